Background: an optimization exercise with open tools, aiming at small area. Do not read the settings as production practice.
The RTL was checked by simulation tests, not by an equivalence proof against the original design.
Runs are listed by start time; runs that overlapped did not see each other's results, and the first one shown may already differ from the original design.
Some runs may be left out. An edit can pass the tests and still lose a function that they never use.
The clock port is modelled as an ideal driver; clocking choices that lean on that would not hold on a real chip.
No activity file was given, so power comes from the tool's default toggle rates.

File: config.mk
export PLATFORM = sky130hd
export DESIGN_NAME = parking_meter
export DESIGN_NICKNAME = parking_meter
export VERILOG_FILES = /design/flow/design.v
export SDC_FILE = /design/flow/constraint.sdc
export NUM_CORES = 4
export LEC_CHECK = 0
export CAP_MARGIN = 20
export CORE_MARGIN = 2
export CORE_UTILIZATION = 40
export SLEW_MARGIN = 20
File: constraint.sdc
create_clock -name core_clock -period 20.0 [get_ports {clk}]
set_input_delay 4.0000 -clock core_clock [delete_from_list [all_inputs] [get_ports {clk}]]
set_output_delay 4.0000 -clock core_clock [all_outputs]
set_load 0.01 [all_outputs]
File: design.v
`timescale 1ns / 1ps
module parking_meter(
    input clk,  
    input rst, 
    input add1,add2,add3,add4,rst1,rst2,  
    output reg a1,a2,a3,a4,    
    output [6:0] led_seg,      
    output [3:0] val1,val2,val3,val4  
    );
localparam INITIAL     = 3'b000;
localparam ADD_60      = 3'b001;
localparam ADD_120     = 3'b010;
localparam ADD_180     = 3'b011;
localparam ADD_300     = 3'b100;
localparam COUNT_DOWN  = 3'b101;
localparam RST_16      = 3'b110;
localparam RST_150     = 3'b111;
reg [13:0] input_time;  
reg [13:0] timer;  
reg [2:0] state;  
reg initial_state;  
reg return_initial;  
reg input_time_valid;  
reg input_time_captured;  
wire tick_1Hz;    
wire tick_2Hz;    
always @ (posedge(clk))
begin
    if (rst == 1'b1 && rst1 == 1'b0 && rst2 == 1'b0) begin   
        input_time <= 0;   
        state   <= INITIAL;  
        input_time_valid <= 1'b0;
        initial_state <= 1'b0;
    end 
    else if (rst == 1'b0 && rst1 == 1'b1 && rst2 == 1'b0) begin   
        state   <= RST_16;  
        input_time <= 14'd16;  
        input_time_valid <= 1'b1;  
        initial_state <= 1'b0;  
    end
    else if (rst == 1'b0 && rst1 == 1'b0 && rst2 == 1'b1) begin   
        state   <= RST_150;  
        input_time <= 14'd150;   
        input_time_valid <= 1'b1;  
        initial_state <= 1'b0;  
    end
    else begin
        case (state)
            INITIAL:begin
                if (add1 == 1'b1 && add2 == 1'b0 && add3 == 1'b0 && add4 == 1'b0) begin  
                    input_time <= input_time + 14'd60;  
                    input_time_valid <= 1'b1;  
                    initial_state <= 1'b0;  
                    state   <= ADD_60;  
                end
                else if (add1 == 1'b0 && add2 == 1'b1 && add3 == 1'b0 && add4 == 1'b0) begin  
                    input_time <= input_time + 14'd120;
                    input_time_valid <= 1'b1;
                    initial_state <= 1'b0;
                    state   <= ADD_120;
                end
                else if (add1 == 1'b0 && add2 == 1'b0 && add3 == 1'b1 && add4 == 1'b0) begin  
                    input_time <= input_time + 14'd180;
                    input_time_valid <= 1'b1;
                    initial_state <= 1'b0;
                    state   <= ADD_180;
                end
                else if (add1 == 1'b0 && add2 == 1'b0 && add3 == 1'b0 && add4 == 1'b1) begin  
                    input_time <= input_time + 14'd300;
                    input_time_valid <= 1'b1;
                    initial_state <= 1'b0;
                    state   <= ADD_300;
                end
                else begin  
                    state   <= INITIAL;
                    input_time_valid <= 1'b0;
                    initial_state <= 1'b1;
                    input_time <= 0;
                end
            end
            ADD_60:begin   
                if (add1 == 1'b0)
                    state <= COUNT_DOWN;
                else
                    state <= ADD_60;  
            end
            ADD_120:begin
                if (add2 == 1'b0)  
                    state <= COUNT_DOWN;
                else
                    state <= ADD_120;
            end
            ADD_180:begin 
                if (add3 == 1'b0)  
                    state <= COUNT_DOWN;
                else
                    state <= ADD_180;
            end   
            ADD_300:begin   
                if (add4 == 1'b0)
                    state <= COUNT_DOWN;
                else
                    state <= ADD_300;
            end      
            COUNT_DOWN:begin  
                if (add1 == 1'b1 && add2 == 1'b0 && add3 == 1'b0 && add4 == 1'b0) begin  
                    input_time <= input_time + 14'd60;  
                    input_time_valid <= 1'b1;
                    state   <= ADD_60;
                end
                else if (add1 == 1'b0 && add2 == 1'b1 && add3 == 1'b0 && add4 == 1'b0) begin  
                    input_time <= input_time + 14'd120;  
                    input_time_valid <= 1'b1;
                    state   <= ADD_120;
                end
                else if (add1 == 1'b0 && add2 == 1'b0 && add3 == 1'b1 && add4 == 1'b0) begin  
                    input_time <= input_time + 14'd180;  
                    input_time_valid <= 1'b1;
                    state   <= ADD_180;
                end
                else if (add1 == 1'b0 && add2 == 1'b0 && add3 == 1'b0 && add4 == 1'b1) begin  
                    input_time <= input_time + 14'd300;  
                    input_time_valid <= 1'b1;
                    state   <= ADD_300;
                end
                else if (input_time_captured == 1'b1) begin
                    input_time <= 0;   
                    input_time_valid <= 1'b0;
                    state   <= COUNT_DOWN;
                end
                else if (return_initial == 1'b1)begin  
                    input_time <= 0;  
                    input_time_valid <= 1'b0;
                    state <= INITIAL;
                end
                else begin  
                    state   <= COUNT_DOWN;
                end
            end 
            RST_16:begin
                if (input_time_captured == 1'b1) begin  
                    input_time <= 0;
                    input_time_valid <= 1'b0;
                    state   <= RST_16;
                end
                else if (return_initial == 1'b1)begin  
                    input_time <= 0;
                    input_time_valid <= 1'b0;
                    state <= INITIAL;
                end
                else begin  
                    state   <= RST_16;  
                end
            end
            RST_150:begin
                if (input_time_captured == 1'b1) begin  
                    input_time <= 0;
                    input_time_valid <= 1'b0;
                    state   <= RST_150;
                end
                else if (return_initial == 1'b1)begin   
                    input_time <= 0;
                    input_time_valid <= 1'b0;
                    state <= INITIAL;
                end
                else begin  
                    state   <= RST_150;
                end
            end
            default:
                state <= INITIAL;
        endcase
    end
end
always @ (posedge(clk))
begin
    if (rst == 1'b1 || rst1 == 1'b1 || rst2 == 1'b1) begin
            timer <= 0;
            input_time_captured <= 1'b0;
            return_initial <= 1'b0;
    end
    else if (tick_1Hz)
        if (input_time_valid == 1'b0 && initial_state == 1'b1) begin
            timer <= 0;
            input_time_captured <= 0;
            return_initial <= 1'b0;
        end
        else if (input_time_valid == 1'b1 && initial_state == 1'b0) begin
            if ((timer + input_time) > 14'd9999) begin 
                timer <= 14'd9999;
                input_time_captured <= 1;
                return_initial <= 1'b0;
            end 
            else begin
                timer <= timer + input_time - 1;
                input_time_captured <= 1;
                return_initial <= 1'b0;                
            end
        end   
        else begin
            if (timer == 14'd0) begin 
                return_initial <= 1;
                input_time_captured <= 0;
            end
            else begin
                timer <= timer - 1;
                return_initial <= 0;
                input_time_captured <= 0;
            end
        end
end
clk_divider_1Hz i_clk_divider_1Hz (
    .clk(clk), 
    .rst(rst), 
    .clk_div(),
    .tick(tick_1Hz)
    );
clk_divider_2Hz i_clk_divider_2Hz (
    .clk(clk), 
    .rst(rst), 
    .clk_div(),
    .tick(tick_2Hz)
    );
wire two_sec_flash;  
wire one_sec_flash;   
reg [1:0] flash_counter;   
wire [3:0] anode_array;
assign two_sec_flash = ((timer > 0) && (timer <= 14'd180)) ? 1'b1 : 1'b0; 
assign one_sec_flash = (timer == 0) ? 1'b1 : 1'b0;
always @ (posedge(clk))
begin
     if (rst) 
        flash_counter <= 1;  
     else if (tick_2Hz)
        flash_counter <= flash_counter + 1;
end
always @ (*)
begin
    if (one_sec_flash == 1'b1 && flash_counter[0] == 1'b0) begin
        a1 <= anode_array[0];
        a2 <= anode_array[1];
        a3 <= anode_array[2];
        a4 <= anode_array[3];
    end
    else if (one_sec_flash == 1'b1 && flash_counter[0] == 1'b1) begin
        a1 <= 1'b1;  
        a2 <= 1'b1;  
        a3 <= 1'b1;  
        a4 <= 1'b1;  
    end
    else if (two_sec_flash == 1'b1 && flash_counter[1] == 1'b0) begin
        a1 <= anode_array[0];
        a2 <= anode_array[1];
        a3 <= anode_array[2];
        a4 <= anode_array[3];
    end
    else if (two_sec_flash == 1'b1 && flash_counter[1] == 1'b1) begin
        a1 <= 1'b1;  
        a2 <= 1'b1;  
        a3 <= 1'b1;  
        a4 <= 1'b1;  
    end
    else begin 
        a1 <= anode_array[0];
        a2 <= anode_array[1];
        a3 <= anode_array[2];
        a4 <= anode_array[3];  
    end      
end
wire [15:0] bcd_array;
assign val1 = bcd_array[ 3:0];
assign val2 = bcd_array[ 7:4];
assign val3 = bcd_array[11:8];
assign val4 = bcd_array[15:12];
binary2BCD i_binary2BCD (  
    .decimal(timer), 
    .bcd_array(bcd_array)
    );
four_digit_seven_seg_controller i_four_digit_seven_seg_controller (  
    .clk     (clk     ),
    .rst     (rst     ),
    .val1      (val1    ),
    .val2      (val2    ),
    .val3      (val3    ),
    .val4      (val4    ),
    .anode_array(anode_array),
    .led_seg (led_seg )
);
endmodule
module clk_divider_1Hz(
    input clk, 
    input rst,
    output reg clk_div,
    output tick
    );
localparam terminalcount = (50 - 1);  
reg [31:0] count;
wire tc;
assign tc = (count == terminalcount); 
assign tick = tc & ~clk_div;  
always @ (posedge(clk))
begin
    if (rst) 
        count <= 0;
    else if (tc) 
        count <= 0;      
    else 
        count <= count + 1;
end
always @ (posedge(clk))
begin
    if (rst) 
        clk_div <= 0;
    else if (tc) 
        clk_div <= !clk_div;  
end
endmodule
module clk_divider_2Hz (
    input clk, 
    input rst,
    output reg clk_div,
    output tick
    );
localparam terminalcount = (25 - 1); 
reg [31:0] count;
wire tc;
assign tc = (count == terminalcount); 
assign tick = tc & ~clk_div;  
always @ (posedge(clk))
begin
    if (rst) 
        count <= 0;
    else if (tc) 
        count <= 0;      
    else 
        count <= count + 1;
end
always @ (posedge(clk))
begin
    if (rst) 
        clk_div <= 1;
    else if (tc) 
        clk_div <= !clk_div;  
end
endmodule
module four_digit_seven_seg_controller (
    input clk,
    input rst,
    input [3:0] val1,  
    input [3:0] val2,  
    input [3:0] val3,  
    input [3:0] val4,  
    output [3:0] anode_array,
    output [6:0] led_seg  
    );
reg [1:0] refresh_counter;  
always @ (posedge(clk))
begin
     if (rst) 
        refresh_counter <= 0;
     else 
        refresh_counter <= refresh_counter + 1;
end
wire [3:0] seven_seg;
mux i_mux (.val1(val1), .val2(val2), .val3(val3), .val4(val4), .refresh_counter(refresh_counter), .O(seven_seg));
decoder i_decoder (.in(refresh_counter), .out(anode_array));  
seven_seg_controller i_seven_seg_controller (  
    .bcd_in   (seven_seg),
    .led_seg  (led_seg  )
);
endmodule
module binary2BCD(  
  decimal,
  bcd_array
);
  input         [13:0] decimal;  
  output    reg [15:0] bcd_array;
  reg [29:0] temp_reg;
  integer index;
  always @ (decimal) begin
    temp_reg [29:14] = 0;  
    temp_reg [13:0] = decimal;  
    for(index=0; index < 14; index = index+1)
      begin
        if(temp_reg[29:26] > 4) begin
          temp_reg[29:26] = temp_reg[29:26] + 3;  
        end
        if(temp_reg[25:22] > 4) begin
          temp_reg[25:22] = temp_reg[25:22] + 3;
        end
        if(temp_reg[21:18] > 4) begin
          temp_reg[21:18] = temp_reg[21:18] + 3;
        end
        if(temp_reg[17:14] > 4) begin
          temp_reg[17:14] = temp_reg[17:14] + 3;
        end
        temp_reg = temp_reg << 1;  
      end  
    bcd_array = temp_reg[29:14];  
  end
endmodule
module decoder (  
    input [1:0] in, 
    output reg [3:0] out
    );
    always @ (*)
    begin
     case(in) 
        2'b00 : begin  
            out <= 4'b1110;
        end
        2'b01 : begin
            out <= 4'b1101;
        end
        2'b10 : begin
            out <= 4'b1011;
        end
        2'b11 : begin
            out <= 4'b0111;
        end
     endcase 
    end
endmodule
module mux (
    input [3:0] val1,  
    input [3:0] val2,  
    input [3:0] val3,  
    input [3:0] val4,  
    input [1:0] refresh_counter,
    output reg [3:0] O  
    );
    always @ (*)
    begin : MUX
     case(refresh_counter) 
        2'b00 : 
            O <= val1;
        2'b01 : 
            O <= val2;
        2'b10 : 
            O <= val3;
        2'b11 : 
            O <= val4;
        default : 
            O <= val1;
     endcase 
    end
endmodule
module seven_seg_controller (  
    input [3:0] bcd_in,
    output reg [6:0] led_seg
    );
always @(*)
    begin
     case(bcd_in)
     4'b0000: led_seg <= 7'b0000001;  
     4'b0001: led_seg <= 7'b1001111;  
     4'b0010: led_seg <= 7'b0010010;  
     4'b0011: led_seg <= 7'b0000110;  
     4'b0100: led_seg <= 7'b1001100;  
     4'b0101: led_seg <= 7'b0100100;  
     4'b0110: led_seg <= 7'b0100000;  
     4'b0111: led_seg <= 7'b0001111;  
     4'b1000: led_seg <= 7'b0000000;  
     4'b1001: led_seg <= 7'b0000100;  
     default: led_seg <= 7'b0000001;  
     endcase
    end
endmodule
File: run.sh
#!/bin/bash
# synth_recipe.tcl (not shown) runs the flow's synth.tcl, then flattens the netlist and writes it again
# the make line also repeats each setting of config.mk as NAME=value (left out here)
make -C /OpenROAD-flow-scripts/flow DESIGN_CONFIG=/design/flow/config.mk WORK_HOME=/design/flow/orfs CLKGATE_MAP_FILE= SYNTH_SCRIPT=/design/flow/synth_recipe.tcl finish
==> metrics.yaml, run 1 <==
sta:
  finClkSkew_ns: 0.01197
  min_period_ns: 15.18
  rsz0062_at_grt: "no"
  finalSetupViolations: 0
  hold_viol: 0
  whs_ns: 0.4848
  setup_tns_ns: 0
  final.period_utilization_pct: 75.92
  max_freq_mhz: 65.86
  relSlewSlack_pct: 29.71
  worst_slew_pin_slew_ns: 1.047
  slew_violations: 0
route:
  wl_um: 32410
  vias: 12290
  drt_iter0_markers: 1105
  drc_errors: 0
  ant_nets: 0
  avgRoutedWirePerCell_um: 15.86
  drt-pass1-iter-count: 6
  vias_per_cell: 6.013
synthesis:
  synth_xor_area_share_pct: 8.896
  synthSimpleGateAreaFrac_pct: 27.66
  ys.flop_type: "dfxtp_1"
  synth_fa_ha_area_share_pct: 9.759
  synthCells: 1682
  synth_top_family_by_area: "compound AO/OA/AOI/OAI gates"
  synth_enable_flop_cells: 0
  syn_nets: 1785
  synth_top_area_share_pct: 17.04
  synth_compound_area_share_pct: 28.55
  ys_top_cells_by_area: "dfxtp_1, ha_1, nor2_1, xnor2_1, a21oi_1"
  yosysTopAreaCell: "dfxtp_1"
  synthMuxAreaShare_pct: 2.151
  ys_async_sr_fraction_pct: 0
  ys_ff_latch: 105
  avgSynthCellArea_sq_um: 7.333
  ys_types: 124
  netlist_area_sq_um: 12330
  synth_warnings: 8
  ys_seq_area_share_pct: 17.04
finish:
  n_antenna_cell: 0
  fin_area_sq_um: 13140
  drive_above_1_share_pct: 6.675
  fin_util_pct: 43.07
  area_growth_pct: 6.533
  nets: 1746
critical_path:
  criticalPathCategory: "flip-flop to primary output"
  crit_path_top_delay_cell: "o32ai_2"
  crit_fanout: 13
  reg2reg_slack_ns: 15.39
  worstRegToRegCells: 22
  path_common_cell: "ha_1"
  crit_required_ns: 16.00
  cp-end-kind: "primary output"
  worst_path_largest_cell_delay_ns: 0.70
  arrival_ns: 11.18
  cp-start-kind: "flip-flop"
  r2r_end: "timer[8]"
  r2r-start: "timer[1]"
clock_tree:
  cts_buffers: 9
  cts_tree: "yes"
  cts_resized: 0
  clock-sinks: 105
  post_cts_buffers: 0
  holdBufCountCts: 0
  clkLatencyLatePin_ns: 0.36
  cts_htree_levels: 3
  path_clk_slew_ns: 0.08
  clockRootBuffer: "clkbuf_16"
  clk_path_buf_depth: 2
placed_design:
  place.gp.congestion: 0.8548
  io_buffers: 34
  dpl_cell_area_sq_um: 12820
  place.detailed.hpwl_um: 24120
floorplanning:
  ioPinCount: 35
  fp.coreArea_sq_um: 30510
  start_util_pct: 40.43
  die_y_um: 179.6
  die_x_um: 179.6
  row_count: 64
  die_area_sq_um: 32260
global_routing:
  antenna_found_initial: 0
  grt_max_degree: 33
  gr-usage-all-layers_pct: 19.67
  grt_pass1_vias: 11360
  grt-ovfl-total: 0
  grt_pass1_wl_um: 55530
hold_path:
  hp-start: "i_clk_divider_1Hz.count[0]"
  hold_path.class: "flip-flop to flip-flop"
  whs_endpoint: "i_clk_divider_1Hz.count[0]"
  min_path_cells: 1
run:
  cap_violations: 0
outcome:
  status: "finished clean"
pwr:
  peakVddDrop_mv: 0.05455
  p_leak_nw: 4.917
  power_density_nw_per_um2: 59.07
## cell usage after synthesis, types with 6 or more instances
library cell and instances:
clkbuf_1 65, xor2_1 54, a221oi_1 8, clkinv_1 6, nand2b_1 13, o22ai_1 20, nand3_1 77, o221ai_1 11
o21ai_1 9, o21bai_1 7, a22oi_1 23, a211o_1 11, o31ai_1 9, o2111ai_1 7, o21ai_0 67, a31oi_1 14
nor4_1 34, o211ai_1 17, nand2_1 138, a21oi_1 104, ha_1 93, o311a_1 6, xnor2_1 62, mux2i_1 18
inv_1 81, o21a_1 15, nor3_1 58, o211a_1 6, a21o_1 23, nor2_1 205, and2_1 15, and3_1 26
or2_2 9, buf_2 16, nand4_1 22, nor2b_1 19, and4_1 6, a211oi_1 23, nand3b_1 7, or3_1 18
dfxtp_1 105
## layout make-up
type	count	area, sq um
clock inverters	7	92.59
flip-flops and latches	105	2102
clock buffers	9	225.2
repair buffers	41	392.9
multi-input cells	1399	9505
fillers	3054	17370
well taps	396	495.5
inverters	87	326.6
## sequential cells by signal, indices dropped and copies added, names as in the netlist, named ones only
register / count
i_clk_divider_2Hz.count: 32
input_time_valid: 1
input_time_captured: 1
i_clk_divider_2Hz.clk_div: 1
timer: 14
input_time: 13
initial_state: 1
flash_counter: 2
i_clk_divider_1Hz.clk_div: 1
i_four_digit_seven_seg_controller.refresh_counter: 2
i_clk_divider_1Hz.count: 32
return_initial: 1
state: 3
## critical path: cells and delay by family, from the launching register on
kind,cells,cell delay [ns]
buf+inv,7,1.14
fa+ha+maj,8,1.72
xor+xnor,4,1.06
mux,3,0.76
flops,1,0.53
compound gates,11,3.16
simple gates,9,2.45
## per-layer routing
metal | vias up | GRT usage [%] | part of all wire (%)
li1 | 6091 | - | -
met1 | 5812 | 28.00 | 48
met2 | 355 | 32.43 | 46
met3 | 33 | 1.621 | 4.6
met4 | 0 | 4.065 | 1.0
met5 | - | 0 | 0
## through the flow
stage	power, mW	std cells	setup WS [ns]
2_1_floorplan	0.5108	1682	7.493
3_3_place_gp	0.5818	2028	5.639
3_5_place_dp	0.5832	2028	5.240
4_1_cts	0.7782	2044	4.810
5_1_grt	0.8345	2044	3.779
6_report	0.7762	2044	4.816
## kinds of logic after synthesis
logic type / count (synthesis)
muxes: 25
xor gates and xnor gates: 121
and+or+nand+nor: 685
DFF: 105
buffers and inverters: 178
AOI/OAI and AO/OA: 473
adders and majority gates: 95
## cells in the final DEF (no fill, tap or decap), types with 58 or more instances in the layout
| cell type | n |
|---|---|
| nor2_1 | 205 |
| ha_1 | 93 |
| inv_1 | 81 |
| o21ai_0 | 66 |
| nand2_1 | 138 |
| a21oi_1 | 104 |
| xnor2_1 | 62 |
| dfxtp_1 | 105 |
| nor3_1 | 58 |
| nand3_1 | 77 |
## how the worst max path moves through the flow
stage	startpoint	end	slack [ns]	cells past startpoint
finish	timer[11]	led_seg[1]	4.82	42
global route	timer[11]	led_seg[1]	3.78	42
floorplan	timer[11]	led_seg[1]	7.49	42
CTS	timer[11]	led_seg[1]	4.81	42
global placement	timer[11]	led_seg[1]	5.64	41
detailed placement	timer[11]	led_seg[1]	5.24	42
## report_power, final
group          leakage [nW]  total (mW)  internal [mW]  switching [mW]
Clock                 0.156       0.190          0.101          0.0889
Sequential            0.851       0.258          0.221          0.0365
Combinational          3.91       0.329          0.134           0.195
==> run 2: changes to the inputs <==
==> design.v (replaced) <==
`timescale 1ns / 1ps
module parking_meter(
    input clk,
    input rst,
    input add1,add2,add3,add4,rst1,rst2,
    output reg a1,a2,a3,a4,
    output reg [6:0] led_seg,
    output [3:0] val1,val2,val3,val4
    );
localparam INIT0 = 3'd0;   
localparam INIT1 = 3'd1;   
localparam A60   = 3'd2;
localparam A120  = 3'd3;
localparam A180  = 3'd4;
localparam A300  = 3'd5;
localparam CD    = 3'd6;   
localparam RSTX  = 3'd7;   
reg [2:0]  state;
reg [13:1] input_time;      
reg        valid;
reg [13:0] timer;
reg        captured;
reg        ret;
reg [5:0]  m;               
reg [1:0]  flash;
wire tick2 = (m == 6'd49);
wire tick1 = tick2 & flash[0];
always @(posedge clk) begin
    if (rst) begin
        m <= 0;
        flash <= 2'd1;
    end else begin
        m <= tick2 ? 6'd0 : m + 6'd1;
        if (tick2) flash <= flash + 2'd1;
    end
end
wire [1:0] refresh = {m[1] ^ ~flash[0], m[0]};
wire one  = add1 & ~add2 & ~add3 & ~add4;
wire two  = ~add1 & add2 & ~add3 & ~add4;
wire thr  = ~add1 & ~add2 & add3 & ~add4;
wire four = ~add1 & ~add2 & ~add3 & add4;
wire press = one | two | thr | four;
wire [13:1] coin = one ? 13'd30 : two ? 13'd60 : thr ? 13'd90 : 13'd150;
always @(posedge clk) begin
    if (rst & ~rst1 & ~rst2) begin
        input_time <= 0;
        state <= INIT0;
        valid <= 1'b0;
    end else if (~rst & rst1 & ~rst2) begin
        state <= RSTX;
        input_time <= 13'd8;
        valid <= 1'b1;
    end else if (~rst & ~rst1 & rst2) begin
        state <= RSTX;
        input_time <= 13'd75;
        valid <= 1'b1;
    end else begin
        case (state)
            INIT0, INIT1: begin
                if (press) begin
                    input_time <= input_time + coin;
                    valid <= 1'b1;
                    state <= one ? A60 : two ? A120 : thr ? A180 : A300;
                end else begin
                    state <= INIT1;
                    valid <= 1'b0;
                    input_time <= 0;
                end
            end
            A60:  if (~add1) state <= CD;
            A120: if (~add2) state <= CD;
            A180: if (~add3) state <= CD;
            A300: if (~add4) state <= CD;
            CD: begin
                if (press) begin
                    input_time <= input_time + coin;
                    valid <= 1'b1;
                    state <= one ? A60 : two ? A120 : thr ? A180 : A300;
                end else if (captured) begin
                    input_time <= 0;
                    valid <= 1'b0;
                end else if (ret) begin
                    input_time <= 0;
                    valid <= 1'b0;
                    state <= INIT0;
                end
            end
            RSTX: begin
                if (captured) begin
                    input_time <= 0;
                    valid <= 1'b0;
                end else if (ret) begin
                    input_time <= 0;
                    valid <= 1'b0;
                    state <= INIT0;
                end
            end
        endcase
    end
end
wire [13:0] itime = {input_time, 1'b0};
wire [13:0] sum = timer + itime;
wire tz = (timer == 14'd0);
always @(posedge clk) begin
    if (rst | rst1 | rst2) begin
        timer <= 0;
        captured <= 1'b0;
        ret <= 1'b0;
    end else if (tick1) begin
        if (state == INIT1) begin
            timer <= 0;
            captured <= 1'b0;
            ret <= 1'b0;
        end else if (valid) begin
            timer <= (sum > 14'd9999) ? 14'd9999 : sum - 14'd1;
            captured <= 1'b1;
            ret <= 1'b0;
        end else begin
            if (tz) begin
                ret <= 1'b1;
                captured <= 1'b0;
            end else begin
                timer <= timer - 14'd1;
                ret <= 1'b0;
                captured <= 1'b0;
            end
        end
    end
end
function [3:0] dd3(input [3:0] x);
    case (x)
        4'd5: dd3 = 4'd8;
        4'd6: dd3 = 4'd9;
        4'd7: dd3 = 4'd10;
        4'd8: dd3 = 4'd11;
        4'd9: dd3 = 4'd12;
        4'd10: dd3 = 4'd13;
        4'd11: dd3 = 4'd14;
        4'd12: dd3 = 4'd15;
        4'd13: dd3 = 4'd0;
        4'd14: dd3 = 4'd1;
        4'd15: dd3 = 4'd2;
        default: dd3 = x;
    endcase
endfunction
reg [29:0] t;
integer i;
always @(*) begin
    t = {16'd0, timer};
    for (i = 0; i < 14; i = i + 1) begin
        t[29:26] = dd3(t[29:26]);
        t[25:22] = dd3(t[25:22]);
        t[21:18] = dd3(t[21:18]);
        t[17:14] = dd3(t[17:14]);
        t = t << 1;
    end
end
assign {val4, val3, val2, val1} = t[29:14];
wire blank = tz ? flash[0] : ((timer <= 14'd180) & flash[1]);
reg [3:0] digit;
always @(*) begin
    case (refresh)
        2'd0: digit = val1;
        2'd1: digit = val2;
        2'd2: digit = val3;
        default: digit = val4;
    endcase
    a1 = blank | (refresh != 2'd0);
    a2 = blank | (refresh != 2'd1);
    a3 = blank | (refresh != 2'd2);
    a4 = blank | (refresh != 2'd3);
    case (digit)
        4'd0: led_seg = 7'b0000001;
        4'd1: led_seg = 7'b1001111;
        4'd2: led_seg = 7'b0010010;
        4'd3: led_seg = 7'b0000110;
        4'd4: led_seg = 7'b1001100;
        4'd5: led_seg = 7'b0100100;
        4'd6: led_seg = 7'b0100000;
        4'd7: led_seg = 7'b0001111;
        4'd8: led_seg = 7'b0000000;
        4'd9: led_seg = 7'b0000100;
        default: led_seg = 7'b0000001;
    endcase
end
endmodule
--- a/config.mk
+++ b/config.mk
@@ -5,6 +5,7 @@
 export SDC_FILE = /design/flow/constraint.sdc
 export NUM_CORES = 4
 export LEC_CHECK = 0
+export ABC_AREA = 1
 export CAP_MARGIN = 20
 export CORE_MARGIN = 2
 export CORE_UTILIZATION = 40
==> run 2 against run 1 <==
  * Sequential share of layout area fell by 2.5 points
  * Combinational power decreased by 43%
  * Cell count down 43%
  * Critical path type unchanged
  * Setup slack better by 5.5 ns
  * Sequential cell count down 64
  * Core utilization increased by 2.9 points
  * Sequential power is 57% lower
  * Synthesized area is 56% lower
==> metrics.yaml, run 2 <==
sta:
  min_period_ns: 9.733
  slew_violations: 0
  relSlewSlack_pct: 43.88
  setup_tns_ns: 0
  finalSetupViolations: 0
  whs_ns: 0.4738
  final.period_utilization_pct: 48.67
  max_freq_mhz: 102.7
  finClkSkew_ns: 0.003355
  worst_slew_pin_slew_ns: 0.8288
  hold_viol: 0
  rsz0062_at_grt: "no"
  worst_slack_ns: 10.27
critical_path:
  cp.depth: 40
  crit_path_top_delay_cell: "clkdlybuf4s50_1"
  crit_fanout: 10
  worst_path_largest_cell_delay_ns: 0.55
  crit_required_ns: 16.00
  path_common_cell: "nand2_1"
  cp-start-kind: "flip-flop"
  path_buf_inv: 6
  arrival_ns: 5.73
  worstRegToRegCells: 20
  criticalPathCategory: "flip-flop to primary output"
  cp-end-kind: "primary output"
  critPathTopFamily: "simple AND/OR/NAND/NOR gates"
pwr:
  power_density_nw_per_um2: 63.62
  peakVddDrop_mv: 0.04662
  p_leak_nw: 3.327
synthesis:
  syn_nets: 985
  synth_warnings: 1
  synth.most_common_cell: "nand2_1"
  ys_seq_area_share_pct: 15.27
  ys_types: 50
  synth_xor_area_share_pct: 3.585
  ys_ff_latch: 41
  synth_enable_flop_cells: 0
  synth_fa_ha_area_share_pct: 7.030
  synth_top_area_share_pct: 17.04
  synth_compound_area_share_pct: 17.69
  ys.flop_type: "dfxtp_1"
  synthMuxAreaShare_pct: 0
  avgSynthCellArea_sq_um: 5.670
  synthCells: 948
  synth_top_family_by_area: "simple AND/OR/NAND/NOR gates"
  netlist_area_sq_um: 5375
  ys_async_sr_fraction_pct: 0
  ys_top_cells_by_area: "nand2_1, dfxtp_1, nand3_1, inv_1, ha_1"
  synthSimpleGateAreaFrac_pct: 43.90
  yosys-top-cells-count: "nand2_1, inv_1, nand3_1"
  yosysTopAreaCell: "nand2_1"
clock_tree:
  cts_htree_levels: 2
  post_cts_buffers: 0
  holdBufCountCts: 0
  clock-sinks: 41
  clk_path_buf_depth: 2
  path_clk_slew_ns: 0.06
  cts_buffers: 5
  cts_tree: "yes"
  clockRootBuffer: "clkbuf_16"
  clkLatencyLatePin_ns: 0.29
  cts_resized: 0
floorplanning:
  fp.coreArea_sq_um: 13190
  die_x_um: 119.9
  row_count: 42
  ioPinCount: 35
  die_area_sq_um: 14380
  start_util_pct: 40.75
  die_y_um: 119.9
global_routing:
  gr-usage-all-layers_pct: 18.87
  grt-ovfl-total: 0
  grt_pass1_vias: 5268
  grt_max_degree: 17
  antenna_found_initial: 0
  grt_pass1_wl_um: 23270
finish:
  largest_reg_flops: 14
  fill_cells: 1403
  nets: 1019
  top_register: "timer"
  drive_above_1_share_pct: 8.138
  n_antenna_cell: 0
  reg_top3: "timer: 14 flops, input_time: 13 flops, m: 6 flops"
  layout_common_cells: "nand2_1, inv_1, nand3_1"
  fin_area_sq_um: 6070
  final_common_cell: "nand2_1"
  fin_cells: 1159
  area_growth_pct: 12.92
placed_design:
  io_buffers: 34
  dp.cells: 1151
  place.detailed.hpwl_um: 11060
  dp_slack_ns: 10.63
  place.gp.congestion: 0.8411
  dpl_cell_area_sq_um: 5912
run:
  cap_violations: 0
route:
  drt_iter0_markers: 286
  vias_per_cell: 5.062
  top_layer: "met4"
  ant_nets: 0
  wl_um: 13180
  drt-pass1-iter-count: 4
  drc_errors: 0
  vias: 5867
  wl_met2_um: 6178
  avgRoutedWirePerCell_um: 11.37
  drt-met1-wl_um: 6566
  wl_met3_um: 247
outcome:
  status: "finished clean"
hold_path:
  hold_path.class: "flip-flop to flip-flop"
  min_path_cells: 2
## run 2: tightest hold or removal path, stage by stage (launching register included)
cell,delay (ns)
dfxtp_1,0.30
inv_1,0.07
a21oi_1,0.06
## run 2: final timing paths
check | from | slack [ns] | end
setup reg to reg | timer[1] | 16.31 | timer[10]
hold / removal | flash[1] | 0.47 | flash[1]
setup / recovery | timer[12] | 10.27 | led_seg[5]
hold reg to reg | flash[1] | 0.47 | flash[1]
## run 2: where the power goes
group,internal [mW],switching (mW)
Combinational,0.0700,0.119
Clock,0.0528,0.0322
Sequential,0.0943,0.0176
Total,0.217,0.169
## run 2: metal layers
metal / vias to the layer above / global-route usage [%]
li1: 3221 / -
met5: - / 0
met2: 72 / 32.46
met1: 2562 / 25.62
met4: 0 / 4.559
met3: 12 / 1.331
## run 2: cell type report
type	count	area (sq um)	area share, %
flip-flops and latches	41	820.8	13.52
clock buffers	7	152.6	2.515
well taps	176	220.2	3.628
repair buffers	36	355.3	5.854
clock inverters	1	5.005	0.08246
inverters	169	634.4	10.45
multi-input cells	729	3881	63.95
## run 2: cell families after synthesis
kind of cell	Yosys count
simple gates	526
fa+ha+maj	29
flops	41
compound gates	152
xor+xnor	22
buf+inv	178
## run 2: metrics by stage
step | utilization [%] | power [mW]
2_1_floorplan | - | 0.2572
3_3_place_gp | 44.82 | 0.3030
3_5_place_dp | 44.82 | 0.3019
4_1_cts | 46.02 | 0.3887
5_1_grt | 46.02 | 0.4219
6_report | 46.02 | 0.3862
==> run 3: changes to the inputs <==
--- a/design.v
+++ b/design.v
@@ -16,7 +16,7 @@
 localparam CD    = 3'd6;   
 localparam RSTX  = 3'd7;   
 reg [2:0]  state;
-reg [13:1] input_time;      
+reg [13:1] im1;             
 reg        valid;
 reg [13:0] timer;
 reg        captured;
@@ -41,30 +41,29 @@
 wire four = ~add1 & ~add2 & ~add3 & add4;
 wire press = one | two | thr | four;
 wire [13:1] coin = one ? 13'd30 : two ? 13'd60 : thr ? 13'd90 : 13'd150;
+wire [13:1] isum = im1 + coin;
 always @(posedge clk) begin
     if (rst & ~rst1 & ~rst2) begin
-        input_time <= 0;
+        im1 <= 13'h1fff;
         state <= INIT0;
         valid <= 1'b0;
     end else if (~rst & rst1 & ~rst2) begin
         state <= RSTX;
-        input_time <= 13'd8;
+        im1 <= 13'd7;       
         valid <= 1'b1;
     end else if (~rst & ~rst1 & rst2) begin
         state <= RSTX;
-        input_time <= 13'd75;
+        im1 <= 13'd74;      
         valid <= 1'b1;
     end else begin
         case (state)
             INIT0, INIT1: begin
                 if (press) begin
-                    input_time <= input_time + coin;
+                    im1 <= isum;
                     valid <= 1'b1;
                     state <= one ? A60 : two ? A120 : thr ? A180 : A300;
                 end else begin
                     state <= INIT1;
-                    valid <= 1'b0;
-                    input_time <= 0;
                 end
             end
             A60:  if (~add1) state <= CD;
@@ -73,24 +72,24 @@
             A300: if (~add4) state <= CD;
             CD: begin
                 if (press) begin
-                    input_time <= input_time + coin;
+                    im1 <= isum;
                     valid <= 1'b1;
                     state <= one ? A60 : two ? A120 : thr ? A180 : A300;
                 end else if (captured) begin
-                    input_time <= 0;
+                    im1 <= 13'h1fff;
                     valid <= 1'b0;
                 end else if (ret) begin
-                    input_time <= 0;
+                    im1 <= 13'h1fff;
                     valid <= 1'b0;
                     state <= INIT0;
                 end
             end
             RSTX: begin
                 if (captured) begin
-                    input_time <= 0;
+                    im1 <= 13'h1fff;
                     valid <= 1'b0;
                 end else if (ret) begin
-                    input_time <= 0;
+                    im1 <= 13'h1fff;
                     valid <= 1'b0;
                     state <= INIT0;
                 end
@@ -98,33 +97,21 @@
         endcase
     end
 end
-wire [13:0] itime = {input_time, 1'b0};
-wire [13:0] sum = timer + itime;
+wire [13:0] d = timer + {im1, 1'b1};
 wire tz = (timer == 14'd0);
+wire dmax = &d;
+wire sat = valid & ~dmax & (d >= 14'd9999);
 always @(posedge clk) begin
     if (rst | rst1 | rst2) begin
         timer <= 0;
         captured <= 1'b0;
         ret <= 1'b0;
     end else if (tick1) begin
-        if (state == INIT1) begin
-            timer <= 0;
-            captured <= 1'b0;
-            ret <= 1'b0;
-        end else if (valid) begin
-            timer <= (sum > 14'd9999) ? 14'd9999 : sum - 14'd1;
-            captured <= 1'b1;
-            ret <= 1'b0;
-        end else begin
-            if (tz) begin
-                ret <= 1'b1;
-                captured <= 1'b0;
-            end else begin
-                timer <= timer - 14'd1;
-                ret <= 1'b0;
-                captured <= 1'b0;
-            end
-        end
+        captured <= valid;
+        ret <= ~valid & tz & (state != INIT1);
+        if (state == INIT1) timer <= 0;
+        else if (sat) timer <= 14'd9999;
+        else if (valid | ~tz) timer <= d;
     end
 end
 function [3:0] dd3(input [3:0] x);
==> flow/run.sh (new file) <==
#!/bin/bash
# Layout flow: the standard ORFS flow, with an area-oriented ABC script in
# synthesis (registers are untouched: only the combinational mapping changes),
# the smallest buffer on the ports and small clock buffers.
set -euo pipefail
W=$(pwd)
F=$W/flow
# synthesis script: the standard flow's own, with ORFS synth.tcl's ABC call using flow/abc.script
sed 's|log_cmd abc {\*}$abc_args|log_cmd abc -script $::env(PM_ABC_SCRIPT) {*}[lrange $abc_args 2 end]|' \
    $FLOW_HOME/scripts/synth.tcl > $W/pm_synth_core.tcl
grep -q PM_ABC_SCRIPT $W/pm_synth_core.tcl
sed "s|\$::env(SCRIPTS_DIR)/synth.tcl|$W/pm_synth_core.tcl|" $W/synth_recipe.tcl > $W/pm_synth.tcl
grep -q pm_synth_core $W/pm_synth.tcl
export PM_ABC_SCRIPT=$F/abc.script
MK=(make -C $FLOW_HOME DESIGN_CONFIG=$FLOW_CONFIG WORK_HOME=$W/orfs CLKGATE_MAP_FILE=
    SYNTH_SCRIPT=$W/pm_synth.tcl ADDER_MAP_FILE=
    "BUFFER_PORTS_ARGS=-buffer_cell sky130_fd_sc_hd__buf_1")
"${MK[@]}" synth > $W/synth.log 2>&1
"${MK[@]}" finish > $W/layout.log 2>&1
R=$W/orfs/results/$FLOW_PLATFORM/parking_meter/base
: # left out here: write the final layout as DEF
==> flow/abc.script (new file) <==
strash
&get -n
&deepsyn -T 60
&put
&get -n
&dch
&nf -R 1000
&put
topo
==> standard.sh (new file) <==
#!/bin/bash
# synth_recipe.tcl (not shown) runs the flow's synth.tcl, then flattens the netlist and writes it again
# the make line also repeats each setting of config.mk as NAME=value (left out here)
make -C /OpenROAD-flow-scripts/flow DESIGN_CONFIG=/design/flow/config.mk WORK_HOME=/design/flow/orfs CLKGATE_MAP_FILE= SYNTH_SCRIPT=/design/flow/synth_recipe.tcl "${@:-finish}"
--- a/config.mk
+++ b/config.mk
@@ -5,8 +5,8 @@
 export SDC_FILE = /design/flow/constraint.sdc
 export NUM_CORES = 4
 export LEC_CHECK = 0
-export ABC_AREA = 1
 export CAP_MARGIN = 20
 export CORE_MARGIN = 2
 export CORE_UTILIZATION = 40
+export CTS_BUF_LIST = sky130_fd_sc_hd__clkbuf_2 sky130_fd_sc_hd__clkbuf_4
 export SLEW_MARGIN = 20
removed: run.sh
==> run 3 against run 2 <==
  * Still clean
  * Setup slack got worse by 1.9 ns
  * Register-to-register slack got worse by 1.2 ns
  * Clock-buffer cell count decreased by 2
  * First-iteration DRC count decreased by 38%
  * Power decreased by 28%
  * Combinational power decreased by 39%
  * Worst hold slack improved by 0.022 ns
  * Die area decreased by 33%
  * Critical path type unchanged
  * Largest cell class unchanged
  * Largest power group is now registers
==> metrics.yaml, run 3 <==
outcome:
  status: "finished clean"
synthesis:
  ys_types: 50
  netlist_area_sq_um: 3565
  yosysTopAreaCell: "dfxtp_1"
  ys_seq_area_share_pct: 23.03
  synthCells: 529
  yosys-top-cells-count: "nor2_1, nand2_1, o21ai_0"
  synth_enable_flop_cells: 0
  avgSynthCellArea_sq_um: 6.739
  ys_ff_latch: 41
  syn_nets: 537
  synth.most_common_cell: "nor2_1"
  ys_top_cells_by_area: "dfxtp_1, xnor2_1, nor2_1, nand2_1, o21ai_0"
  ys_async_sr_fraction_pct: 0
  ys.flop_type: "dfxtp_1"
  synth_top_area_share_pct: 23.03
  synth_warnings: 1
critical_path:
  worstRegToRegCells: 20
  crit_fanout: 17
  crit_required_ns: 16.00
  r2r-start: "timer[1]"
  reg2reg_slack_ns: 15.08
  crit_path_top_delay_cell: "dfxtp_1"
  r2r_end: "timer[0]"
  worst_path_largest_cell_delay_ns: 0.71
  cp-start-kind: "flip-flop"
  cp-end-kind: "primary output"
  criticalPathCategory: "flip-flop to primary output"
  arrival_ns: 7.66
finish:
  drive_above_1_share_pct: 1.053
  final_common_cell: "nor2_1"
  seq_area_sq_um: 820.8
  layout_common_cells: "nor2_1, nand2_1, o21ai_0"
  area_growth_pct: 8.564
  multi_input_area_sq_um: 2669
  n_antenna_cell: 0
  fill_cells: 958
  reg_top3: "timer: 14 flops, im1: 13 flops, m: 6 flops"
  nets: 577
  fin_util_pct: 44.59
  largest_reg_flops: 14
  top_register: "timer"
sta:
  final.period_utilization_pct: 58.29
  setup_tns_ns: 0
  finClkSkew_ns: 0.008857
  max_freq_mhz: 85.78
  min_period_ns: 11.66
  worst_slew_pin_slew_ns: 1.011
  worst_slack_ns: 8.342
  slew_violations: 0
  finalSetupViolations: 0
  relSlewSlack_pct: 32.49
  rsz0062_at_grt: "no"
  hold_viol: 0
run:
  cap_violations: 0
global_routing:
  grt-ovfl-total: 0
  grt_pass1_wl_um: 15900
  met2_usage_pct: 33.80
  grt_pass1_vias: 3505
  use_met3_pct: 2.577
  grt_max_degree: 19
  gr-usage-all-layers_pct: 19.23
  grt_busiest_layer: "met2"
  gr-usage-met1_pct: 24.47
  antenna_found_initial: 0
route:
  vias_per_cell: 5.650
  drt-pass1-iter-count: 5
  drc_errors: 0
  ant_nets: 0
  vias: 3831
  wl_um: 9127
  drt_iter0_markers: 176
  avgRoutedWirePerCell_um: 13.46
pwr:
  p_leak_nw: 1.367
  p_seq_share_pct: 44.0
  power.total_mw: 0.2780
  switchingPower_mw: 0.1142
  power_density_nw_per_um2: 71.84
  p_sw_share_pct: 41.07
  peakVddDrop_mv: 0.05856
  clockPowerShare_pct: 14.2
  combPwrFrac_pct: 41.8
  internal_power_mw: 0.1638
placed_design:
  dp_slack_ns: 8.764
  place.detailed.hpwl_um: 7240
  io_buffers: 34
  place.gp.congestion: 0.8879
clock_tree:
  clockRootBuffer: "clkbuf_4"
  clkLatencyLatePin_ns: 0.35
  cts_htree_levels: 2
  cts_buffers: 5
  path_clk_slew_ns: 0.12
  holdBufCountCts: 0
  post_cts_buffers: 0
  cts_tree: "yes"
  clk_path_buf_depth: 2
  clock-sinks: 41
  cts_resized: 0
hold_path:
  hp-start: "m[5]"
  whs_endpoint: "m[5]"
  hold_path.class: "flip-flop to flip-flop"
  min_path_cells: 1
floorplanning:
  die_y_um: 98.40
  start_util_pct: 41.08
  fp.coreArea_sq_um: 8678
  ioPinCount: 35
  die_x_um: 98.40
  row_count: 34
  die_area_sq_um: 9683
-- run 3: how the worst max path moves through the flow --
| stage | start | endpoint | slack (ns) | cells after the start |
|---|---|---|---|---|
| global placement | timer[11] | led_seg[6] | 9.08 | 33 |
| finish | timer[12] | led_seg[6] | 8.34 | 31 |
| CTS | timer[12] | led_seg[6] | 8.36 | 31 |
| floorplan | timer[12] | led_seg[6] | 9.65 | 31 |
| global route | timer[12] | led_seg[6] | 7.47 | 31 |
| detailed placement | timer[12] | led_seg[6] | 8.76 | 31 |
-- run 3: power groups by stage --
| stage | combinational [mW] | sequential (mW) | clock [mW] |
|---|---|---|---|
| floorplan | 0.0962 | 0.118 | 0 |
| global placement | 0.113 | 0.124 | 0 |
| detailed placement | 0.116 | 0.124 | 0 |
| CTS | 0.116 | 0.122 | 0.0409 |
| global route | 0.133 | 0.127 | 0.0440 |
| finish | 0.116 | 0.122 | 0.0394 |
-- run 3: layer usage --
metal / routed length [um] / up-vias / share of wire [%]
li1: - / 1989 / -
met1: 4184 / 1727 / 46
met2: 4386 / 103 / 48
met3: 430 / 12 / 4.7
met4: 125 / 0 / 1.4
met5: 0 / - / 0
-- run 3: logic make-up after synthesis --
group / share of synthesized area, %
and+or+nand+nor: 34.82
DFF: 23.03
AOI/OAI and AO/OA: 27.20
xor gates and xnor gates: 10.57
muxes: 1.158
adders and majority gates: 1.123
buffers and inverters: 2.106
-- run 3: cell type report --
cell class	instances	area share (%)
Inverter	18	1.746
Tap cell	108	3.492
Clock buffer	5	0.9699
Sequential cell	41	21.21
Clock inverter	3	0.3233
Timing Repair Buffer	34	3.298
Multi-Input combinational cell	469	68.96
-- run 3: stage by stage --
stage,hold slack [ns],cell area [sq um],instances
global placement,0.4742,3820,670
global route,0.5521,3870,678
floorplan,0.4388,3565,529
finish,0.4954,3870,678
CTS,0.4954,3870,678
detailed placement,0.4776,3820,670
-- run 3: critical path, delay by kind of cell (launching register included) --
family                 cells  cell delay (ns)
AO/OA/AOI/OAI             10             2.22
XOR/XNOR                   3             0.80
buffers and inverters      2             0.22
flip-flops                 1             0.71
AND/OR/NAND/NOR           16             3.36
==> run 4: changes to the inputs <==
--- a/config.mk
+++ b/config.mk
@@ -8,5 +8,5 @@
 export CAP_MARGIN = 20
 export CORE_MARGIN = 2
 export CORE_UTILIZATION = 40
-export CTS_BUF_LIST = sky130_fd_sc_hd__clkbuf_2 sky130_fd_sc_hd__clkbuf_4
+export CTS_BUF_LIST = sky130_fd_sc_hd__clkbuf_4 sky130_fd_sc_hd__clkbuf_8
 export SLEW_MARGIN = 20
==> run 4 against run 3 <==
  * Setup slack better by 0.058 ns
  * Sequential power is essentially flat
  * Sequential cell count did not move
  * Global-route usage down 0.077 points
  * Clock-buffer cell count increased by 2
  * Worst hold slack worse by 0.0062 ns
  * Synthesized cell count is the same
  * Synthesized area is the same
  * Critical path type unchanged
  * Largest power group unchanged
  * Highest routed layer unchanged
==> metrics.yaml, run 4 <==
outcome:
  status: "finished clean"
route:
  vias: 3845
  avgRoutedWirePerCell_um: 13.53
  drc_errors: 0
  wl_um: 9176
  drt_iter0_markers: 148
  drt-pass1-iter-count: 5
  ant_nets: 0
  vias_per_cell: 5.671
critical_path:
  criticalPathCategory: "flip-flop to primary output"
  crit_fanout: 17
  crit_path_top_delay_cell: "dfxtp_1"
  arrival_ns: 7.60
  cp-end-kind: "primary output"
  cp-start-kind: "flip-flop"
  crit_required_ns: 16.00
  worst_path_largest_cell_delay_ns: 0.70
  reg2reg_slack_ns: 15.06
clock_tree:
  cts_buffers: 5
  cts_tree: "yes"
  clock-sinks: 41
  post_cts_buffers: 0
  cts_htree_levels: 2
  clkLatencyLatePin_ns: 0.30
  path_clk_slew_ns: 0.08
  cts_resized: 0
  clk_path_buf_depth: 2
  clockRootBuffer: "clkbuf_8"
  holdBufCountCts: 0
synthesis:
  yosysTopAreaCell: "dfxtp_1"
  synth.most_common_cell: "nor2_1"
  netlist_area_sq_um: 3565
  synth_warnings: 1
  ys_seq_area_share_pct: 23.03
  synthCells: 529
  synth_top_area_share_pct: 23.03
  synth_top_family_by_area: "simple AND/OR/NAND/NOR gates"
  ys_async_sr_fraction_pct: 0
  synth_compound_area_share_pct: 27.20
  yosys-top-cells-count: "nor2_1, nand2_1, o21ai_0"
  synthMuxAreaShare_pct: 1.158
  synthSimpleGateAreaFrac_pct: 34.82
  ys_types: 50
  synth_xor_area_share_pct: 10.57
  synth_enable_flop_cells: 0
  syn_nets: 537
  synth_fa_ha_area_share_pct: 1.123
  ys.flop_type: "dfxtp_1"
  ys_ff_latch: 41
  avgSynthCellArea_sq_um: 6.739
  ys_top_cells_by_area: "dfxtp_1, xnor2_1, nor2_1, nand2_1, o21ai_0"
finish:
  n_antenna_cell: 0
  nets: 577
  reg_top3: "timer: 14 flops, im1: 13 flops, m: 6 flops"
  final_common_cell: "nor2_1"
  top_register: "timer"
  area_growth_pct: 10.00
  drive_above_1_share_pct: 1.404
  largest_reg_flops: 14
  layout_common_cells: "nor2_1, nand2_1, o21ai_0"
  fin_util_pct: 45.18
floorplanning:
  die_y_um: 98.40
  die_x_um: 98.40
  start_util_pct: 41.08
  row_count: 34
  die_area_sq_um: 9683
  fp.coreArea_sq_um: 8678
  ioPinCount: 35
hold_path:
  hold_path.class: "flip-flop to flip-flop"
global_routing:
  grt_pass1_wl_um: 15930
  grt_pass1_vias: 3509
  antenna_found_initial: 0
  gr-usage-all-layers_pct: 19.15
  grt-ovfl-total: 0
  grt_max_degree: 19
sta:
  relSlewSlack_pct: 30.85
  setup_tns_ns: 0
  min_period_ns: 11.60
  finalSetupViolations: 0
  worst_slew_pin_slew_ns: 1.035
  hold_viol: 0
  rsz0062_at_grt: "no"
  whs_ns: 0.4892
  slew_violations: 0
  finClkSkew_ns: 0.006115
  final.period_utilization_pct: 58.00
  max_freq_mhz: 86.20
pwr:
  switchingPower_mw: 0.1165
  p_sw_share_pct: 38.98
  p_seq_share_pct: 41.0
  internal_power_mw: 0.1823
  power_density_nw_per_um2: 76.20
  clockPowerShare_pct: 20.0
  p_leak_nw: 1.391
  peakVddDrop_mv: 0.05508
  power.total_mw: 0.2988
  combPwrFrac_pct: 38.9
placed_design:
  place.detailed.hpwl_um: 7240
  io_buffers: 34
  place.gp.congestion: 0.8879
run:
  cap_violations: 0
## run 4: cell type report
cell class	instances	area, sq um
Sequential cell	41	820.8
Inverter	18	67.56
Fill cell	952	4757
Timing Repair Buffer	34	127.6
Tap cell	108	135.1
Clock inverter	1	5.005
Multi-Input combinational cell	469	2669
Clock buffer	7	96.34
## run 4: worst paths after layout
kind	start	to	depth (start not counted)
max	timer[12]	led_seg[6]	31
min	m[5]	m[5]	1
max reg2reg	timer[1]	timer[0]	20
min reg2reg	m[5]	m[5]	1
## run 4: metal layers
layer  vias up  global-route usage (%)  wire length, um  share of wire [%]
met5         -                       0                0                  0
met4         0                   5.690              148                1.6
met3        19                   2.362              419                4.6
met2       105                   33.91             4377                 48
met1      1733                   24.29             4231                 46
li1       1988                       -                -                  -
## run 4: cells by family (layout without fill, tap and decap cells)
| logic type | after synthesis | in the layout |
|---|---|---|
| and+or+nand+nor | 262 | 262 |
| AOI/OAI and AO/OA | 156 | 156 |
| buffers and inverters | 19 | 60 |
| adders and majority gates | 4 | 4 |
| DFF | 41 | 41 |
| muxes | 4 | 4 |
| xor gates and xnor gates | 43 | 43 |
## run 4: power by group through the flow
stage	Clock, mW	Sequential [mW]	Combinational [mW]
after floorplan	0	0.118	0.0962
after global placement	0	0.124	0.113
after detailed placement	0	0.124	0.116
after CTS	0.0614	0.122	0.116
after global routing	0.0641	0.126	0.133
final	0.0599	0.123	0.116
## run 4: metrics by stage
step	cell area [sq um]	instances	setup slack [ns]
2_1_floorplan	3565	529	9.653
3_3_place_gp	3820	670	9.082
3_5_place_dp	3820	670	8.764
4_1_cts	3921	678	8.423
5_1_grt	3921	678	7.547
6_report	3921	678	8.399
## run 4: worst max-delay path, delay by kind of cell (launching register included)
family                    cells  cell delay, ns
AOI/OAI and AO/OA            10            2.22
buffers and inverters         2            0.22
xor gates and xnor gates      3            0.80
and+or+nand+nor              16            3.35
DFF                           1            0.70
==> run 5: changes to the inputs <==
--- a/config.mk
+++ b/config.mk
@@ -8,5 +8,7 @@
 export CAP_MARGIN = 20
 export CORE_MARGIN = 2
 export CORE_UTILIZATION = 40
-export CTS_BUF_LIST = sky130_fd_sc_hd__clkbuf_4 sky130_fd_sc_hd__clkbuf_8
+export CTS_BUF_LIST = sky130_fd_sc_hd__clkbuf_8
+export CTS_CLUSTER_DIAMETER = 500
+export CTS_CLUSTER_SIZE = 50
 export SLEW_MARGIN = 20
==> run 5 against run 4 <==
  * Critical path type unchanged
  * Synthesized cell count stayed put
  * Fmax stayed put
  * Combinational power hardly changed
  * Non-clock buffer count stayed put
==> metrics.yaml, run 5 <==
route:
  drc_errors: 0
  wl_um: 9176
  avgRoutedWirePerCell_um: 13.53
  drt-pass1-iter-count: 5
  wl_met2_um: 4377
  vias: 3845
  vias_per_cell: 5.671
  drt-met1-wl_um: 4231
  ant_nets: 0
  drt_iter0_markers: 148
  wl_met3_um: 419
  top_layer: "met4"
sta:
  rsz0062_at_grt: "no"
  hold_viol: 0
  worst_slack_ns: 8.399
  whs_ns: 0.4892
  relSlewSlack_pct: 30.85
  slew_violations: 0
  finalSetupViolations: 0
  min_period_ns: 11.60
  worst_slew_pin_slew_ns: 1.035
  max_freq_mhz: 86.20
  finClkSkew_ns: 0.006115
  final.period_utilization_pct: 58.00
  setup_tns_ns: 0
synthesis:
  ys_async_sr_fraction_pct: 0
  syn_nets: 537
  synth_enable_flop_cells: 0
  ys_seq_area_share_pct: 23.03
  netlist_area_sq_um: 3565
  ys_types: 50
  synth_top_area_share_pct: 23.03
  ys_top_cells_by_area: "dfxtp_1, xnor2_1, nor2_1, nand2_1, o21ai_0"
  avgSynthCellArea_sq_um: 6.739
  yosys-top-cells-count: "nor2_1, nand2_1, o21ai_0"
  synthCells: 529
  yosysTopAreaCell: "dfxtp_1"
  ys_ff_latch: 41
  synth_warnings: 1
  synth.most_common_cell: "nor2_1"
  ys.flop_type: "dfxtp_1"
floorplanning:
  row_count: 34
  ioPinCount: 35
  die_area_sq_um: 9683
  start_util_pct: 41.08
  die_y_um: 98.40
  die_x_um: 98.40
  fp.coreArea_sq_um: 8678
clock_tree:
  clockRootBuffer: "clkbuf_8"
  path_clk_slew_ns: 0.08
  holdBufCountCts: 0
  cts_resized: 0
  clk_path_buf_depth: 2
  clkLatencyLatePin_ns: 0.30
  post_cts_buffers: 0
  clock-sinks: 41
  cts_buffers: 5
  cts_htree_levels: 2
  cts_tree: "yes"
critical_path:
  crit_fanout: 17
  worst_path_largest_cell_delay_ns: 0.70
  crit_required_ns: 16.00
  path_buf_inv: 2
  crit_path_top_delay_cell: "dfxtp_1"
  critPathTopFamily: "simple AND/OR/NAND/NOR gates"
  worstRegToRegCells: 20
  cp-end-kind: "primary output"
  cp.depth: 31
  cp-start-kind: "flip-flop"
  criticalPathCategory: "flip-flop to primary output"
  arrival_ns: 7.60
placed_design:
  dpl_cell_area_sq_um: 3820
  dp_slack_ns: 8.764
  io_buffers: 34
  place.gp.congestion: 0.8879
  place.detailed.hpwl_um: 7240
global_routing:
  grt_max_degree: 19
  grt_pass1_vias: 3509
  gr-usage-all-layers_pct: 19.15
  antenna_found_initial: 0
  grt_pass1_wl_um: 15930
  grt-ovfl-total: 0
finish:
  reg_top3: "timer: 14 flops, im1: 13 flops, m: 6 flops"
  area_growth_pct: 10.00
  layout_common_cells: "nor2_1, nand2_1, o21ai_0"
  top_register: "timer"
  largest_reg_flops: 14
  nets: 577
  n_antenna_cell: 0
  fin_area_sq_um: 3921
  final_common_cell: "nor2_1"
  drive_above_1_share_pct: 1.404
pwr:
  p_leak_nw: 1.391
  peakVddDrop_mv: 0.05508
  power_density_nw_per_um2: 76.20
run:
  cap_violations: 0
hold_path:
  hold_path.class: "flip-flop to flip-flop"
  min_path_cells: 1
outcome:
  status: "finished clean"
[run 5: cell families (layout without fill, tap and decap cells)]
group	count (synthesis)	after routing	share of synthesized area, %
buf+inv	19	60	2.106
flops	41	41	23.03
compound gates	156	156	27.20
mux	4	4	1.158
simple gates	262	262	34.82
fa+ha+maj	4	4	1.123
xor+xnor	43	43	10.57
[run 5: power by group]
part / internal, mW / switching [mW] / total, mW / leakage (nW)
clock: 0.0312 / 0.0287 / 0.0599 / 0.0542
sequential: 0.0990 / 0.0235 / 0.123 / 0.337
combinational: 0.0521 / 0.0642 / 0.116 / 1.00
total: 0.182 / 0.116 / 0.299 / 1.39
[run 5: per-layer routing]
layer | GRT usage (%) | up-vias
li1 | - | 1988
met4 | 5.690 | 0
met5 | 0 | -
met3 | 2.362 | 19
met1 | 24.29 | 1733
met2 | 33.91 | 105
[run 5: worst paths after layout]
kind         slack [ns]    endpoint  startpoint
max reg2reg       15.06    timer[0]    timer[1]
min                0.49        m[5]        m[5]
max                8.40  led_seg[6]   timer[12]
min reg2reg        0.49        m[5]        m[5]
[run 5: final cells by class]
cell class | instances | area, sq um
Multi-Input combinational cell | 469 | 2669
Sequential cell | 41 | 820.8
Timing Repair Buffer | 34 | 127.6
Clock buffer | 7 | 96.34
Inverter | 18 | 67.56
Clock inverter | 1 | 5.005
Tap cell | 108 | 135.1
Fill cell | 952 | 4757
[run 5: through the flow]
step	utilization, %	total power [mW]	instances
2_1_floorplan	-	0.2143	529
3_3_place_gp	44.02	0.2375	670
3_5_place_dp	44.02	0.2399	670
4_1_cts	45.18	0.2998	678
6_report	45.18	0.2988	678
5_1_grt	45.18	0.3229	678
[run 5: worst register-to-register path, stage by stage (launching register included)]
cell	delay, ns
dfxtp_1	0.52
xnor2_1	0.15
nor2_1	0.11
nor2_1	0.07
nor2_1	0.17
or3_1	0.17
nand2_1	0.09
maj3_1	0.40
maj3_1	0.41
nor2_1	0.15
nor3_1	0.07
a21oi_1	0.20
or2_0	0.17
nand2_1	0.10
o21ai_0	0.30
a21oi_1	0.16
maj3_1	0.41
maj3_1	0.38
xnor2_1	0.16
or3_1	0.53
o211ai_1	0.14
==> run 6: changes to the inputs <==
--- a/flow/run.sh
+++ b/flow/run.sh
@@ -1,7 +1,9 @@
 #!/bin/bash
 # Layout flow: the standard ORFS flow, with an area-oriented ABC script in
 # synthesis (registers are untouched: only the combinational mapping changes),
-# the smallest buffer on the ports and small clock buffers.
+# the smallest buffer on the ports, and a clock tree of two buffers put in by
+# flow/clock.tcl before CTS (TritonCTS is then given only the port net, which
+# it skips).
 set -euo pipefail
 W=$(pwd)
 F=$W/flow
@@ -14,7 +16,9 @@
 export PM_ABC_SCRIPT=$F/abc.script
 MK=(make -C $FLOW_HOME DESIGN_CONFIG=$FLOW_CONFIG WORK_HOME=$W/orfs CLKGATE_MAP_FILE=
     SYNTH_SCRIPT=$W/pm_synth.tcl ADDER_MAP_FILE=
-    "BUFFER_PORTS_ARGS=-buffer_cell sky130_fd_sc_hd__buf_1")
+    "BUFFER_PORTS_ARGS=-buffer_cell sky130_fd_sc_hd__buf_1"
+    PRE_CTS_TCL=$F/clock.tcl
+    "CTS_ARGS=-clk_nets clk -buf_list sky130_fd_sc_hd__clkbuf_16")
 "${MK[@]}" synth > $W/synth.log 2>&1
 "${MK[@]}" finish > $W/layout.log 2>&1
 R=$W/orfs/results/$FLOW_PLATFORM/parking_meter/base
==> flow/clock.tcl (new file) <==
proc pm_clock_buffers { master_name nclu } {
  set db [ord::get_db]
  set blk [ord::get_db_block]
  set clknet [$blk findNet clk]
  set master [$db findMaster $master_name]
  set sinks {}
  foreach it [$clknet getITerms] {
    set loc [[$it getInst] getLocation]
    lappend sinks [list [lindex $loc 0] [lindex $loc 1] $it]
  }
  # split the sinks into nclu groups: by y into rows, then by x
  set sinks [lsort -integer -index 1 $sinks]
  set n [llength $sinks]
  set nrow [expr {$nclu >= 4 ? 2 : 1}]
  set ncol [expr {$nclu / $nrow}]
  set groups {}
  set per_row [expr {int(ceil(double($n) / $nrow))}]
  for {set r 0} {$r < $nrow} {incr r} {
    set row [lsort -integer -index 0 [lrange $sinks [expr {$r * $per_row}] [expr {($r + 1) * $per_row - 1}]]]
    set m [llength $row]
    set per_col [expr {int(ceil(double($m) / $ncol))}]
    for {set c 0} {$c < $ncol} {incr c} {
      set g [lrange $row [expr {$c * $per_col}] [expr {($c + 1) * $per_col - 1}]]
      if {[llength $g] > 0} { lappend groups $g }
    }
  }
  set k 0
  foreach g $groups {
    set inst [odb::dbInst_create $blk $master pm_clkbuf_$k]
    set net [odb::dbNet_create $blk pm_clk_$k]
    $net setSigType CLOCK
    set xs 0; set ys 0
    foreach s $g {
      set xs [expr {$xs + [lindex $s 0]}]; set ys [expr {$ys + [lindex $s 1]}]
      set it [lindex $s 2]
      $it disconnect
      $it connect $net
    }
    [$inst findITerm A] connect $clknet
    [$inst findITerm X] connect $net
    $inst setLocation [expr {$xs / [llength $g]}] [expr {$ys / [llength $g]}]
    $inst setPlacementStatus PLACED
    puts "pm_clock_buffers: $master_name pm_clkbuf_$k drives [llength $g] clock pins"
    incr k
  }
}

# two clkbuf_16, each driving the registers of one half of the core
pm_clock_buffers sky130_fd_sc_hd__clkbuf_16 2
set_propagated_clock [all_clocks]
--- a/config.mk
+++ b/config.mk
@@ -8,7 +8,4 @@
 export CAP_MARGIN = 20
 export CORE_MARGIN = 2
 export CORE_UTILIZATION = 40
-export CTS_BUF_LIST = sky130_fd_sc_hd__clkbuf_8
-export CTS_CLUSTER_DIAMETER = 500
-export CTS_CLUSTER_SIZE = 50
 export SLEW_MARGIN = 20
==> run 6 against run 5 <==
  * Highest routed layer unchanged
  * Critical path type unchanged
  * Die area stayed put
  * Setup slack worse by 0.094 ns
  * Still clean
  * Critical path depth unchanged
  * Register-to-register slack about the same
  * Global-route usage down 0.33 points
  * Via count shrank 0.73%
==> metrics.yaml, run 6 <==
outcome:
  status: "finished clean"
route:
  wl_um: 9073
  ant_nets: 0
  drt-pass1-iter-count: 4
  drc_errors: 0
  drt_iter0_markers: 202
  vias_per_cell: 5.655
  vias: 3817
  avgRoutedWirePerCell_um: 13.44
hold_path:
  hold_path.class: "flip-flop to flip-flop"
  min_path_cells: 1
synthesis:
  synthCells: 529
  synth_enable_flop_cells: 0
  ys_top_cells_by_area: "dfxtp_1, xnor2_1, nor2_1, nand2_1, o21ai_0"
  ys_seq_area_share_pct: 23.03
  ys_types: 50
  ys_ff_latch: 41
  synth_top_area_share_pct: 23.03
  synth.most_common_cell: "nor2_1"
  yosys-top-cells-count: "nor2_1, nand2_1, o21ai_0"
  yosysTopAreaCell: "dfxtp_1"
  netlist_area_sq_um: 3565
  ys.flop_type: "dfxtp_1"
  avgSynthCellArea_sq_um: 6.739
  ys_async_sr_fraction_pct: 0
  syn_nets: 537
  synth_warnings: 1
finish:
  top_register: "timer"
  fin_cells: 675
  drive_above_1_share_pct: 0.8818
  final_common_cell: "nor2_1"
  reg_top3: "timer: 14 flops, im1: 13 flops, m: 6 flops"
  layout_common_cells: "nor2_1, nand2_1, o21ai_0"
  fill_cells: 947
  area_growth_pct: 10.67
  largest_reg_flops: 14
  nets: 577
  n_antenna_cell: 0
clock_tree:
  post_cts_buffers: 0
  cts_resized: 0
  path_clk_slew_ns: 0.08
  clkLatencyLatePin_ns: 0.39
  cts_tree: "yes"
  cts_buffers: 3
  holdBufCountCts: 0
floorplanning:
  fp.coreArea_sq_um: 8678
  die_area_sq_um: 9683
  row_count: 34
  start_util_pct: 41.08
  die_y_um: 98.40
  ioPinCount: 35
  die_x_um: 98.40
sta:
  relSlewSlack_pct: 31.54
  final.period_utilization_pct: 58.48
  rsz0062_at_grt: "no"
  max_freq_mhz: 85.51
  worst_slew_pin_slew_ns: 1.025
  whs_ns: 0.4883
  finalSetupViolations: 0
  finClkSkew_ns: 0.009890
  min_period_ns: 11.70
  slew_violations: 0
  hold_viol: 0
  setup_tns_ns: 0
global_routing:
  grt-ovfl-total: 0
  antenna_found_initial: 0
  gr-usage-all-layers_pct: 18.82
  grt_pass1_wl_um: 15850
  grt_max_degree: 22
  grt_pass1_vias: 3495
critical_path:
  arrival_ns: 7.70
  worstRegToRegCells: 20
  crit_required_ns: 16.00
  worst_path_largest_cell_delay_ns: 0.69
  crit_path_top_delay_cell: "dfxtp_1"
  cp-end-kind: "primary output"
  cp-start-kind: "flip-flop"
  criticalPathCategory: "flip-flop to primary output"
  crit_fanout: 17
run:
  cap_violations: 0
pwr:
  p_leak_nw: 1.398
  power_density_nw_per_um2: 78.43
  peakVddDrop_mv: 0.08563
placed_design:
  dp.cells: 670
  place.detailed.hpwl_um: 7240
  io_buffers: 34
  place.gp.congestion: 0.8879
run 6: cell types whose count changed in the layout (fill, tap and decap cells not counted):
cell       change
clkbuf_8       -7
clkbuf_16      +5
clkinv_2       -1
run 6: stage by stage:
stage / power (mW) / area (sq um) / utilization [%] / worst slack, ns
2_1_floorplan: 0.2143 / 3565 / - / 9.653
3_3_place_gp: 0.2375 / 3820 / 44.02 / 9.082
3_5_place_dp: 0.2399 / 3820 / 44.02 / 8.764
4_1_cts: 0.3113 / 3945 / 45.46 / 8.337
5_1_grt: 0.3351 / 3945 / 45.46 / 7.455
6_report: 0.3094 / 3945 / 45.46 / 8.305
run 6: worst paths after layout:
path	startpoint	to	slack, ns
max	timer[12]	led_seg[6]	8.30
min	m[5]	m[5]	0.49
max reg2reg	timer[1]	timer[0]	15.07
min reg2reg	m[5]	m[5]	0.49
run 6: layout make-up, clock buffers not listed:
class	count	area [sq um]	share of cell area (%)
sequential	41	820.8	20.81
tap	108	135.1	3.425
inverter	18	67.56	1.713
multi-input combinational	469	2669	67.65
timing repair buffer	34	127.6	3.235
buffer	2	50.05	1.269
run 6: power by group:
part	leakage, nW	internal (mW)	switching [mW]	total (mW)
sequential	0.337	0.0990	0.0234	0.122
combinational	1.00	0.0521	0.0642	0.116
clock	0.0616	0.0437	0.0270	0.0707
run 6: layer usage:
metal / share of wire [%] / track usage (%)
met1: 46 / 24.31
met4: 0.93 / 3.161
met3: 4.5 / 2.291
met5: 0 / 0
met2: 48 / 34.01
run 6: logic make-up (layout without fill, tap and decap cells):
family	after synthesis	after routing	synth area share (%)
fa+ha+maj	4	4	1.123
flops	41	41	23.03
mux	4	4	1.158
buf+inv	19	57	2.106
compound gates	156	156	27.20
simple gates	262	262	34.82
xor+xnor	43	43	10.57
run 6: worst max-delay path, delay by kind of cell (launching register included):
kind	cells	cell delay, ns
compound gates	10	2.22
buf+inv	2	0.22
flops	1	0.69
simple gates	16	3.37
xor+xnor	3	0.80
==> run 7: changes to the inputs <==
--- a/flow/clock.tcl
+++ b/flow/clock.tcl
@@ -1,4 +1,7 @@
-proc pm_clock_buffers { master_name nclu } {
+# Clock buffering done by hand: the clock port drives one root buffer, which
+# drives a few leaf buffers, each driving the register clock pins of one region
+# of the core. With a single sink on the port net, TritonCTS leaves it alone.
+proc pm_clock_buffers { root_name master_name nclu } {
   set db [ord::get_db]
   set blk [ord::get_db_block]
   set clknet [$blk findNet clk]
@@ -24,7 +27,13 @@
       if {[llength $g] > 0} { lappend groups $g }
     }
   }
+  set root [odb::dbInst_create $blk [$db findMaster $root_name] pm_clkroot]
+  set rnet [odb::dbNet_create $blk pm_clk_root]
+  $rnet setSigType CLOCK
+  [$root findITerm A] connect $clknet
+  [$root findITerm X] connect $rnet
   set k 0
+  set rx 0; set ry 0
   foreach g $groups {
     set inst [odb::dbInst_create $blk $master pm_clkbuf_$k]
     set net [odb::dbNet_create $blk pm_clk_$k]
@@ -36,15 +45,19 @@
       $it disconnect
       $it connect $net
     }
-    [$inst findITerm A] connect $clknet
+    [$inst findITerm A] connect $rnet
     [$inst findITerm X] connect $net
-    $inst setLocation [expr {$xs / [llength $g]}] [expr {$ys / [llength $g]}]
+    set bx [expr {$xs / [llength $g]}]; set by [expr {$ys / [llength $g]}]
+    set rx [expr {$rx + $bx}]; set ry [expr {$ry + $by}]
+    $inst setLocation $bx $by
     $inst setPlacementStatus PLACED
     puts "pm_clock_buffers: $master_name pm_clkbuf_$k drives [llength $g] clock pins"
     incr k
   }
+  $root setLocation [expr {$rx / $k}] [expr {$ry / $k}]
+  $root setPlacementStatus PLACED
 }
 
-# two clkbuf_16, each driving the registers of one half of the core
-pm_clock_buffers sky130_fd_sc_hd__clkbuf_16 2
+# a clkbuf_2 root and two clkbuf_16, each driving the registers of one half of the core
+pm_clock_buffers sky130_fd_sc_hd__clkbuf_2 sky130_fd_sc_hd__clkbuf_16 2
 set_propagated_clock [all_clocks]
==> run 7 against run 6 <==
  * Sequential share of layout area is 0.38 points higher
  * Critical path depth unchanged
  * Die area unchanged
  * Setup slack better by 0.048 ns
  * Via count down 0.34%
  * Cell count decreased by 0.30%
  * Synthesized area unchanged
  * Routed wire length fell by 0.69%
  * Combinational power about the same
  * Register-to-register slack is essentially flat
  * Largest power group unchanged
==> metrics.yaml, run 7 <==
synthesis:
  netlist_area_sq_um: 3565
  ys_top_cells_by_area: "dfxtp_1, xnor2_1, nor2_1, nand2_1, o21ai_0"
  synth_warnings: 1
  ys.flop_type: "dfxtp_1"
  ys_seq_area_share_pct: 23.03
  syn_nets: 537
  synth.most_common_cell: "nor2_1"
  ys_async_sr_fraction_pct: 0
  yosys-top-cells-count: "nor2_1, nand2_1, o21ai_0"
  ys_types: 50
  avgSynthCellArea_sq_um: 6.739
  ys_ff_latch: 41
  synth_enable_flop_cells: 0
  synth_top_area_share_pct: 23.03
  synthCells: 529
  yosysTopAreaCell: "dfxtp_1"
critical_path:
  arrival_ns: 7.65
  crit_fanout: 17
  worst_path_largest_cell_delay_ns: 0.69
  crit_required_ns: 16.00
  reg2reg_slack_ns: 15.08
  cp-start-kind: "flip-flop"
  crit_path_top_delay_cell: "dfxtp_1"
  worstRegToRegCells: 20
  criticalPathCategory: "flip-flop to primary output"
  cp-end-kind: "primary output"
sta:
  relSlewSlack_pct: 31.14
  setup_tns_ns: 0
  slew_violations: 0
  final.period_utilization_pct: 58.24
  max_freq_mhz: 85.86
  rsz0062_at_grt: "no"
  worst_slack_ns: 8.353
  finalSetupViolations: 0
  min_period_ns: 11.65
  finClkSkew_ns: 0.007938
  worst_slew_pin_slew_ns: 1.031
  hold_viol: 0
clock_tree:
  cts_resized: 0
  path_clk_slew_ns: 0.08
  holdBufCountCts: 0
  post_cts_buffers: 0
  clkLatencyLatePin_ns: 0.34
finish:
  fin_cells: 673
  n_antenna_cell: 0
  seq_area_sq_um: 820.8
  area_growth_pct: 8.705
  drive_above_1_share_pct: 0.5310
  fill_cells: 958
  largest_reg_flops: 14
  reg_top3: "timer: 14 flops, im1: 13 flops, m: 6 flops"
  final_common_cell: "nor2_1"
  layout_common_cells: "nor2_1, nand2_1, o21ai_0"
  nets: 575
  multi_input_area_sq_um: 2669
  fin_area_sq_um: 3875
  top_register: "timer"
route:
  vias: 3804
  ant_nets: 0
  vias_per_cell: 5.652
  wl_um: 9010
  drt-pass1-iter-count: 4
  drt_iter0_markers: 175
  drc_errors: 0
  avgRoutedWirePerCell_um: 13.39
pwr:
  power_density_nw_per_um2: 72.78
  p_leak_nw: 1.365
  internal_power_mw: 0.1703
  switchingPower_mw: 0.1117
  combPwrFrac_pct: 41.2
  peakVddDrop_mv: 0.06988
  clockPowerShare_pct: 15.5
  p_seq_share_pct: 43.4
  p_sw_share_pct: 39.60
placed_design:
  place.detailed.hpwl_um: 7240
  dp_slack_ns: 8.764
  io_buffers: 34
  place.gp.congestion: 0.8879
  dpl_cell_area_sq_um: 3820
  dp.cells: 670
global_routing:
  grt_pass1_wl_um: 15800
  grt_pass1_vias: 3466
  grt-ovfl-total: 0
  antenna_found_initial: 0
  grt_max_degree: 22
  gr-usage-all-layers_pct: 18.41
floorplanning:
  start_util_pct: 41.08
  fp.coreArea_sq_um: 8678
  ioPinCount: 35
  die_y_um: 98.40
  die_x_um: 98.40
  row_count: 34
  die_area_sq_um: 9683
hold_path:
  min_path_cells: 1
  hold_path.class: "flip-flop to flip-flop"
run:
  cap_violations: 0
outcome:
  status: "finished clean"
run 7: cell counts after synthesis:
No cell type changed its count.
run 7: path summary, 6_finish.rpt:
kind / startpoint / to
setup reg to reg: timer[1] / timer[0]
hold reg to reg: m[5] / m[5]
setup / recovery: timer[12] / led_seg[6]
hold / removal: m[5] / m[5]
run 7: logic make-up (layout without fill, tap and decap cells):
| group | Yosys count | in the layout | share of synthesized area (%) |
|---|---|---|---|
| compound gates | 156 | 156 | 27.20 |
| fa+ha+maj | 4 | 4 | 1.123 |
| mux | 4 | 4 | 1.158 |
| xor+xnor | 43 | 43 | 10.57 |
| buf+inv | 19 | 55 | 2.106 |
| simple gates | 262 | 262 | 34.82 |
| flops | 41 | 41 | 23.03 |
run 7: layer usage:
| layer | track usage [%] | vias to the layer above | share of wire, % |
|---|---|---|---|
| li1 | - | 1979 | - |
| met1 | 24.42 | 1710 | 46 |
| met2 | 33.75 | 105 | 48 |
| met3 | 1.288 | 10 | 4.9 |
| met4 | 2.002 | 0 | 0.78 |
| met5 | 0 | - | 0 |
run 7: layout make-up:
cell class                      instances  area share, %
Tap cell                              108          3.487
Inverter                               18          1.744
Multi-Input combinational cell        469          68.87
Buffer                                  3          1.421
Timing Repair Buffer                   34          3.293
Sequential cell                        41          21.18
run 7: metrics by stage:
| stage | power, mW | utilization, % | hold slack [ns] |
|---|---|---|---|
| after floorplan | 0.2143 | - | 0.4388 |
| after detailed placement | 0.2399 | 44.02 | 0.4776 |
| after global routing | 0.3072 | 44.65 | 0.5436 |
| after global placement | 0.2375 | 44.02 | 0.4742 |
| final | 0.2820 | 44.65 | 0.4883 |
| after CTS | 0.2838 | 44.65 | 0.4894 |
run 7: critical path, delay by kind of cell (launching register included):
kind | cells | cell delay [ns]
and+or+nand+nor | 16 | 3.37
DFF | 1 | 0.69
AOI/OAI and AO/OA | 10 | 2.23
xor gates and xnor gates | 3 | 0.80
buffers and inverters | 2 | 0.22
run 7: power by group through the flow:
stage,sequential (mW),clock [mW],combinational [mW]
2_1_floorplan,0.118,0,0.0962
3_3_place_gp,0.124,0,0.113
3_5_place_dp,0.124,0,0.116
4_1_cts,0.122,0.0455,0.116
5_1_grt,0.126,0.0488,0.132
6_report,0.122,0.0437,0.116
==> run 8: changes to the inputs <==
==> flow/abc.script (replaced) <==
strash
&get -n
&deepsyn -T 300
&put
&get -n
&dch
&nf -R 1000
&put
topo
==> run 8 against run 7 <==
  * Still clean
  * Synthesized cell count down 5.1%
  * Global-route usage down 0.61 points
  * Combinational power about the same
  * First-iteration DRC count down 20%
  * Cell count down 4.5%
  * Worst hold slack worse by 0.0066 ns
  * Routed wire length down 5.5%
  * Critical path type unchanged
  * Largest cell class unchanged
==> metrics.yaml, run 8 <==
outcome:
  status: "finished clean"
synthesis:
  synth_top_family_by_area: "simple AND/OR/NAND/NOR gates"
  ys_seq_area_share_pct: 23.81
  synth_enable_flop_cells: 0
  synth_xor_area_share_pct: 12.45
  synthMuxAreaShare_pct: 1.887
  synth_top_area_share_pct: 23.81
  synth_warnings: 1
  ys_async_sr_fraction_pct: 0
  syn_nets: 510
  ys_top_cells_by_area: "dfxtp_1, nor2_1, nand2_1, xnor2_1, o21ai_0"
  synthCells: 502
  ys_types: 49
  synth.most_common_cell: "nor2_1"
  ys_ff_latch: 41
  ys.flop_type: "dfxtp_1"
  synthSimpleGateAreaFrac_pct: 31.69
  synth_fa_ha_area_share_pct: 1.452
  netlist_area_sq_um: 3447
  avgSynthCellArea_sq_um: 6.867
  yosys-top-cells-count: "nor2_1, nand2_1, o21ai_0"
  synth_compound_area_share_pct: 26.42
  yosysTopAreaCell: "dfxtp_1"
placed_design:
  place.gp.congestion: 0.9385
  place.detailed.hpwl_um: 6843
  io_buffers: 34
route:
  avgRoutedWirePerCell_um: 13.24
  drt-pass1-iter-count: 5
  drt_iter0_markers: 140
  ant_nets: 0
  wl_um: 8514
  vias_per_cell: 5.675
  drc_errors: 0
  vias: 3649
critical_path:
  criticalPathCategory: "flip-flop to primary output"
  path_common_cell: "o21ai_0"
  reg2reg_slack_ns: 15.05
  arrival_ns: 8.65
  crit_required_ns: 16.00
  crit_fanout: 13
  r2r_end: "timer[7]"
  crit_path_top_delay_cell: "dfxtp_1"
  critPathTopFamily: "compound AO/OA/AOI/OAI gates"
  r2r-start: "timer[1]"
  path_buf_inv: 2
  cp-start-kind: "flip-flop"
  worst_path_largest_cell_delay_ns: 0.57
  cp-end-kind: "primary output"
  worstRegToRegCells: 20
pwr:
  peakVddDrop_mv: 0.07977
  internal_power_mw: 0.1684
  switchingPower_mw: 0.1137
  p_leak_nw: 1.345
  clockPowerShare_pct: 15.9
  combPwrFrac_pct: 40.3
  p_seq_share_pct: 43.8
  power.total_mw: 0.2820
  power_density_nw_per_um2: 75.14
  p_sw_share_pct: 40.31
floorplanning:
  die_x_um: 96.83
  die_area_sq_um: 9376
  row_count: 33
  ioPinCount: 35
  fp.coreArea_sq_um: 8299
  die_y_um: 96.83
  start_util_pct: 41.53
global_routing:
  gr-usage-all-layers_pct: 17.80
  grt_pass1_wl_um: 14970
  antenna_found_initial: 0
  grt_max_degree: 22
  grt-ovfl-total: 0
  grt_pass1_vias: 3344
finish:
  largest_reg_flops: 14
  area_growth_pct: 8.893
  layout_common_cells: "nor2_1, nand2_1, o21ai_0"
  reg_top3: "timer: 14 flops, im1: 13 flops, m: 6 flops"
  fill_cells: 885
  drive_above_1_share_pct: 0.5576
  nets: 548
  seq_area_sq_um: 820.8
  n_antenna_cell: 0
  top_register: "timer"
  final_common_cell: "nor2_1"
  multi_input_area_sq_um: 2547
sta:
  rsz0062_at_grt: "no"
  relSlewSlack_pct: 33.13
  setup_tns_ns: 0
  finClkSkew_ns: 0.002707
  final.period_utilization_pct: 63.26
  worst_slew_pin_slew_ns: 1.001
  hold_viol: 0
  min_period_ns: 12.65
  slew_violations: 0
  max_freq_mhz: 79.04
  finalSetupViolations: 0
clock_tree:
  path_clk_slew_ns: 0.09
  holdBufCountCts: 0
  cts_resized: 0
  post_cts_buffers: 0
  clkLatencyLatePin_ns: 0.34
hold_path:
  whs_endpoint: "m[5]"
  min_path_cells: 1
  hp-start: "m[5]"
  hold_path.class: "flip-flop to flip-flop"
run:
  cap_violations: 0
run 8: cell types whose count changed in the layout (fill, tap and decap cells not counted), sizes merged, moves of 4 or more:
cell    change
xnor2       -9
nand2       -8
o22ai       -4
o211ai      -4
or2         +6
nor3        -4
nor2        -8
nand2b     -12
xor2       +15
run 8: per-stage QoR:
step	std cells	area [sq um]	setup slack [ns]	utilization (%)	hold slack (ns)
global route	643	3754	6.290	45.23	0.5134
CTS	643	3754	7.400	45.23	0.4852
detailed placement	640	3699	7.768	44.57	0.4691
floorplan	502	3447	8.597	-	0.4371
global placement	640	3699	8.376	44.57	0.4582
finish	643	3754	7.348	45.23	0.4817
run 8: logic make-up after synthesis:
| family | Yosys count |
|---|---|
| multiplexers | 6 |
| adder cells (fa/ha/maj) | 5 |
| buffers and inverters | 20 |
| AO/OA/AOI/OAI | 149 |
| XOR/XNOR | 49 |
| AND/OR/NAND/NOR | 232 |
| flip-flops | 41 |
run 8: cell type report:
cell class | count | area share, %
buffer | 3 | 1.467
inverter | 19 | 1.900
multi-input combinational | 441 | 67.87
sequential | 41 | 21.87
tap | 105 | 3.500
timing repair buffer | 34 | 3.400
run 8: power groups by stage:
stage          registers [mW]  clock network [mW]  logic, mW
2_1_floorplan           0.119                   0     0.0941
3_3_place_gp            0.125                   0      0.113
3_5_place_dp            0.126                   0      0.114
4_1_cts                 0.123              0.0457      0.114
5_1_grt                 0.128              0.0492      0.130
6_report                0.123              0.0449      0.114
run 8: metal layers:
layer / share of wire, % / vias up / GRT usage (%)
li1: - / 1883 / -
met1: 47 / 1669 / 22.84
met2: 47 / 83 / 32.26
met3: 4.1 / 14 / 1.373
met4: 1.7 / 0 / 4.225
met5: 0 / - / 0
run 8: worst reg2reg max path: stages (launching register included):
cell and delay, ns:
dfxtp_1 0.58, xor2_1 0.19, nand2_1 0.15, a31oi_1 0.13, maj3_1 0.41, maj3_1 0.41, maj3_1 0.40, maj3_1 0.40
maj3_1 0.42, nor2_1 0.15, nor2_1 0.08, o21ai_0 0.24, nand2_1 0.12, and2_0 0.18, o21ai_0 0.14, nand2_1 0.08
xnor2_1 0.22, nor2_1 0.11, nor2_1 0.12, clkinv_1 0.16, o21ai_0 0.20
run 8: how the worst max path moves through the flow:
stage | from | to | slack [ns] | cells past startpoint
floorplan | timer[13] | led_seg[3] | 8.60 | 33
global placement | timer[11] | led_seg[3] | 8.38 | 33
detailed placement | timer[11] | led_seg[3] | 7.77 | 33
CTS | timer[11] | led_seg[3] | 7.40 | 34
global route | timer[11] | led_seg[3] | 6.29 | 31
finish | timer[11] | led_seg[3] | 7.35 | 34
==> run 9: changes to the inputs <==
==> flow/run.sh (replaced) <==
#!/bin/bash
# Layout flow: the standard ORFS flow, with area-oriented ABC runs in
# synthesis (flow/abc.script with five seeds, the smallest result kept by
# flow/multi_abc.tcl; registers are untouched: only the combinational mapping changes),
# the smallest buffer on the ports, and a clock tree of two buffers put in by
# flow/clock.tcl before CTS (TritonCTS is then given only the port net, which
# it skips).
set -euo pipefail
W=$(pwd)
F=$W/flow
# synthesis script: the standard flow's own, with ORFS synth.tcl's ABC call replaced by pm_multi_abc
sed 's|log_cmd abc {\*}$abc_args|pm_multi_abc $abc_args|' \
    $FLOW_HOME/scripts/synth.tcl > $W/pm_synth_core.tcl
grep -q pm_multi_abc $W/pm_synth_core.tcl
sed -i "1i source $F/multi_abc.tcl" $W/pm_synth_core.tcl
sed "s|\$::env(SCRIPTS_DIR)/synth.tcl|$W/pm_synth_core.tcl|" $W/synth_recipe.tcl > $W/pm_synth.tcl
grep -q pm_synth_core $W/pm_synth.tcl
PM_ABC_SCRIPTS=""
for seed in 0 1 2 3 4; do
  sed "s/SEED/$seed/" $F/abc.script > $W/abc_$seed.script
  PM_ABC_SCRIPTS="$PM_ABC_SCRIPTS $W/abc_$seed.script"
done
export PM_ABC_SCRIPTS
MK=(make -C $FLOW_HOME DESIGN_CONFIG=$FLOW_CONFIG WORK_HOME=$W/orfs CLKGATE_MAP_FILE=
    SYNTH_SCRIPT=$W/pm_synth.tcl ADDER_MAP_FILE=
    "BUFFER_PORTS_ARGS=-buffer_cell sky130_fd_sc_hd__buf_1"
    PRE_CTS_TCL=$F/clock.tcl
    "CTS_ARGS=-clk_nets clk -buf_list sky130_fd_sc_hd__clkbuf_16")
"${MK[@]}" synth > $W/synth.log 2>&1
"${MK[@]}" finish > $W/layout.log 2>&1
R=$W/orfs/results/$FLOW_PLATFORM/parking_meter/base
: # left out here: write the final layout as DEF
==> flow/abc.script (replaced) <==
strash
&get -n
&deepsyn -T 60 -S SEED
&put
&get -n
&dch
&nf -R 1000
&put
topo
==> flow/multi_abc.tcl (new file) <==
# Runs ABC once per script in PM_ABC_SCRIPTS on the same netlist and keeps the
# mapping with the smallest cell area. Only the combinational logic that ABC
# maps differs between the tries; registers and names are untouched.
proc pm_multi_abc { abc_args } {
  set best_area ""
  set best_script ""
  design -save pm_pre
  foreach s $::env(PM_ABC_SCRIPTS) {
    design -load pm_pre
    log_cmd abc -script $s {*}[lrange $abc_args 2 end]
    set st [tee -q -s result.string stat {*}$::lib_args]
    if { ![regexp {Chip area for module[^:]*: *([0-9.eE+]+)} $st -> area] } {
      error "pm_multi_abc: no area in stat output"
    }
    puts "pm_multi_abc: $s area $area"
    if { $best_area eq "" || $area < $best_area } {
      set best_area $area
      set best_script $s
      design -save pm_best
    }
  }
  design -load pm_best
  puts "pm_multi_abc: kept $best_script area $best_area"
}
==> run 9 against run 8 <==
  * Still clean on timing, DRC and antenna
  * Sequential cell count unchanged
  * Combinational power down 31%
  * Core utilization down 1.0 points
  * Critical path type unchanged
  * Largest cell class unchanged
  * Largest power group unchanged
==> metrics.yaml, run 9 <==
critical_path:
  worst_path_largest_cell_delay_ns: 0.57
  r2r_end: "timer[0]"
  arrival_ns: 9.19
  crit_end: "led_seg[6]"
  reg2reg_slack_ns: 14.19
  crit_fanout: 13
  cp-start-kind: "flip-flop"
  cp-end-kind: "primary output"
  crit_start: "timer[13]"
  crit_path_top_delay_cell: "dfxtp_1"
  criticalPathCategory: "flip-flop to primary output"
  crit_required_ns: 16.00
  r2r-start: "timer[1]"
  worstRegToRegCells: 21
floorplanning:
  row_count: 34
  die_area_sq_um: 9467
  die_x_um: 97.30
  start_util_pct: 40.52
  die_y_um: 97.30
  fp.coreArea_sq_um: 8593
  ioPinCount: 35
sta:
  max_freq_mhz: 75.81
  hold_viol: 0
  finClkSkew_ns: 0.003112
  rsz0062_at_grt: "no"
  final.period_utilization_pct: 65.96
  whs_ns: 0.4748
  setup_tns_ns: 0
  worst_slew_pin_slew_ns: 0.8012
  finalSetupViolations: 0
  min_period_ns: 13.19
  worst_slack_ns: 6.809
  relSlewSlack_pct: 46.48
  slew_violations: 0
global_routing:
  use_met3_pct: 1.151
  grt_max_degree: 22
  grt_busiest_layer: "met2"
  met2_usage_pct: 32.53
  grt-ovfl-total: 0
  gr-usage-met1_pct: 22.95
  grt_pass1_wl_um: 14660
  antenna_found_initial: 0
  gr-usage-all-layers_pct: 17.47
  grt_pass1_vias: 3251
synthesis:
  synth.most_common_cell: "nor2_1"
  ys_async_sr_fraction_pct: 0
  netlist_area_sq_um: 3482
  synth_enable_flop_cells: 0
  syn_nets: 518
  synth_warnings: 1
  ys_types: 49
  yosysTopAreaCell: "dfxtp_1"
  synthCells: 510
  avgSynthCellArea_sq_um: 6.828
  ys.flop_type: "dfxtp_1"
  ys_seq_area_share_pct: 23.57
  ys_top_cells_by_area: "dfxtp_1, nor2_1, nand2_1, xnor2_1, a21oi_1"
  yosys-top-cells-count: "nor2_1, nand2_1, dfxtp_1"
  synth_top_area_share_pct: 23.57
  ys_ff_latch: 41
clock_tree:
  post_cts_buffers: 0
  path_clk_slew_ns: 0.09
  cts_resized: 0
  holdBufCountCts: 0
  clkLatencyLatePin_ns: 0.35
pwr:
  p_sw_share_pct: 36.64
  internal_power_mw: 0.1487
  p_seq_share_pct: 47.4
  clockPowerShare_pct: 19.1
  switchingPower_mw: 0.08600
  peakVddDrop_mv: 0.06329
  combPwrFrac_pct: 33.5
  power_density_nw_per_um2: 61.76
  p_leak_nw: 1.422
hold_path:
  hold_path.class: "flip-flop to flip-flop"
finish:
  final_common_cell: "nor2_1"
  drive_above_1_share_pct: 0.7313
  multi_input_area_sq_um: 2571
  fin_cells: 655
  layout_common_cells: "nor2_1, nand2_1, dfxtp_1"
  top_register: "timer"
  area_growth_pct: 9.127
  seq_area_sq_um: 820.8
  largest_reg_flops: 14
  n_antenna_cell: 0
  fin_area_sq_um: 3800
  fill_cells: 913
  nets: 557
  reg_top3: "timer: 14 flops, im1: 13 flops, m: 6 flops"
route:
  vias_per_cell: 5.565
  wl_um: 8601
  drc_errors: 0
  drt-pass1-iter-count: 4
  vias: 3645
  drt_iter0_markers: 143
  avgRoutedWirePerCell_um: 13.13
  ant_nets: 0
outcome:
  status: "finished clean"
placed_design:
  dpl_cell_area_sq_um: 3745
  dp_slack_ns: 7.207
  place.gp.congestion: 0.9265
  place.detailed.hpwl_um: 6956
  io_buffers: 34
  dp.cells: 652
run:
  cap_violations: 0
## run 9: layout make-up
type / count / share of cell area (%)
multi-input combinational: 446 / 67.67
buffer: 3 / 1.449
inverter: 22 / 2.173
sequential: 41 / 21.60
timing repair buffer: 35 / 3.556
tap: 108 / 3.556
## run 9: critical path, delay by kind of cell, from the launching register on
family / cells / cell delay, ns
and+or+nand+nor: 12 / 2.53
buffers and inverters: 2 / 0.24
AOI/OAI and AO/OA: 15 / 4.28
DFF: 1 / 0.57
xor gates and xnor gates: 5 / 1.22
## run 9: metal layers
layer  up-vias  wire [um]
li1       1913          -
met1      1649       4047
met2        75       4148
met3         8        311
met4         0         95
met5         -          0
## run 9: kinds of logic after synthesis
| kind of cell | Yosys count | share of synthesized area [%] |
|---|---|---|
| compound gates | 145 | 26.48 |
| xor+xnor | 47 | 11.82 |
| fa+ha+maj | 7 | 2.012 |
| buf+inv | 23 | 2.587 |
| flops | 41 | 23.57 |
| mux | 4 | 1.150 |
| simple gates | 243 | 32.38 |
## run 9: power by group through the flow
stage / clock [mW] / combinational, mW / sequential, mW
floorplan: 0 / 0.0652 / 0.109
global placement: 0 / 0.0772 / 0.112
detailed placement: 0 / 0.0789 / 0.113
CTS: 0.0470 / 0.0794 / 0.111
global route: 0.0490 / 0.0895 / 0.114
finish: 0.0449 / 0.0786 / 0.111
## run 9: worst min-delay path by stage
stage | from | endpoint | cells past startpoint
2_1_floorplan | valid | captured | 2
3_3_place_gp | im1[1] | im1[1] | 2
3_5_place_dp | im1[1] | im1[1] | 2
4_1_cts | im1[1] | im1[1] | 2
5_1_grt | im1[1] | im1[1] | 2
6_report | im1[1] | im1[1] | 2
## run 9: metrics by stage
| stage | util, % | power, mW |
|---|---|---|
| 4_1_cts | 44.22 | 0.2377 |
| 6_report | 44.22 | 0.2347 |
| 3_5_place_dp | 43.58 | 0.1920 |
| 5_1_grt | 44.22 | 0.2526 |
| 3_3_place_gp | 43.58 | 0.1895 |
| 2_1_floorplan | - | 0.1737 |
==> run 10: changes to the inputs <==
--- a/design.v
+++ b/design.v
@@ -3,8 +3,8 @@
     input clk,
     input rst,
     input add1,add2,add3,add4,rst1,rst2,
-    output reg a1,a2,a3,a4,
-    output reg [6:0] led_seg,
+    output a1,a2,a3,a4,
+    output [6:0] led_seg,
     output [3:0] val1,val2,val3,val4
     );
 localparam INIT0 = 3'd0;   
@@ -114,6 +114,16 @@
         else if (valid | ~tz) timer <= d;
     end
 end
+wire [15:0] bcd;
+pm_bcd i_bcd (.bin(timer), .bcd(bcd));
+assign {val4, val3, val2, val1} = bcd;
+pm_disp i_disp (.bcd(bcd), .refresh(refresh), .tz(tz), .le180(timer <= 14'd180), .flash(flash),
+                .a1(a1), .a2(a2), .a3(a3), .a4(a4), .led_seg(led_seg));
+endmodule
+module pm_bcd(
+    input [13:0] bin,
+    output [15:0] bcd
+    );
 function [3:0] dd3(input [3:0] x);
     case (x)
         4'd5: dd3 = 4'd8;
@@ -133,7 +143,7 @@
 reg [29:0] t;
 integer i;
 always @(*) begin
-    t = {16'd0, timer};
+    t = {16'd0, bin};
     for (i = 0; i < 14; i = i + 1) begin
         t[29:26] = dd3(t[29:26]);
         t[25:22] = dd3(t[25:22]);
@@ -142,15 +152,25 @@
         t = t << 1;
     end
 end
-assign {val4, val3, val2, val1} = t[29:14];
-wire blank = tz ? flash[0] : ((timer <= 14'd180) & flash[1]);
+assign bcd = t[29:14];
+endmodule
+module pm_disp(
+    input [15:0] bcd,
+    input [1:0] refresh,
+    input tz,
+    input le180,
+    input [1:0] flash,
+    output reg a1,a2,a3,a4,
+    output reg [6:0] led_seg
+    );
+wire blank = tz ? flash[0] : (le180 & flash[1]);
 reg [3:0] digit;
 always @(*) begin
     case (refresh)
-        2'd0: digit = val1;
-        2'd1: digit = val2;
-        2'd2: digit = val3;
-        default: digit = val4;
+        2'd0: digit = bcd[3:0];
+        2'd1: digit = bcd[7:4];
+        2'd2: digit = bcd[11:8];
+        default: digit = bcd[15:12];
     endcase
     a1 = blank | (refresh != 2'd0);
     a2 = blank | (refresh != 2'd1);
--- a/flow/run.sh
+++ b/flow/run.sh
@@ -1,7 +1,9 @@
 #!/bin/bash
 # Layout flow: the standard ORFS flow, with area-oriented ABC runs in
-# synthesis (flow/abc.script with five seeds, the smallest result kept by
-# flow/multi_abc.tcl; registers are untouched: only the combinational mapping changes),
+# synthesis (flow/abc.script with three seeds, the smallest result kept by
+# flow/multi_abc.tcl; registers are untouched: only the combinational mapping
+# changes; the register-free modules pm_bcd and pm_disp are mapped on their own
+# and flattened afterwards, as the standard flow's synthesis script does),
 # the smallest buffer on the ports, and a clock tree of two buffers put in by
 # flow/clock.tcl before CTS (TritonCTS is then given only the port net, which
 # it skips).
@@ -16,13 +18,13 @@
 sed "s|\$::env(SCRIPTS_DIR)/synth.tcl|$W/pm_synth_core.tcl|" $W/synth_recipe.tcl > $W/pm_synth.tcl
 grep -q pm_synth_core $W/pm_synth.tcl
 PM_ABC_SCRIPTS=""
-for seed in 0 1 2 3 4; do
+for seed in 0 1 2; do
   sed "s/SEED/$seed/" $F/abc.script > $W/abc_$seed.script
   PM_ABC_SCRIPTS="$PM_ABC_SCRIPTS $W/abc_$seed.script"
 done
 export PM_ABC_SCRIPTS
 MK=(make -C $FLOW_HOME DESIGN_CONFIG=$FLOW_CONFIG WORK_HOME=$W/orfs CLKGATE_MAP_FILE=
-    SYNTH_SCRIPT=$W/pm_synth.tcl ADDER_MAP_FILE=
+    SYNTH_SCRIPT=$W/pm_synth.tcl ADDER_MAP_FILE= "SYNTH_KEEP_MODULES=pm_bcd pm_disp"
     "BUFFER_PORTS_ARGS=-buffer_cell sky130_fd_sc_hd__buf_1"
     PRE_CTS_TCL=$F/clock.tcl
     "CTS_ARGS=-clk_nets clk -buf_list sky130_fd_sc_hd__clkbuf_16")
--- a/flow/multi_abc.tcl
+++ b/flow/multi_abc.tcl
@@ -9,7 +9,8 @@
     design -load pm_pre
     log_cmd abc -script $s {*}[lrange $abc_args 2 end]
     set st [tee -q -s result.string stat {*}$::lib_args]
-    if { ![regexp {Chip area for module[^:]*: *([0-9.eE+]+)} $st -> area] } {
+    if { ![regexp {Chip area for top module[^:]*: *([0-9.eE+]+)} $st -> area] &&
+         ![regexp {Chip area for module[^:]*: *([0-9.eE+]+)} $st -> area] } {
       error "pm_multi_abc: no area in stat output"
     }
     puts "pm_multi_abc: $s area $area"
==> run 10 against run 9 <==
  * Sequential cell count unchanged
  * Synthesized cell count is 3.7% lower
  * Fmax is 3.2% lower
  * Setup slack got worse by 0.44 ns
  * Sequential share of layout area rose by 0.34 points
  * Critical endpoint unchanged
  * Still clean
  * Critical path type unchanged
==> metrics.yaml, run 10 <==
outcome:
  status: "finished clean"
synthesis:
  yosys-top-cells-count: "nor2_1, nand2_1, a21oi_1"
  netlist_area_sq_um: 3411
  synth_enable_flop_cells: 0
  syn_nets: 499
  ys_seq_area_share_pct: 24.06
  ys_ff_latch: 41
  ys.flop_type: "dfxtp_1"
  ys_types: 46
  synth_warnings: 3
  synth_top_area_share_pct: 24.06
  yosysTopAreaCell: "dfxtp_1"
  avgSynthCellArea_sq_um: 6.947
  synthCells: 491
  synth.most_common_cell: "nor2_1"
  ys_top_cells_by_area: "dfxtp_1, xnor2_1, nor2_1, nand2_1, xor2_1"
  ys_async_sr_fraction_pct: 0
pwr:
  combPwrFrac_pct: 29.8
  p_leak_nw: 1.521
  peakVddDrop_mv: 0.05242
  p_sw_share_pct: 34.59
  power_density_nw_per_um2: 57.26
  switchingPower_mw: 0.07409
  clockPowerShare_pct: 20.2
  internal_power_mw: 0.1401
  p_seq_share_pct: 50.0
finish:
  layout_common_cells: "nor2_1, nand2_1, a21oi_1"
  fin_area_sq_um: 3741
  final_common_cell: "nor2_1"
  n_antenna_cell: 0
  reg_top3: "timer: 14 flops, im1: 13 flops, m: 6 flops"
  nets: 539
  fin_util_pct: 45.30
  drive_above_1_share_pct: 1.323
  area_growth_pct: 9.685
  largest_reg_flops: 14
  top_register: "timer"
  fill_cells: 890
clock_tree:
  clkLatencyLatePin_ns: 0.33
  path_clk_slew_ns: 0.08
  post_cts_buffers: 0
  cts_resized: 0
  holdBufCountCts: 0
sta:
  relSlewSlack_pct: 41.69
  slew_violations: 0
  max_freq_mhz: 73.37
  worst_slew_pin_slew_ns: 0.8611
  finClkSkew_ns: 0.004666
  hold_viol: 0
  setup_tns_ns: 0
  rsz0062_at_grt: "no"
  finalSetupViolations: 0
  min_period_ns: 13.63
  final.period_utilization_pct: 68.15
critical_path:
  crit_fanout: 9
  arrival_ns: 9.63
  path_common_cell: "nor2_1"
  worst_path_largest_cell_delay_ns: 0.55
  crit_path_top_delay_cell: "a21boi_0"
  criticalPathCategory: "flip-flop to primary output"
  cp-start-kind: "flip-flop"
  cp-end-kind: "primary output"
  reg2reg_slack_ns: 14.53
  crit_required_ns: 16.00
global_routing:
  grt_pass1_vias: 3018
  grt-ovfl-total: 0
  gr-usage-all-layers_pct: 17.26
  grt_pass1_wl_um: 13430
  antenna_found_initial: 0
  grt_max_degree: 22
route:
  vias_per_cell: 5.492
  drt_iter0_markers: 134
  drt-pass1-iter-count: 4
  avgRoutedWirePerCell_um: 12.93
  wl_um: 8199
  ant_nets: 0
  drc_errors: 0
  vias: 3482
floorplanning:
  row_count: 33
  die_y_um: 96.34
  ioPinCount: 35
  fp.coreArea_sq_um: 8258
  start_util_pct: 41.30
  die_x_um: 96.34
  die_area_sq_um: 9281
placed_design:
  place.detailed.hpwl_um: 6517
  place.gp.congestion: 0.8574
  dpl_cell_area_sq_um: 3677
  io_buffers: 34
run:
  cap_violations: 0
hold_path:
  hold_path.class: "flip-flop to flip-flop"
[run 10: changes by cell type after synthesis, moves of 5 or more]
cell | previous run | this run
a22o_1 | 5 | 0
a21oi_1 | 39 | 45
a31oi_1 | 13 | 5
nand2_1 | 69 | 61
nor3_1 | 22 | 16
nor2_1 | 79 | 63
xnor2_1 | 25 | 31
o21ai_0 | 32 | 40
and2_0 | 9 | 3
nand3_1 | 6 | 21
[run 10: cells by family after synthesis]
logic type / count (synthesis) / synth area share (%)
flops: 41 / 24.06
mux: 3 / 0.8804
fa+ha+maj: 6 / 1.761
compound gates: 155 / 28.21
simple gates: 210 / 28.25
xor+xnor: 57 / 14.64
buf+inv: 19 / 2.201
[run 10: path summary, 6_finish.rpt]
check                           startpoint    endpoint  depth (start not counted)
worst max-delay path             timer[13]  led_seg[6]                         40
worst min-delay path                  m[5]        m[5]                          1
worst max register to register    timer[1]   timer[12]                         19
worst min register to register        m[5]        m[5]                          1
[run 10: critical path: cells and delay by family (launching register included)]
family                    cells  cell delay, ns
DFF                           1            0.50
buffers and inverters         2            0.31
and+or+nand+nor              18            3.50
xor gates and xnor gates      6            1.21
AOI/OAI and AO/OA            14            3.78
[run 10: Yosys stat by module (local to each module, per instance)]
module / cells / flops+latches
pm_bcd: 175 / 0
pm_disp: 42 / 0
parking_meter: 274 / 41
[run 10: routing by layer]
metal  up-vias  part of all wire, %  track usage (%)
met5         -                    0                0
met1      1587                   47            22.53
met3         2                  3.7           0.8614
met4         0                 0.30           0.9390
li1       1836                    -                -
met2        57                   49            32.70
[run 10: power by group through the flow]
stage | Sequential (mW) | Combinational (mW) | Clock (mW)
after floorplan | 0.105 | 0.0531 | 0
after global placement | 0.109 | 0.0628 | 0
after detailed placement | 0.109 | 0.0633 | 0
after CTS | 0.107 | 0.0637 | 0.0452
after global routing | 0.109 | 0.0725 | 0.0475
final | 0.107 | 0.0639 | 0.0432
[run 10: layout make-up]
class | count | area [sq um] | area share [%]
sequential | 41 | 820.8 | 21.94
tap | 105 | 131.4 | 3.512
inverter | 18 | 67.56 | 1.806
buffer | 3 | 55.05 | 1.472
multi-input combinational | 431 | 2524 | 67.46
timing repair buffer | 36 | 142.6 | 3.813
[run 10: stage by stage]
step / std cells / setup WS [ns] / power (mW) / hold WS, ns
2_1_floorplan: 491 / 7.639 / 0.1579 / 0.4287
3_3_place_gp: 631 / 7.147 / 0.1713 / 0.4457
3_5_place_dp: 631 / 6.927 / 0.1721 / 0.4522
4_1_cts: 634 / 6.511 / 0.2158 / 0.4676
5_1_grt: 634 / 4.975 / 0.2288 / 0.4983
6_report: 634 / 6.370 / 0.2142 / 0.4661
==> run 11: changes to the inputs <==
--- a/flow/run.sh
+++ b/flow/run.sh
@@ -1,10 +1,11 @@
 #!/bin/bash
 # Layout flow: the standard ORFS flow, with area-oriented ABC runs in
-# synthesis (flow/abc.script with three seeds, the smallest result kept by
-# flow/multi_abc.tcl; registers are untouched: only the combinational mapping
-# changes; the register-free modules pm_bcd and pm_disp are mapped on their own
-# and flattened afterwards, as the standard flow's synthesis script does),
-# the smallest buffer on the ports, and a clock tree of two buffers put in by
+# synthesis (the register-free modules pm_bcd and pm_disp are kept apart until
+# the flattening at the end of the standard flow's synthesis script, and flow/multi_abc.tcl
+# maps each module with flow/abc.script under three seeds, keeping the smallest;
+# registers are untouched: only the combinational mapping changes; no buffer
+# is put on the one output that is a register output passed through),
+# the smallest buffer on the ports, and a clock tree of four buffers put in by
 # flow/clock.tcl before CTS (TritonCTS is then given only the port net, which
 # it skips).
 set -euo pipefail
@@ -23,8 +24,9 @@
   PM_ABC_SCRIPTS="$PM_ABC_SCRIPTS $W/abc_$seed.script"
 done
 export PM_ABC_SCRIPTS
+export PM_ABC_MODULES="pm_bcd pm_disp parking_meter"
 MK=(make -C $FLOW_HOME DESIGN_CONFIG=$FLOW_CONFIG WORK_HOME=$W/orfs CLKGATE_MAP_FILE=
-    SYNTH_SCRIPT=$W/pm_synth.tcl ADDER_MAP_FILE= "SYNTH_KEEP_MODULES=pm_bcd pm_disp"
+    SYNTH_SCRIPT=$W/pm_synth.tcl ADDER_MAP_FILE= "SYNTH_KEEP_MODULES=pm_bcd pm_disp" SYNTH_INSBUF=0
     "BUFFER_PORTS_ARGS=-buffer_cell sky130_fd_sc_hd__buf_1"
     PRE_CTS_TCL=$F/clock.tcl
     "CTS_ARGS=-clk_nets clk -buf_list sky130_fd_sc_hd__clkbuf_16")
--- a/flow/clock.tcl
+++ b/flow/clock.tcl
@@ -58,6 +58,6 @@
   $root setPlacementStatus PLACED
 }
 
-# a clkbuf_2 root and two clkbuf_16, each driving the registers of one half of the core
-pm_clock_buffers sky130_fd_sc_hd__clkbuf_2 sky130_fd_sc_hd__clkbuf_16 2
+# a clkbuf_2 root and three clkbuf_8, each driving the registers of a third of the core
+pm_clock_buffers sky130_fd_sc_hd__clkbuf_2 sky130_fd_sc_hd__clkbuf_8 3
 set_propagated_clock [all_clocks]
==> flow/multi_abc.tcl (replaced) <==
# Maps each module of PM_ABC_MODULES on its own: ABC runs once per script in
# PM_ABC_SCRIPTS on that module's logic, and the mapping with the smallest cell
# area is kept. Only the combinational logic that ABC maps differs between the
# tries; registers and names are untouched.
proc pm_module_area { mod } {
  set st [tee -q -s result.string stat {*}$::lib_args $mod]
  if { ![regexp {Chip area for module[^:]*: *([0-9.eE+]+)} $st -> area] } {
    error "pm_multi_abc: no area for $mod in stat output"
  }
  return $area
}

proc pm_multi_abc { abc_args } {
  foreach mod $::env(PM_ABC_MODULES) {
    set best_area ""
    set best_script ""
    design -save pm_pre
    foreach s $::env(PM_ABC_SCRIPTS) {
      design -load pm_pre
      log_cmd abc -script $s {*}[lrange $abc_args 2 end] $mod
      set area [pm_module_area $mod]
      puts "pm_multi_abc: $mod $s area $area"
      if { $best_area eq "" || $area < $best_area } {
        set best_area $area
        set best_script $s
        design -save pm_best
      }
    }
    design -load pm_best
    puts "pm_multi_abc: $mod kept $best_script area $best_area"
  }
}
==> run 11 against run 10 <==
  * Sequential cell count stayed put
  * Clock skew grew 0.011 ns
  * Cell count is 1.4% lower
  * Sequential share of layout area grew 0.21 points
  * Critical endpoint unchanged
  * Largest cell class unchanged
==> metrics.yaml, run 11 <==
synthesis:
  yosys-top-cells-count: "nand2_1, nor2_1, a21oi_1"
  syn_nets: 490
  ys_ff_latch: 41
  ys_types: 44
  synth_warnings: 3
  synth_top_area_share_pct: 24.16
  avgSynthCellArea_sq_um: 7.048
  yosysTopAreaCell: "dfxtp_1"
  synthCells: 482
  ys.flop_type: "dfxtp_1"
  ys_async_sr_fraction_pct: 0
  ys_seq_area_share_pct: 24.16
  netlist_area_sq_um: 3397
  synth_enable_flop_cells: 0
  ys_top_cells_by_area: "dfxtp_1, xnor2_1, xor2_1, nand2_1, nor2_1"
sta:
  finClkSkew_ns: 0.01606
  finalSetupViolations: 0
  slew_violations: 0
  relSlewSlack_pct: 40.49
  min_period_ns: 13.54
  final.period_utilization_pct: 67.68
  worst_slew_pin_slew_ns: 0.8788
  whs_ns: 0.4982
  max_freq_mhz: 73.87
  hold_viol: 0
  rsz0062_at_grt: "no"
  setup_tns_ns: 0
finish:
  fin_util_pct: 45.09
  drive_above_1_share_pct: 0.9615
  fill_cells: 880
  largest_reg_flops: 14
  top_register: "timer"
  n_antenna_cell: 0
  seq_area_sq_um: 820.8
  multi_input_area_sq_um: 2519
  area_growth_pct: 9.061
  fin_cells: 625
  nets: 530
  layout_common_cells: "nor2_1, nand2_1, a21oi_1"
  reg_top3: "timer: 14 flops, im1: 13 flops, m: 6 flops"
route:
  drc_errors: 0
  avgRoutedWirePerCell_um: 12.76
  ant_nets: 0
  vias: 3513
  wl_um: 7975
  drt_iter0_markers: 109
  vias_per_cell: 5.621
  drt-pass1-iter-count: 4
outcome:
  status: "finished clean"
clock_tree:
  cts_resized: 0
  clkLatencyLatePin_ns: 0.35
  holdBufCountCts: 0
  path_clk_slew_ns: 0.09
  post_cts_buffers: 0
floorplanning:
  die_x_um: 96.16
  fp.coreArea_sq_um: 8217
  ioPinCount: 35
  row_count: 33
  start_util_pct: 41.34
  die_y_um: 96.16
  die_area_sq_um: 9246
critical_path:
  critPathTopFamily: "compound AO/OA/AOI/OAI gates"
  path_buf_inv: 2
  cp-start-kind: "flip-flop"
  crit_path_top_delay_cell: "a21boi_0"
  crit_fanout: 9
  worst_path_largest_cell_delay_ns: 0.56
  cp.depth: 40
  cp-end-kind: "primary output"
  criticalPathCategory: "flip-flop to primary output"
  crit_required_ns: 16.00
  path_common_cell: "nor2_1"
  arrival_ns: 9.54
  worstRegToRegCells: 18
  reg2reg_slack_ns: 14.51
global_routing:
  antenna_found_initial: 0
  grt_max_degree: 16
  grt_pass1_wl_um: 13240
  gr-usage-all-layers_pct: 16.82
  grt-ovfl-total: 0
  grt_pass1_vias: 3016
placed_design:
  io_buffers: 34
  dp.cells: 621
  place.gp.congestion: 0.8263
  place.detailed.hpwl_um: 6425
run:
  cap_violations: 0
pwr:
  power_density_nw_per_um2: 59.99
  p_leak_nw: 1.468
  peakVddDrop_mv: 0.07222
  power.total_mw: 0.2223
hold_path:
  hold_path.class: "flip-flop to flip-flop"
  min_path_cells: 1
## run 11: modules after synthesis, one instance, submodules excluded
module,flip-flops and latches,cells inside,cell area [sq um],times used
pm_disp,0,40,209.0,1
pm_bcd,0,174,1012,1
parking_meter,41,268,2176,1
## run 11: path summary, 6_finish.rpt
kind | startpoint | end
min | flash[1] | flash[1]
max | timer[13] | led_seg[6]
max reg2reg | timer[1] | timer[0]
min reg2reg | flash[1] | flash[1]
## run 11: cells by family after synthesis
logic type / Yosys count / share of synthesized area, %
simple gates: 200 / 27.29
compound gates: 158 / 29.14
xor+xnor: 57 / 14.70
flops: 41 / 24.16
buf+inv: 16 / 1.768
fa+ha+maj: 6 / 1.768
mux: 4 / 1.179
## run 11: worst register-to-register path: stages, from the launching register on
cell and delay, ns:
dfxtp_1 0.53, xor2_1 0.25, a21oi_1 0.11, or2_0 0.29, o211ai_1 0.13, a31oi_1 0.15, nor2b_1 0.16, a21oi_1 0.20
a21oi_1 0.13, maj3_1 0.40, maj3_1 0.40, maj3_1 0.40, maj3_1 0.41, maj3_1 0.41, maj3_1 0.38, xnor2_1 0.17
a311oi_1 0.23, nor2b_1 0.51, a211o_1 0.17
## run 11: metrics by stage
step / cell area, sq um / setup slack, ns
floorplan: 3397 / 7.628
global placement: 3656 / 7.118
detailed placement: 3656 / 6.854
CTS: 3702 / 6.411
global route: 3705 / 5.211
finish: 3705 / 6.463
## run 11: layout make-up
class | count | area share, %
Multi-Input combinational cell | 425 | 67.98
Inverter | 16 | 1.621
Tap cell | 105 | 3.546
Timing Repair Buffer | 34 | 3.445
Sequential cell | 41 | 22.15
Buffer | 4 | 1.250
## run 11: layer usage
layer	routed length, um	vias to the layer above	global-route usage (%)
li1	-	1831	-
met3	269	5	0.7831
met1	3790	1623	22.10
met4	61	0	1.429
met2	3854	54	31.37
met5	0	-	0
## run 11: power breakdown
| group | total (mW) | switching [mW] | internal [mW] |
|---|---|---|---|
| logic | 0.0689 | 0.0375 | 0.0314 |
| registers | 0.113 | 0.0189 | 0.0944 |
| clock network | 0.0401 | 0.0252 | 0.0149 |

afterwards: timing with drivers on the ports:
The flow's constraints put no driver on any port. The routed layouts listed below were extracted and timed again, unchanged, in two steps. Step 1 sets driving cells, clkbuf_16 on the clock port and buf_2 on the other inputs (assumed; they add their load-dependent delay and slew). Step 2 moves the port delays by t, midway between the first and last clock arrival at a register: inputs arrive t later, outputs are due t later. That takes back most of the time a late clock gives input paths. Slacks: ideal ports / drivers / drivers and shift; pairs: ideal ports / drivers.
run | t (ns) | setup slack, ns | worst setup path at the end | worst slew at a driven data input, ns | cell pins on the clock port's net
run 1 | 0.396 | 4.816 / 4.775 / 5.171 | register to output | 0.03 | 1
run 2 | 0.320 | 10.267 / 10.233 / 10.553 | register to output | 0.03 | 1
run 3 | 0.373 | 8.342 / 8.312 / 8.686 | register to output | 0.03 | 1
run 4 | 0.323 | 8.399 / 8.369 / 8.692 | register to output | 0.03 | 1
run 5 | 0.323 | 8.399 / 8.369 / 8.692 | register to output | 0.03 | 1
run 6 | 0.414 | 8.305 / 8.272 / 8.686 | register to output | 0.03 | 1
run 7 | 0.364 | 8.353 / 8.327 / 8.691 | register to output | 0.03 | 1
run 8 | 0.363 | 7.348 / 7.322 / 7.685 | register to output | 0.03 | 1
run 9 | 0.377 | 6.809 / 6.783 / 7.159 | register to output | 0.03 | 1
run 10 | 0.352 | 6.370 / 6.344 / 6.696 | register to output | 0.04 | 1
run 11 | 0.367 | 6.463 / 6.437 / 6.804 | register to output | 0.03 | 1
After both steps every run listed still meets setup and hold.
